This is an optimization exercise on Yosys and OpenROAD, whose aim is a short achievable clock period and few clock cycles, not a production implementation.
RTL that was checked went through simulation tests only; none was proved equivalent to the original.
Order is by start time. A run may have started before the one above it ended, and the first run may already hold edits.
Not every run is shown, and edits may drop behaviour that the tests do not exercise.
Function not checked in run 1: the RTL went through the layout flow alone.
Power and IR drop assume default switching activity.

===== flow/config.mk =====
export PLATFORM = sky130hd
export DESIGN_NAME = d16_core
export DESIGN_NICKNAME = d16_core
export VERILOG_FILES = /design/flow/design.v
export SDC_FILE = /design/flow/constraint.sdc
export NUM_CORES = 4
export LEC_CHECK = 0
export CAP_MARGIN = 20
export CORE_MARGIN = 2
export CORE_UTILIZATION = 40
export PLACE_DENSITY = 0.6
export SLEW_MARGIN = 20

===== flow/constraint.sdc =====
create_clock -name core_clock -period 9.0 [get_ports {clk}]
set_input_delay 1.8000 -clock core_clock [delete_from_list [all_inputs] [get_ports {clk}]]
set_output_delay 1.8000 -clock core_clock [all_outputs]
set_load 0.01 [all_outputs]

===== flow/design.v =====
`timescale 1ns/1ps
module alu(
input wire clk,
input wire rst,
input wire en,
input wire [7:0] alu_control,
input wire en_imm,
input wire [15:0] rD_data,
input wire [15:0] rS_data,
input wire [15:0] immediate,
input wire [3:0] condition,
input wire [3:0] flags_in,
input wire mem_displacement,
output wire should_branch,
output wire [15:0] out,
output wire [15:0] mem_data,
output reg write,
output wire [3:0] flags_out,
output reg [15:0] SP_out,
output wire lr_wr_en
);
wire [15:0] data1;
wire [15:0] data2;
reg [16:0] s_output;
reg s_should_branch;
reg s_data1_sign;
reg s_data2_sign;
reg s_lr_wr_en;
wire [3:0] s_flags;
reg ov_op;
reg [15:0] s_mem_data;    
    assign data1 = rD_data;
    assign data2 = en_imm ? immediate : rS_data;
    assign out = s_output[15:0];
    assign should_branch = s_should_branch;
    assign s_flags[0] = s_output[15:0] == 16'h 0000 ? 1'b 1 : 1'b 0;
    assign s_flags[1] = s_output[16];
    assign s_flags[2] = s_output[15];
    assign s_flags[3] = ov_op == 1'b 1 && s_data1_sign == s_data2_sign && s_data1_sign != s_output[15] ? 1'b 1 : 1'b 0;
    assign flags_out = s_flags;
    assign mem_data = s_mem_data;
    assign lr_wr_en = s_lr_wr_en;
    always @(posedge clk) begin
        if(rst == 1'b 1) begin
            s_output <= 17'h 0;
            s_should_branch <= 1'b 0;
            s_lr_wr_en <= 1'b 0;
        end
        else if(en == 1'b 1) begin
            case(alu_control)
            8'h01,8'h02,8'h1F,8'h20,8'h15 : begin
                ov_op <= 1'b 1;
            end
            default : begin
                ov_op <= 1'b 0;
            end
            endcase
            case(alu_control)
            8'h15, 8'h22, 8'h14, 8'h16, 8'h03, 8'h23, 8'h17, 8'h18: begin
                write <= 1'b 0;
            end
            default : begin
                write <= 1'b 1;
            end
            endcase
            case(alu_control)
            8'h16 : begin
                s_should_branch <= get_should_branch(flags_in,condition);
            end
            8'h17 : begin
                if(get_should_branch(flags_in, condition) == 1) begin
                    s_should_branch <= 1;
                    s_lr_wr_en <= 1;
                end
                else begin
                    s_should_branch <= 0;
                    s_lr_wr_en <= 0;
                end
            end
            8'h18: begin
                s_should_branch <= 1;
            end
            default : begin
                s_should_branch <= 1'b 0;
                s_lr_wr_en <= 0;
            end
            endcase
            case(alu_control)
            8'h01 : begin
                s_output <= (data1 + data2);
                s_data1_sign <= data1[15];
                s_data2_sign <= data2[15];
            end
            8'h02 : begin
                s_output <= (data1 - data2);
                s_data1_sign <= data1[15];
                s_data2_sign <=    ~data2[15];
            end
            8'h1F : begin
                s_output <= (data1 + data2 + {15'b 0,flags_in[1]});
                s_data1_sign <= data1[15];
                s_data2_sign <= data2[15];
            end
            8'h20 : begin
                s_output <= (data1 - data2 - {15'b 0,flags_in[1]});
                s_data1_sign <= data1[15];
                s_data2_sign <=    ~data2[15];
            end
            8'h0D : begin
                s_output[15:0] <= data2;
                s_output[16] <= 1'b 0;
            end
            8'h0E : begin
                s_output[15:0] <= data1 & data2;
                s_output[16] <= 1'b 0;
            end
            8'h0F : begin
                s_output[15:0] <= data1 | data2;
                s_output[16] <= 1'b 0;
            end
            8'h10 : begin
                s_output[15:0] <= data1 ^ data2;
                s_output[16] <= 1'b 0;
            end
            8'h11 : begin
                s_output[15:0] <=    ~data1;
                s_output[16] <= 1'b 0;
            end
            8'h12 : begin
                s_output[15:0] <=  -data1;
                s_output[16] <= 1'b 0;
            end
            8'h19 : begin
                s_output <= {1'b0,data1} << data2; 
            end
            8'h1A : begin
                s_output <= {1'b0,data1} >> data2; 
            end
            8'h24 : begin
                s_output[15:0] <= $signed(data1) >>> $unsigned(data2[3:0]); 
                s_output[16] <= 0;
            end
            8'h1B : begin
                s_output[15:0] <= {data1,data1} >> (16-data2[3:0]);
                s_output[16] <= 1'b 0;
            end
            8'h1C : begin
                s_output <= {1'b0,16'hbeef};
            end
	    8'h1D: begin
	       case(condition)
		 0:
		   s_output <= {12'b0, flags_in};
		 default:
		   s_output <= 16'b0;
	       endcase  
	    end
            8'h15 : begin
                s_output <= (data1 - data2);
                s_data1_sign <= data1[15];
                s_data2_sign <=    ~data2[15];
            end
            8'h16 : begin
                if(en_imm == 1'b 1) begin
                    s_output <= {1'b 0,immediate};
                end
                else begin
                    s_output <= {1'b 0,data1};
                end
            end
            8'h17 : begin
                if(en_imm == 1'b1) begin
                    s_output <= {1'b0, immediate};
                end
                else begin
                    s_output <= {1'b0, data1};
                end
            end
            8'h18: begin
                s_output <= {1'b0,immediate};  
            end
            8'h14 : begin
                if(mem_displacement == 1'b 1) begin
                    s_output[15:0] <= rS_data + immediate;
                end
                else begin
                    s_output[15:0] <= data2;
                end
                s_mem_data <= data1;
            end
            8'h13 : begin
                if(mem_displacement == 1'b 1) begin
                    s_output[15:0] <= rS_data + immediate;
                end
                else begin
                    s_output[15:0] <= data2;
                end
            end
            8'h21 : begin
                s_output[16:0] <= {16'b000,get_should_branch(flags_in,condition)};
            end
            8'h22: begin
                s_output[15:0] <= data1 & data2;
                s_output[16] <= 0;
            end
            8'h03 : begin
                if(en_imm == 1'b 1) begin
                    s_mem_data <= immediate;
                end
                else begin
                    s_mem_data <= rD_data;
                end
                s_output[15:0] <= (((rS_data)) - 2);
                SP_out <= (((rS_data)) - 2);
            end
            8'h23: begin
                s_mem_data <= immediate;  
                s_output <= rS_data - 16'h2;
                SP_out <= rS_data - 16'h2;
            end
            8'h04 : begin
                s_output[15:0] <= rS_data;
                SP_out <= (((rS_data)) + 2);
            end
            default : begin
                s_output <= {1'b 0,16'h 0000};
            end
            endcase
        end
    end
    function get_should_branch;
    input [3:0] flags;
    input [3:0] code;
    begin
    case (code)
        4'b1111: get_should_branch = 1;
        4'b0001: get_should_branch = flags[0];
        4'b0010: get_should_branch = ~flags[0];
        4'b0011: get_should_branch = flags[3];
        4'b0100: get_should_branch = ~flags[3];
        4'b0101: get_should_branch = ~flags[1] & ~flags[0];
        4'b0110: get_should_branch = flags[1] | flags[0];
        4'b0111:  get_should_branch = ~flags[2];
        4'b1000:  get_should_branch = flags[2];
        4'b1001: get_should_branch = flags[1];
        4'b1010: get_should_branch = ~flags[1];
        4'b1011:  get_should_branch = 
            ~flags[2] ^ flags[3];
        4'b1100: get_should_branch = 
            (~flags[2] ^ flags[3]) & ~flags[0];
        4'b1101: get_should_branch =
            (flags[2] ^ flags[3]) | flags[0];
        4'b1110:  get_should_branch =
            flags[2] ^ flags[3];
        default:       get_should_branch = 0;
    endcase
    end
    endfunction
endmodule
`timescale 1ns/1ps
module control(
 input wire 			  clk,
 input wire 			  en,
 input wire 			  rst,
 input wire 			  en_mem,
 input wire 			  mem_wait,
 input wire 			  should_branch,
 input wire 			  imm,
 output reg [7:0] control_o,
 output reg [1:0] 		  pc_op
);
   localparam 			 
     RST = 0,
     FETCH = 4'h1,
     DECODE = 4'h2,
     REG_READ = 4'h3,
     ALU = 4'h4,
     MEM = 4'h5,
     REG_WR = 4'h6,
     PC_DELAY = 4'h7,
     MEM_DELAY = 4'h8;
   reg [3:0] 			 
				state, next_state;
   always @(posedge clk) begin
      if(rst)
	state <= 0;
      else if(en)
	state <= next_state;
   end  
   always @( should_branch or state) begin
      control_o <= 0;
	case(state)
	  FETCH:
	    control_o[0] <= 1;
	  DECODE:
	    control_o[1] <= 1;
	  REG_READ:
	    control_o[2] <= 1;
	  ALU:
	    control_o[3] <= 1;
	  REG_WR:begin
	     if(!should_branch)
	       control_o[0] <= 1;
	     control_o[5] <= 1;
	     end
	  MEM:
	    control_o[4] <= 1;
	  PC_DELAY:
	    control_o[6] <= 1;
	  default:
	    control_o <= 0;
	endcase  
   end
   always @( imm or should_branch or state) begin
      pc_op <= 2'b00;
      case(state)
	RST:
	  pc_op <= 2'b11;
        REG_READ:
	  if(imm)
	    pc_op <= 2'b01;
	FETCH:
	  pc_op <= 2'b01;
	REG_WR:
	  if(!should_branch)
	    pc_op <= 2'b01;
	  else
	    pc_op <= 2'b10;
      endcase  
   end
   always @( en_mem or mem_wait or should_branch or state) begin
      case(state)
	FETCH:
	  next_state <= DECODE;
	DECODE:
	  next_state <= REG_READ;
	REG_READ:
	  next_state <= ALU;
	ALU:
	   if(en_mem)
	     next_state <= MEM;
	   else
	     next_state <= REG_WR;
	MEM:
	  if(mem_wait)
	    next_state <= MEM;
	  else
	    next_state <= MEM_DELAY;
	REG_WR:
	  if(should_branch)
	    next_state <= PC_DELAY;
	  else
	    next_state <= DECODE;
	PC_DELAY:
	  next_state <= FETCH;
	MEM_DELAY:
	  next_state <= REG_WR;
	default:
	  next_state <= FETCH;
      endcase  
   end
   reg [71:0]		state_ascii;		 
   always @(state) begin
       case ({state})
	 RST:       state_ascii = "rst      ";
	 FETCH:     state_ascii = "fetch    ";
	 DECODE:    state_ascii = "decode   ";
	 REG_READ:  state_ascii = "reg_read ";
	 ALU:       state_ascii = "alu      ";
	 MEM:       state_ascii = "mem      ";
	 REG_WR:    state_ascii = "reg_wr   ";
	 PC_DELAY:  state_ascii = "pc_delay ";
	 MEM_DELAY: state_ascii = "mem_delay";
	 default:   state_ascii = "%Error   ";
       endcase
   end
endmodule  
`timescale 1ns/1ps
module decoder(
input wire clk,
input wire en,
input wire [15:0] instruction,
output wire [7:0] alu_control,
output wire [2:0] rD_sel,
output wire [2:0] rS_sel,
output wire [15:0] immediate,
output wire en_immediate,
output wire next_word,
output reg en_mem,
output reg mem_displacement,
output reg mem_byte,
output reg lr_is_input,
output reg [3:0] condition
);
reg [7:0] s_alu_control;
reg [2:0] s_rD_sel;
reg [2:0] s_rS_sel;
reg [15:0] s_immediate;
reg s_en_imm;
reg s_next_word;
wire [7:0] opcode;
assign opcode = instruction[15:8];
assign alu_control = s_alu_control;
assign rD_sel = s_rD_sel;
assign rS_sel = s_rS_sel;
assign immediate = s_immediate;
assign en_immediate = s_en_imm;
assign next_word = s_next_word;
always @(posedge clk) begin : P1
    if(en == 1'b 1) begin
        if((((opcode)) <= ((8'h0C)) && ((opcode)) >= ((8'h05)))) begin
            s_en_imm <= 1'b 1;
            s_alu_control <= 8'h0D;
            s_next_word <= 1'b 0;
            s_immediate <= {8'h 00,instruction[7:0]};
            case(opcode)
            8'h05 : begin
                s_rD_sel <= 3'b 000;
            end
            8'h06 : begin
                s_rD_sel <= 3'b 001;
            end
            8'h07 : begin
                s_rD_sel <= 3'b 010;
            end
            8'h08 : begin
                s_rD_sel <= 3'b 011;
            end
            8'h09 : begin
                s_rD_sel <= 3'b 100;
            end
            8'h0A : begin
                s_rD_sel <= 3'b 101;
            end
            8'h0B : begin
                s_rD_sel <= 3'b 110;
            end
            8'h0C : begin
                s_rD_sel <= 3'b 111;
            end
            default : begin
            end
            endcase
        end
        else begin
            s_alu_control <= {1'b 0,opcode[6:0]};
            s_en_imm <= instruction[15];
            s_next_word <= instruction[15];
            s_rD_sel <= instruction[2:0];
            s_immediate <= 16'h 0000;
            if(opcode == 8'h03 || opcode == 8'h04 ||
               opcode == 8'h83 || opcode == 8'h23) begin
                s_rS_sel <= ~instruction[5:3];
            end
            else begin
                s_rS_sel <= instruction[5:3];
            end
        end
        if(opcode == 8'h14 || opcode == 8'h13 || opcode == 8'h93 ||
           opcode == 8'h94 || opcode == 8'h03 || opcode == 8'h83 ||
           opcode == 8'h04 || opcode == 8'h23) begin
            en_mem <= 1'b 1;
            if(opcode == 8'h14 || opcode == 8'h13 ||
               opcode == 8'h93 || opcode == 8'h94) 
                mem_byte <= instruction[7];
            else
                mem_byte <= 0;
        end
        else begin
            mem_byte <= 1'b 0;
            en_mem <= 1'b 0;
        end
        if(opcode == 8'h93 || opcode == 8'h94) begin
            mem_displacement <= instruction[6];
        end
        else begin
            mem_displacement <= 1'b 0;
        end
        if(opcode == 8'h18 || opcode == 8'h23)
            lr_is_input <= 1;
        else
            lr_is_input <= 0;
        if(opcode == 8'h16 || opcode == 8'h96 ||
           opcode == 8'h21 || opcode == 8'h17 ||
           opcode == 8'h97 ) begin
            condition <= instruction[6:3];
        end
        else begin
            condition <= 4'b 0000;
        end
    end
end
endmodule
`timescale 1ns/1ps
module pc_unit(
clk,
en,
rst,
pc_in,
pc_op,
pc_out
);
input clk;
input en;
input rst;
input [15:0] pc_in;
input [1:0] pc_op;
output [15:0] pc_out;
wire clk;
wire en;
wire [15:0] pc_in;
wire [1:0] pc_op;
wire [15:0] pc_out;
reg [15:0] pc;
  assign pc_out = pc;
  always @(posedge clk) begin
    if(rst == 1) 
        pc <= 0;
    else if(en == 1'b 1) begin
      case(pc_op)
      2'b00 : begin
        pc <= pc;
      end
      2'b01 : begin
        pc <= (((pc)) + 2);
      end
      2'b10 : begin
        pc <= pc_in;
      end
      2'b11 : begin
        pc <= 16'h 0000;
      end
      default : begin
      end
      endcase
    end
  end
endmodule
`timescale 1ns/1ps
module register_unit(
    input  clk,
    input  en,
    input  rst,
    input  wr_en,
    input  rS_wr_en,
    input  [2:0] rD_sel,
    input  [2:0] rS_sel,
    input  [15:0] rD_data_in,
    output [15:0] rD_data_out,
    input  [15:0] rS_data_in,
    output [15:0] rS_data_out);
    reg [15:0] registers[0:7];
    integer i;
    reg [15:0] rD_data;
    reg [15:0] rS_data;
    assign rD_data_out = rD_data;
    assign rS_data_out = rS_data;
always @(posedge clk)
    if(rst == 1)
        for(i=0;i<8;i=i+1)
            registers[i] <= 0;
    else if(en == 1) begin
        rD_data <= registers[rD_sel];
        rS_data <= registers[rS_sel];
        if (wr_en == 1) 
            registers[rD_sel] <= rD_data_in;
        if (rS_wr_en == 1)
            registers[rS_sel] <= rS_data_in;
    end
endmodule
`timescale 1ns/1ps
module lr(input clk,
    input rst,
    input wr_en,
    input [15:0] lr_in,
    output [15:0] lr_out);
reg [15:0] link_register;
assign lr_out = link_register;
always @(posedge clk) begin
    if(rst == 1)
        link_register <= 0;
    else if(wr_en == 1)
        link_register <= lr_in;
end
endmodule
`timescale 1ns/1ps
module d16_core(
    input         clk,
    input         rst_n,
    output [14:0] mem_addr,    
    output [1:0]  mem_wmask,   
    output [15:0] mem_wdata,
    input  [15:0] mem_rdata    
);
wire [15:0]             SP_out;
wire [7:0]              alu_control;
wire [3:0]              condition;
wire [7:0] control_state;
wire [15:0]             data_out;
wire                    en_mem;
wire [3:0]              flags_out;
wire [15:0]             immediate;
wire                    mem_byte;
wire [15:0]             mem_data;
wire                    mem_displacement;
wire                    mem_wait;
wire                    next_word;
wire [15:0]             alu_output;
wire [15:0]             pc_out;
wire [2:0]              rD_sel;
wire [2:0]              rS_sel;
wire                    should_branch;
wire                    alu_wr_en;
wire                    en_immediate;
wire [15:0]             rD_data;
wire [15:0]             rS_data;
wire [15:0]             pc_in;
wire [15:0]             dec_immediate;
wire en_alu, en_pc, en_decoder, en_register;
wire [15:0]             addr;
wire [15:0]             mem_addr_out;
wire [15:0]             rS_data_in, rD_data_in;
wire [15:0]             data_in;
wire write_enable, byte_enable, byte_select;
wire reg_write_enable, rS_wr_en;
wire en;
wire rst;
wire [15:0] lr_in, lr_out;
wire lr_wr_en, alu_lr_wr_en;
wire lr_is_input, dec_lr_is_input;
wire [1:0]              pc_op;
reg [3:0]              flags_in;
reg [15:0]             instruction;
reg [15:0] 	       mem_out_reg;
reg                    rd_byte, rd_byte_sel;
alu alu(
        .should_branch                  (should_branch),
        .out                            (alu_output[15:0]),
        .mem_data                       (mem_data[15:0]),
        .write                          (alu_wr_en),
        .flags_out                      (flags_out[3:0]),
        .SP_out                         (SP_out[15:0]),
        .clk                            (clk),
        .rst                            (rst),
        .en                             (en_alu),
        .alu_control                    (alu_control[7:0]),
        .en_imm                         (en_immediate),
        .rD_data                        (rD_data[15:0]),
        .rS_data                        (rS_data[15:0]),
        .immediate                      (immediate[15:0]),
        .condition                      (condition[3:0]),
        .flags_in                       (flags_in[3:0]),
        .mem_displacement               (mem_displacement),
        .lr_wr_en                       (alu_lr_wr_en));
control control(
                .control_o              (control_state[7:0]),
		.pc_op			(pc_op[1:0]),
                .clk                    (clk),
                .en                     (en),
                .rst                    (rst),
                .en_mem                 (en_mem),
                .mem_wait               (mem_wait),
                .should_branch          (should_branch),
		.imm			(instruction[15]));
decoder decoder(
                .alu_control            (alu_control[7:0]),
                .rD_sel                 (rD_sel[2:0]),
                .rS_sel                 (rS_sel[2:0]),
                .immediate              (dec_immediate[15:0]),
                .en_immediate           (en_immediate),
                .next_word              (next_word),
                .en_mem                 (en_mem),
                .mem_displacement       (mem_displacement),
                .mem_byte               (mem_byte),
                .condition              (condition[3:0]),
                .lr_is_input            (dec_lr_is_input),
                .clk                    (clk),
                .en                     (en_decoder),
                .instruction            (instruction[15:0]));
pc_unit pc_unit(
                .pc_out                 (pc_out[15:0]),
                .clk                    (clk),
                .en                     (en_pc),
                .rst                    (rst),
                .pc_in                  (pc_in[15:0]),
                .pc_op                  (pc_op[1:0]));
register_unit reg_unit(
                       .rD_data_out     (rD_data[15:0]),
                       .rS_data_out     (rS_data[15:0]),
                       .clk             (clk),
                       .en              (en_register),
                       .rst             (rst),
                       .wr_en           (reg_write_enable),
                       .rS_wr_en        (rS_wr_en),
                       .rD_sel          (rD_sel[2:0]),
                       .rS_sel          (rS_sel[2:0]),
                       .rD_data_in      (rD_data_in[15:0]),
                       .rS_data_in      (rS_data_in[15:0]));
lr lr(
      .lr_out                           (lr_out[15:0]),
      .clk                              (clk),
      .rst                              (rst),
      .wr_en                            (lr_wr_en),
      .lr_in                            (lr_in[15:0]));
    assign mem_addr = addr[14:0];
    assign mem_wmask = !write_enable ? 2'b00 :
                       !byte_enable  ? 2'b11 :
                       byte_select   ? 2'b10 : 2'b01;
    assign mem_wdata = byte_enable ? {data_in[7:0], data_in[7:0]} : data_in;
    assign data_out = !rd_byte ? mem_rdata :
                      rd_byte_sel ? {8'b0, mem_rdata[15:8]} : {8'b0, mem_rdata[7:0]};
    always @(posedge clk) begin
        rd_byte <= byte_enable;
        rd_byte_sel <= byte_select;
    end
    assign en_alu = control_state[3];
    assign en_decoder = control_state[1];
    assign en_pc = control_state[0] | control_state[2] | control_state[5];
    assign en_register = control_state[2] | control_state[5];
    assign write_enable = control_state[4] &&
        ({1'b0,instruction[14:8]} == 8'h14 ||
         {1'b0,instruction[14:8]} == 8'h03 ||
         {1'b0,instruction[14:8]} == 8'h23);
    assign reg_write_enable = control_state[5] ? alu_wr_en : 0;
    assign immediate = lr_is_input ? lr_out : (next_word ? data_out : dec_immediate);
    assign rD_data_in = en_mem ? mem_out_reg : alu_output;
    assign pc_in = alu_output;
	assign mem_addr_out = control_state[4]? alu_output : pc_out;
	assign byte_select = mem_addr_out[0];
    assign byte_enable = control_state[4]? mem_byte : 0;
    assign addr = {1'b0,mem_addr_out[15:1]};
    assign rS_data_in = SP_out;
    assign rS_wr_en = (instruction[14:8] == 8'h03 ||
					   instruction[14:8] == 8'h04 ||
					   instruction[14:8] == 8'h23)
						&& control_state[5]? 1 : 0;
    assign data_in = mem_data;
    assign en = rst_n;  
    assign rst = ~rst_n;
    assign lr_in = pc_out;
    assign lr_wr_en = control_state[5] ? alu_lr_wr_en : 0;
    assign lr_is_input = dec_lr_is_input && control_state[3];
    assign mem_wait = 1'b0;
    always @(posedge clk) begin
		if (rst_n == 0)
		  flags_in <= 0;
	else begin
	   if(control_state[0])
		 instruction <= data_out;
	   if(control_state[1])
	     flags_in <= flags_out;
	end
    end
    always @(posedge clk) begin
	mem_out_reg <= data_out;
    end
endmodule

===== flow/run.sh =====
#!/bin/bash
# synth_recipe.tcl (not shown) runs the flow's synth.tcl, then flattens the netlist and writes it again
# the make line also repeats each setting of config.mk as NAME=value (left out here)
make -C /OpenROAD-flow-scripts/flow DESIGN_CONFIG=/design/flow/config.mk WORK_HOME=/design/flow/orfs CLKGATE_MAP_FILE= SYNTH_SCRIPT=/design/flow/synth_recipe.tcl finish

==> flow_summary.ini, run 1 <==
[power]
combPwrFrac_pct = 34.1
leakage_nw = 10.2
seqPwrFrac_pct = 35.1
powerDensity_mw_per_mm2 = 178
ir_drop_mv = 0.159
p_sw_w = 0.00193
p_int_w = 0.00316
swShare_pct = 37.9
power_frac_clock_pct = 30.9

[timing]
grt_setup_unrepaired = no
relSlewSlack_pct = 27.2
tightest_slew_ns = 1.09
fin_crit_ns = 7.09
setup_viol = 0
fin_worst_skew_ns = 0.0314
hold_violations = 0
finalSetupTns_ns = 0
report.final.slew_viol_count = 0
clock.fmax_ghz = 0.141
final.period_utilization_pct = 78.7

[finish]
drive_gt1_share_pct = 11.4
largest_register_ffs = 128
nFillCells = 6314
syn_to_final_growth_pct = 10.8
largest_register = reg_unit.registers
final_util_pct = 44.6
nets = 3042
final_cells = 3833

[routing]
met2_length_mm = 60.9
finalWirelength_mm = 137
wl_per_cell_um = 35.8
via_count = 26200
m1WireLength_mm = 51.2
drt_pre_antenna_iters = 8
antenna_left = 0
dr_wl_met3_mm = 13.2
drtIter0Drc = 3354
via_per_inst = 6.83
top_layer_used = met5
remaining_drc_errors = 0

[synth]
yosysMostFrequentCell = nand2_1
syn_area_mm2 = 0.0258
async_flop_share_pct = 0
syn-num-nets = 3095
synth_area_leader_cell = edfxtp_1
ys_types = 113
synth_warnings = 7
netlist.area_leader.share_pct = 28.3
ys_seq_area_share_pct = 34.3
postSynthCellCount = 3001
ys.flop_type = edfxtp_1
syn_area_per_cell_um2 = 8.58
netlist_top_cells_area = edfxtp_1 28%, dfxtp_1 6.0%, nand2_1 5.5%
synth_seq_cells = 320
synth_edf_count = 243
synth_common_cells = 378 x nand2_1, 250 x nor2_1, 243 x edfxtp_1

[min_path]
worstHoldStart = pc_unit.pc[0]$_SDFFE_PN0P_
hold_class = flop to flop

[die]
coreArea_mm2 = 0.0640
start_util_pct = 40.2
io-pin-count = 51
core.rowCount = 93
dieArea_mm2 = 0.0664
die_h_um = 258
dieWidth_um = 258

[clock_tree]
cts_resized = 0
cts_setup_buffers = 0
root_buffer = clkbuf_16
clock_latency_ns = 0.59
cts_buffer_depth = 3
cts_max_level = 2
cts_tree = built
cts_buffers = 37
clk_pin_slew_ns = 0.06
clock_sinks = 320
ctsHoldBuffers = 0

[critical_path]
worstPathArrival_ns = 7.48
path_class = primary input to flop
regToRegStartpoint = control.state[2]$_SDFF_PN0_
worstSetupEndpointType = flop
setup.worst_path.start = mem_rdata[13]
crit_path_cell_trace = clkdlybuf4s50_1 > and3_1 > a211o_1 > a21oi_1 > inv_1 > ha_1 > a2111o_1 > a31o_2 > a41oi_1 > xnor2_1 > a2111oi_0 > o311ai_1 > a2111oi_0 > a31oi_1
cp_common_cell = a2111oi_0
cp-start-kind = primary input
critPathSlowestCell = a2111oi_0
critPathMaxFanout = 6
critPathRequiredTime_ns = 9.39
cpPeakStageDelay_ns = 0.85

[global_route]
grt.total_usage_pct = 40.3
overflow = 0
grt_max_degree = 52
grt_antenna_before_repair = 4
grt_pass1_vias = 24800
grt_pass1_wl_mm = 191

[placement]
hpwl_mm = 102
post-place-cells = 3763
place.gp.congestion = 1.06
port_buffers = 50

[run_status]
status = complete, no violations

[run]
drv_cap = 0
==> path summary, 6_finish.rpt <==
check                                                        end  slack [ns]  cells past startpoint
worst max-delay path                alu.s_output[9]$_SDFFE_PN0N_        1.91                     14
worst min-delay path            lr.link_register[0]$_SDFFE_PN0P_        0.47                      2
worst max register to register      alu.s_output[9]$_SDFFE_PN0N_        2.65                     14
worst min register to register  lr.link_register[0]$_SDFFE_PN0P_        0.47                      2
==> metal layers <==
metal | up-vias | track usage, %
li1 | 11200 | -
met1 | 12800 | 49.4
met2 | 1740 | 63.6
met3 | 442 | 8.30
met4 | 2 | 28.1
met5 | - | 0
==> logic make-up after synthesis <==
logic type / Yosys count / synth area share, %
XOR/XNOR: 101 / 3.54
multiplexers: 174 / 7.69
buffers and inverters: 346 / 5.52
adder cells (fa/ha/maj): 76 / 3.78
AND/OR/NAND/NOR: 1079 / 20.1
AO/OA/AOI/OAI: 905 / 25.0
flip-flops: 320 / 34.3
==> critical path: cells and delay by family <==
family                   cells  cell delay, ns
AO/OA/AOI/OAI                9            3.97
buffers and inverters        2            0.93
adder cells (fa/ha/maj)      1            0.29
AND/OR/NAND/NOR              1            0.28
XOR/XNOR                     1            0.18
==> power by group through the flow <==
stage               Combinational (W)  Sequential (W)  Clock (W)
finish                        0.00173         0.00178    0.00157
CTS                           0.00168         0.00178    0.00158
global route                  0.00182         0.00179    0.00163
floorplan                     0.00113         0.00174          0
global placement              0.00167         0.00181          0
detailed placement            0.00167         0.00181          0
==> placed cells by master, fill, tap and decap left out, types with 16 or more instances in the layout <==
master,n
a211oi_1,33
a21o_1,22
a21oi_1,149
a221oi_1,25
a22oi_1,93
a31oi_1,33
and2_1,33
and3_1,37
buf_4,118
clkbuf_16,38
clkdlybuf4s50_1,50
dfxtp_1,77
edfxtp_1,243
ha_1,73
inv_1,75
mux2_2,50
mux2i_1,109
nand2_1,378
nand2b_1,21
nand3_1,79
nand4_1,45
nor2_1,247
nor2b_1,30
nor3_1,61
nor4_1,22
o211ai_1,42
o21ai_0,127
o22ai_1,16
o31ai_1,135
or2_2,18
or3_1,19
xnor2_1,62
xor2_1,37
==> cell type report <==
| type | instances | area (um^2) | share of cell area (%) |
|---|---|---|---|
| clock buffer | 46 | 1030 | 3.61 |
| clock inverter | 21 | 235 | 0.824 |
| tap | 855 | 1070 | 3.75 |
| antenna | 2 | 5.00 | 0.0175 |
| sequential | 320 | 8840 | 31.0 |
| multi-input combinational | 2335 | 15600 | 54.8 |
| timing repair buffer | 169 | 1400 | 4.91 |
| inverter | 85 | 319 | 1.12 |
==> stage by stage <==
stage,hold slack [ns],power (W),instance area (um^2),setup slack [ns]
after global routing,0.503,0.00524,28500,1.90
after floorplan,0.432,0.00287,25800,2.31
after global placement,0.462,0.00347,27200,1.65
final,0.473,0.00509,28500,1.91
after detailed placement,0.467,0.00348,27200,1.52
after CTS,0.474,0.00503,28500,2.07
==> inputs of run 2 (changes only) <==
==> flow/design.v (replaced) <==
`timescale 1ns/1ps
module d16_core(
    input         clk,
    input         rst_n,
    output [14:0] mem_addr,    
    output [1:0]  mem_wmask,   
    output [15:0] mem_wdata,
    input  [15:0] mem_rdata    
);
    reg [15:0] r0, r1, r2, r3, r4, r5, r6, r7;
    reg [15:0] lr;
    reg        fz, fc, fs, fv;      
    reg        lrflag;              
    reg [14:0] fpc;                 
    reg        fvld;                
    reg [14:0] fa;                  
    reg        dv;                  
    reg [15:0] ir;
    reg [14:0] ipc;                 
    reg        dhave;               
    reg [15:0] imm;
    reg        mreq;
    reg [14:0] maddr;
    reg [1:0]  mwmask;
    reg [15:0] mwdata;
    reg        mld;                 
    reg [2:0]  mrd;
    reg        mbyte, msel;
    reg        wld;
    reg [2:0]  wrd;
    reg        wbyte, wsel;
    wire       immf = ir[15];
    wire [6:0] op   = ir[14:8];
    wire       is_movb = !ir[15] && (ir[14:8] >= 7'h05) && (ir[14:8] <= 7'h0C);
    wire       dneed = immf;
    wire       complete = dv && (!dneed || dhave);
    wire o_add  = !is_movb && op == 7'h01;
    wire o_sub  = !is_movb && op == 7'h02;
    wire o_push = !is_movb && op == 7'h03;
    wire o_pop  = !is_movb && op == 7'h04;
    wire o_mov  = is_movb || op == 7'h0D;
    wire o_and  = !is_movb && op == 7'h0E;
    wire o_or   = !is_movb && op == 7'h0F;
    wire o_xor  = !is_movb && op == 7'h10;
    wire o_not  = !is_movb && op == 7'h11;
    wire o_neg  = !is_movb && op == 7'h12;
    wire o_ld   = !is_movb && op == 7'h13;
    wire o_st   = !is_movb && op == 7'h14;
    wire o_cmp  = !is_movb && op == 7'h15;
    wire o_jmp  = !is_movb && op == 7'h16;
    wire o_call = !is_movb && op == 7'h17;
    wire o_ret  = !is_movb && op == 7'h18;
    wire o_shl  = !is_movb && op == 7'h19;
    wire o_shr  = !is_movb && op == 7'h1A;
    wire o_rol  = !is_movb && op == 7'h1B;
    wire o_adc  = !is_movb && op == 7'h1F;
    wire o_sbb  = !is_movb && op == 7'h20;
    wire o_set  = !is_movb && op == 7'h21;
    wire o_test = !is_movb && op == 7'h22;
    wire o_pushlr = !is_movb && op == 7'h23;
    wire o_sar  = !is_movb && op == 7'h24;
    wire o_stack = o_push | o_pop | o_pushlr;
    wire [2:0] f_rd = is_movb ? (ir[10:8] - 3'd5) : ir[2:0];
    wire [2:0] f_rs = ir[5:3];
    wire [2:0] f_sp = ~ir[5:3];
    wire [3:0] cond = ir[6:3];
    function [15:0] rsel;
        input [2:0] s;
        input [15:0] a0, a1, a2, a3, a4, a5, a6, a7;
        case (s)
            3'd0: rsel = a0; 3'd1: rsel = a1; 3'd2: rsel = a2; 3'd3: rsel = a3;
            3'd4: rsel = a4; 3'd5: rsel = a5; 3'd6: rsel = a6; default: rsel = a7;
        endcase
    endfunction
    function cond_true;
        input [3:0] c;
        input z, cy, s, v;
        case (c)
            4'h0: cond_true = 1'b0;
            4'h1: cond_true = z;
            4'h2: cond_true = ~z;
            4'h3: cond_true = v;
            4'h4: cond_true = ~v;
            4'h5: cond_true = ~cy & ~z;
            4'h6: cond_true = cy | z;
            4'h7: cond_true = ~s;
            4'h8: cond_true = s;
            4'h9: cond_true = cy;
            4'hA: cond_true = ~cy;
            4'hB: cond_true = ~(s ^ v);
            4'hC: cond_true = ~(s ^ v) & ~z;
            4'hD: cond_true = (s ^ v) | z;
            4'hE: cond_true = s ^ v;
            default: cond_true = 1'b1;
        endcase
    endfunction
    wire [15:0] rdv = rsel(f_rd, r0, r1, r2, r3, r4, r5, r6, r7);
    wire [15:0] rsv = rsel(f_rs, r0, r1, r2, r3, r4, r5, r6, r7);
    wire [15:0] spv = rsel(f_sp, r0, r1, r2, r3, r4, r5, r6, r7);
    wire [15:0] data1 = rdv;
    wire [15:0] data2 = is_movb ? {8'h00, ir[7:0]} : (immf ? imm : rsv);
    wire        ctrue = cond_true(cond, fz, fc, fs, fv);
    wire        sub_like = o_sub | o_sbb | o_cmp;
    wire        cin = (o_adc | o_sbb) & fc;
    wire [16:0] addres = o_add ? {1'b0, data1} + {1'b0, data2} :
                         o_adc ? {1'b0, data1} + {1'b0, data2} + {16'b0, cin} :
                         o_sbb ? {1'b0, data1} - {1'b0, data2} - {16'b0, cin} :
                                 {1'b0, data1} - {1'b0, data2};
    wire [16:0] shl17 = (|data2[15:5]) ? 17'b0 : ({1'b0, data1} << data2[4:0]);
    wire [15:0] shr16 = (|data2[15:4]) ? 16'b0 : (data1 >> data2[3:0]);
    wire [15:0] sar16 = $signed(data1) >>> data2[3:0];
    wire [31:0] rol32 = {data1, data1} << data2[3:0];
    wire [15:0] rol16 = rol32[31:16];
    wire [15:0] ldst_addr = (immf && ir[6]) ? rsv + imm : (immf ? imm : rsv);
    wire [15:0] sp_dec = spv - 16'd2;
    wire [15:0] sp_inc = spv + 16'd2;
    wire        pushlr_b = (spv < 16'd2);
    wire [15:0] jtarget = o_ret ? lr : (immf ? imm : data1);
    reg  [16:0] res;        
    reg         keepc;
    always @* begin
        keepc = 1'b0;
        res = 17'b0;
        if (o_add | o_sub | o_adc | o_sbb | o_cmp) res = addres;
        else if (o_mov)  res = {1'b0, data2};
        else if (o_and | o_test) res = {1'b0, data1 & data2};
        else if (o_or)   res = {1'b0, data1 | data2};
        else if (o_xor)  res = {1'b0, data1 ^ data2};
        else if (o_not)  res = {1'b0, ~data1};
        else if (o_neg)  res = {1'b0, -data1};
        else if (o_shl)  res = shl17;
        else if (o_shr)  res = {1'b0, shr16};
        else if (o_sar)  res = {1'b0, sar16};
        else if (o_rol)  res = {1'b0, rol16};
        else if (o_ld | o_st) begin res = {1'b0, ldst_addr}; keepc = 1'b1; end
        else if (o_push) begin res = {1'b0, sp_dec}; keepc = 1'b1; end
        else if (o_pop)  begin res = {1'b0, spv}; keepc = 1'b1; end
        else if (o_pushlr) res = {pushlr_b, sp_dec};
        else if (o_jmp | o_call | o_ret) res = {1'b0, jtarget};
        else if (o_set)  res = {16'b0, ctrue};
    end
    wire ovop = o_add | o_sub | o_adc | o_sbb | o_cmp;
    wire d2s  = sub_like ? ~data2[15] : data2[15];
    wire n_fz = (res[15:0] == 16'b0);
    wire n_fc = keepc ? fc : res[16];
    wire n_fs = res[15];
    wire n_fv = ovop && (data1[15] == d2s) && (data1[15] != res[15]);
    wire wr_rd = o_add | o_sub | o_adc | o_sbb | o_mov | o_and | o_or | o_xor |
                 o_not | o_neg | o_shl | o_shr | o_sar | o_rol | o_set;
    wire use_rd = o_add | o_sub | o_adc | o_sbb | o_and | o_or | o_xor | o_not | o_neg |
                  o_cmp | o_test | o_shl | o_shr | o_sar | o_rol | o_st |
                  (o_push & ~immf) | ((o_jmp | o_call) & ~immf);
    wire use_rs = (~immf & (o_add | o_sub | o_adc | o_sbb | o_and | o_or | o_xor |
                            o_cmp | o_test | o_shl | o_shr | o_sar | o_rol |
                            (o_mov & ~is_movb) | o_ld | o_st)) |
                  ((o_ld | o_st) & immf & ir[6]);
    wire use_sp = o_stack;
    function hit;
        input v;
        input [2:0] a;
        input urd, urs, usp;
        input [2:0] frd, frs, fsp;
        hit = v && ((urd && a == frd) || (urs && a == frs) || (usp && a == fsp));
    endfunction
    wire stall = hit(mld, mrd, use_rd, use_rs, use_sp, f_rd, f_rs, f_sp) ||
                 hit(wld, wrd, use_rd, use_rs, use_sp, f_rd, f_rs, f_sp);
    wire ex_fire = complete && !stall;
    wire jtaken = (o_jmp | o_call) ? ctrue : o_ret;
    wire ex_redirect = ex_fire && jtaken && ((o_jmp | o_call) ? ~immf : o_ret);
    wire fword = fvld;                                   
    wire d_wait_imm = dv && dneed && !dhave;
    wire d_redirect = d_wait_imm && fword && (o_jmp | o_call) && ctrue;
    wire accept = fword && !ex_redirect && (d_wait_imm || !dv || ex_fire);
    wire reject = fword && !ex_redirect && !accept;
    wire [14:0] nfa = ex_redirect ? jtarget[15:1] :
                      d_redirect  ? mem_rdata[15:1] :
                      reject      ? fa : fpc;
    wire [15:0] ldata = !wbyte ? mem_rdata : (wsel ? {8'h00, mem_rdata[15:8]} : {8'h00, mem_rdata[7:0]});
    assign mem_addr  = mreq ? maddr : nfa;
    assign mem_wmask = rst_n ? mwmask : 2'b00;
    assign mem_wdata = mwdata;
    wire [15:0] nextpc_b = {ipc + 15'd1 + {14'b0, immf}, 1'b0};
    wire        wr_sp = ex_fire & o_stack;
    wire [15:0] sp_new = o_pop ? sp_inc : sp_dec;
    wire        wr_d  = ex_fire & wr_rd;
    integer k;
    always @(posedge clk) begin
        if (!rst_n) begin
            r0 <= 0; r1 <= 0; r2 <= 0; r3 <= 0; r4 <= 0; r5 <= 0; r6 <= 0; r7 <= 0;
            lr <= 0;
            fz <= 1'b1; fc <= 1'b0; fs <= 1'b0; fv <= 1'b0;
            lrflag <= 1'b0;
            fpc <= 15'd0; fvld <= 1'b0; fa <= 15'd0;
            dv <= 1'b0; dhave <= 1'b0;
            mreq <= 1'b0; mwmask <= 2'b00; mld <= 1'b0;
            wld <= 1'b0;
        end else begin
            if (wld) begin
                case (wrd)
                    3'd0: r0 <= ldata; 3'd1: r1 <= ldata; 3'd2: r2 <= ldata; 3'd3: r3 <= ldata;
                    3'd4: r4 <= ldata; 3'd5: r5 <= ldata; 3'd6: r6 <= ldata; default: r7 <= ldata;
                endcase
            end
            if (wr_d) begin
                case (f_rd)
                    3'd0: r0 <= res[15:0]; 3'd1: r1 <= res[15:0]; 3'd2: r2 <= res[15:0]; 3'd3: r3 <= res[15:0];
                    3'd4: r4 <= res[15:0]; 3'd5: r5 <= res[15:0]; 3'd6: r6 <= res[15:0]; default: r7 <= res[15:0];
                endcase
            end
            if (wr_sp) begin
                case (f_sp)
                    3'd0: r0 <= sp_new; 3'd1: r1 <= sp_new; 3'd2: r2 <= sp_new; 3'd3: r3 <= sp_new;
                    3'd4: r4 <= sp_new; 3'd5: r5 <= sp_new; 3'd6: r6 <= sp_new; default: r7 <= sp_new;
                endcase
            end
            if (ex_fire) begin
                fz <= n_fz; fc <= n_fc; fs <= n_fs; fv <= n_fv;
                if (o_call) lrflag <= ctrue;
                else if (!(o_jmp | o_ret)) lrflag <= 1'b0;
                if ((o_call && ctrue) || ((o_jmp | o_ret) && lrflag)) lr <= nextpc_b;
            end
            wld   <= mld && !((wr_d && f_rd == mrd) || (wr_sp && f_sp == mrd));
            wrd   <= mrd;
            wbyte <= mbyte;
            wsel  <= msel;
            if (ex_fire && (o_ld | o_st | o_stack)) begin
                mreq   <= 1'b1;
                maddr  <= o_pop ? spv[15:1] : (o_ld | o_st) ? ldst_addr[15:1] : sp_dec[15:1];
                msel   <= ldst_addr[0];
                mbyte  <= (o_ld | o_st) & ir[7];
                mld    <= o_ld | (o_pop && f_rd != f_sp);
                mrd    <= f_rd;
                mwmask <= !(o_st | o_push | o_pushlr) ? 2'b00 :
                          !(o_st & ir[7]) ? 2'b11 :
                          ldst_addr[0] ? 2'b10 : 2'b01;
                mwdata <= o_pushlr ? lr :
                          o_push ? (immf ? imm : data1) :
                          ir[7] ? {data1[7:0], data1[7:0]} : data1;
            end else begin
                mreq   <= 1'b0;
                mld    <= 1'b0;
                mwmask <= 2'b00;
            end
            if (ex_redirect) begin
                dv <= 1'b0;
            end else if (accept) begin
                if (d_wait_imm) begin
                    imm <= mem_rdata;
                    dhave <= 1'b1;
                end else begin
                    ir <= mem_rdata;
                    ipc <= fa;
                    dv <= 1'b1;
                    dhave <= 1'b0;
                end
            end else if (ex_fire) begin
                dv <= 1'b0;
            end
            if (!mreq) begin
                fvld <= 1'b1;
                fa   <= nfa;
                fpc  <= nfa + 15'd1;
            end else begin
                fvld <= 1'b0;
                fpc  <= nfa;
            end
        end
    end
endmodule
==> flow_summary.ini, run 2 <==
[run_status]
status = complete, no violations

[finish]
mostFrequentLayoutCell = nor2_1
final_cell_mix = 432 x nor2_1, 416 x nand2_1, 268 x a21oi_1, 268 x o21ai_0, 236 x a211oi_1
final_cells = 4877
final_area_mm2 = 0.0319
syn_to_final_growth_pct = 10.8
nets = 4002
drive_gt1_share_pct = 10.9
nFillCells = 7374

[timing]
setup_viol = 0
hold_violations = 0
report.final.slew_viol_count = 0
clock.fmax_ghz = 0.114
fin_worst_skew_ns = 0.0347
grt_setup_unrepaired = no
finalWorstSetupSlack_ns = 0.236
finalSetupTns_ns = 0
tightest_slew_ns = 1.25
fin_crit_ns = 8.76
final.period_utilization_pct = 97.4
relSlewSlack_pct = 16.5

[synth]
synth_edf_count = 88
synth_common_cells = 446 x nor2_1, 416 x nand2_1, 269 x o21ai_0
synth_area_leader_cell = dfxtp_1
syn_area_per_cell_um2 = 7.34
yosysMostFrequentCell = nor2_1
syn_area_mm2 = 0.0288
syn-num-nets = 4033
netlist.area_leader.share_pct = 12.9
ys.flop_type = dfxtp_1
netlist_top_cells_area = dfxtp_1 13%, edfxtp_1 9.2%, a211oi_1 6.1%
ys_seq_area_share_pct = 22.1
synth_warnings = 1
postSynthCellCount = 3930
async_flop_share_pct = 0
ys_types = 126
synth_seq_cells = 274

[clock_tree]
clk_pin_slew_ns = 0.07
ctsHoldBuffers = 0
clock_sinks = 274
cts_buffers = 34
cts_setup_buffers = 0
cts_tree = built
root_buffer = clkbuf_16
clock_latency_ns = 0.59
cts_max_level = 2
cts_buffer_depth = 3

[die]
io-pin-count = 51
start_util_pct = 40.3
dieWidth_um = 273
coreArea_mm2 = 0.0715
core.rowCount = 98
dieArea_mm2 = 0.0743
die_h_um = 273

[placement]
place.gp.congestion = 1.12
port_buffers = 50
hpwl_mm = 135
placed_area_mm2 = 0.0307
post-place-cells = 4810
pre_cts_ws_ns = 0.596

[routing]
remaining_drc_errors = 0
drt_pre_antenna_iters = 8
drtIter0Drc = 6122
antenna_left = 0
finalWirelength_mm = 176
via_count = 35300
wl_per_cell_um = 36.1
via_per_inst = 7.25

[critical_path]
critPathMaxFanout = 24
cpPeakStageDelay_ns = 0.89
cp-start-kind = flop
path_class = flop to output pin
critPathSlowestCell = edfxtp_1
cp_common_cell = buf_4
critPathRequiredTime_ns = 7.20
worstSetupEndpointType = output pin
crit_path_cell_trace = or4_2 > buf_4 > a311o_1 > buf_4 > nand2_1 > or2_2 > o41ai_1 > nor2_1 > a211oi_4 > o22ai_4 > mux2_2 > o221ai_1 > o21ai_0 > clkdlybuf4s50_1
worstPathArrival_ns = 6.96

[global_route]
grt_use_met2_pct = 63.6
grt_max_degree = 67
busiest_layer = met2
grt_pass1_vias = 31400
overflow = 0
use_met3_pct = 12.0
grt.total_usage_pct = 45.7
grt_antenna_before_repair = 12
grt_pass1_wl_mm = 245
met1_usage_pct = 62.9

[power]
powerDensity_mw_per_mm2 = 116
ir_drop_mv = 0.136
leakage_nw = 11.1
total_power_w = 0.00372

[min_path]
hold_class = flop to flop

[run]
drv_cap = 0
## run 2: metal layers
layer	up-vias	part of all wire [%]
met4	18	7.4
li1	14900	-
met1	16900	40
met2	2846	39
met5	-	0.067
met3	675	13
## run 2: path summary, 6_finish.rpt
kind                          from                 to  slack, ns  cells past startpoint
setup reg to reg  ir[11]$_DFFE_PP_  r6[11]$_SDFF_PN0_       0.41                     26
hold / removal     mbyte$_DFFE_PP_    wbyte$_DFFE_PP_       0.44                      0
setup / recovery  ir[11]$_DFFE_PP_        mem_addr[4]       0.24                     14
hold reg to reg    mbyte$_DFFE_PP_    wbyte$_DFFE_PP_       0.44                      0
## run 2: per-stage QoR
stage / hold slack (ns) / util, %
3_3_place_gp: 0.404 / 43.0
3_5_place_dp: 0.417 / 43.0
2_1_floorplan: 0.400 / -
5_1_grt: 0.453 / 44.7
6_report: 0.443 / 44.7
4_1_cts: 0.447 / 44.6
## run 2: area by class of cell
| type | count | area, um^2 | share of cell area [%] |
|---|---|---|---|
| Inverter | 114 | 432 | 1.35 |
| Timing Repair Buffer | 246 | 1980 | 6.20 |
| Sequential cell | 274 | 6370 | 19.9 |
| Antenna cell | 4 | 10.0 | 0.0313 |
| Clock inverter | 13 | 174 | 0.544 |
| Tap cell | 950 | 1190 | 3.72 |
| Clock buffer | 47 | 971 | 3.04 |
| Multi-Input combinational cell | 3229 | 20800 | 65.2 |
## run 2: power breakdown
| part | total (W) | internal [W] | switching (W) |
|---|---|---|---|
| Clock | 0.00145 | 0.000827 | 0.000627 |
| Sequential | 0.00132 | 0.00129 | 0.0000248 |
| Combinational | 0.000948 | 0.000267 | 0.000681 |
| Total | 0.00372 | 0.00238 | 0.00133 |
## run 2: worst max-delay path, delay by kind of cell, from the launching register on
| kind | cells | cell delay [ns] |
|---|---|---|
| flops | 1 | 0.89 |
| compound gates | 6 | 2.71 |
| simple gates | 4 | 1.22 |
| mux | 1 | 0.37 |
| buf+inv | 3 | 1.17 |
## run 2: cell families after synthesis
kind of cell,share of synthesized area (%)
adder cells (fa/ha/maj),3.77
AND/OR/NAND/NOR,21.7
AO/OA/AOI/OAI,37.0
buffers and inverters,6.32
XOR/XNOR,3.25
multiplexers,5.90
flip-flops,22.1
## run 2: repair_timing
| item | 4_1_cts | 5_1_grt |
|---|---|---|
| endpoints found under the hold margin | 0 | 0 |
| setup endpoints to repair | 0 | 8 |
| gates resized for setup | 0 | 1 |
Testbench counts for the RTL of run 2, summed over its fixed seeds: cycles 56,601.
==> inputs of run 3 (changes only) <==
==> flow/design.v (replaced) <==
`timescale 1ns/1ps
module d16_core(
    input         clk,
    input         rst_n,
    output [14:0] mem_addr,    
    output [1:0]  mem_wmask,   
    output [15:0] mem_wdata,
    input  [15:0] mem_rdata    
);
    reg [15:0] r0, r1, r2, r3, r4, r5, r6, r7;
    reg [15:0] lr;
    reg        fz, fc, fs, fv;      
    reg        lrflag;              
    reg [14:0] fpc;                 
    reg        fvld;                
    reg [14:0] fa;                  
    reg        dv;                  
    reg        dcomp;               
    reg        dwait;               
    reg        stall;               
    reg [15:0] imm;                 
    reg [15:0] npc;                 
    reg [15:0] opa;                 
    reg [15:0] opb;                 
    reg [15:0] opd;                 
    reg [2:0]  ia, ib, widx, rdw;   
    reg [3:0]  cond;
    reg        use_a, use_b, a_lr, d2imm, disp, bytef;
    reg        o_add, o_sub, o_adc, o_sbb, o_cmp, o_mov, o_and, o_or, o_xor,
               o_test, o_not, o_neg, o_shl, o_shr, o_sar, o_rol, o_set,
               o_ldst, o_push, o_pop, o_pushlr, o_jreg, o_jimm, o_jmp, o_call, o_ret,
               o_exw, o_mem, o_ldw, o_st, o_pushd;
    reg        mreq;
    reg [14:0] maddr;
    reg [1:0]  mwmask;
    reg [15:0] mwdata;
    reg        mld;                 
    reg [2:0]  mrd;
    reg        mbyte, msel;
    reg        wld;
    reg [2:0]  wrd;
    reg        wbyte, wsel;
    function [15:0] rsel;
        input [2:0] s;
        input [15:0] a0, a1, a2, a3, a4, a5, a6, a7;
        case (s)
            3'd0: rsel = a0; 3'd1: rsel = a1; 3'd2: rsel = a2; 3'd3: rsel = a3;
            3'd4: rsel = a4; 3'd5: rsel = a5; 3'd6: rsel = a6; default: rsel = a7;
        endcase
    endfunction
    function cond_true;
        input [3:0] c;
        input z, cy, s, v;
        case (c)
            4'h0: cond_true = 1'b0;
            4'h1: cond_true = z;
            4'h2: cond_true = ~z;
            4'h3: cond_true = v;
            4'h4: cond_true = ~v;
            4'h5: cond_true = ~cy & ~z;
            4'h6: cond_true = cy | z;
            4'h7: cond_true = ~s;
            4'h8: cond_true = s;
            4'h9: cond_true = cy;
            4'hA: cond_true = ~cy;
            4'hB: cond_true = ~(s ^ v);
            4'hC: cond_true = ~(s ^ v) & ~z;
            4'hD: cond_true = (s ^ v) | z;
            4'hE: cond_true = s ^ v;
            default: cond_true = 1'b1;
        endcase
    endfunction
    wire [15:0] w = mem_rdata;
    wire [6:0]  wop = w[14:8];
    wire p_movb = !w[15] && (wop >= 7'h05) && (wop <= 7'h0C);
    wire p_add  = wop == 7'h01, p_sub = wop == 7'h02, p_push = wop == 7'h03,
         p_pop  = wop == 7'h04, p_and = wop == 7'h0E, p_or   = wop == 7'h0F,
         p_xor  = wop == 7'h10, p_not = wop == 7'h11, p_neg  = wop == 7'h12,
         p_ld   = wop == 7'h13, p_st  = wop == 7'h14, p_cmp  = wop == 7'h15,
         p_jmp  = wop == 7'h16, p_call = wop == 7'h17, p_ret = wop == 7'h18,
         p_shl  = wop == 7'h19, p_shr = wop == 7'h1A, p_rol  = wop == 7'h1B,
         p_adc  = wop == 7'h1F, p_sbb = wop == 7'h20, p_set  = wop == 7'h21,
         p_test = wop == 7'h22, p_pushlr = wop == 7'h23, p_sar = wop == 7'h24;
    wire p_mov   = p_movb || wop == 7'h0D;
    wire p_stack = p_push | p_pop | p_pushlr;
    wire p_alu2  = p_add | p_sub | p_adc | p_sbb | p_and | p_or | p_xor |
                   p_cmp | p_test | p_shl | p_shr | p_sar | p_rol;
    wire p_wr    = (p_alu2 & ~p_cmp & ~p_test) | p_mov | p_not | p_neg | p_set;
    wire [2:0] p_ia  = w[2:0];
    wire [2:0] p_ib  = w[5:3] ^ {3{p_stack}};
    wire [2:0] p_rdw = p_movb ? (w[10:8] - 3'd5) : w[2:0];
    wire p_alr   = p_ret | p_pushlr;
    wire p_use_a = p_alu2 | p_not | p_neg | p_st | (p_push & ~w[15]) |
                   ((p_jmp | p_call) & ~w[15]);
    wire p_use_b = (~w[15] & (p_alu2 | (p_mov & ~p_movb) | p_ld | p_st)) |
                   ((p_ld | p_st) & w[15] & w[6]) | p_stack;
    wire        fire  = dcomp & ~stall;
    wire        ctrue = cond_true(cond, fz, fc, fs, fv);
    wire [15:0] a = opa;
    wire [15:0] d = opd;
    wire [16:0] sum = {1'b0, a} + {1'b0, d} + {16'b0, o_adc & fc};
    wire [16:0] dif = {1'b0, a} - {1'b0, d} - {16'b0, o_sbb & fc};
    wire [16:0] shl17 = (|d[15:5]) ? 17'b0 : ({1'b0, a} << d[4:0]);
    wire [15:0] shr16 = (|d[15:4]) ? 16'b0 : (a >> d[3:0]);
    wire [15:0] sar16 = $signed(a) >>> d[3:0];
    wire [31:0] rol32 = {a, a} << d[3:0];
    wire [15:0] rol16 = rol32[31:16];
    wire [15:0] ldst_addr = disp ? opb + imm : d;
    wire [15:0] sp_dec = opb - 16'd2;
    wire [15:0] sp_inc = opb + 16'd2;
    wire        pushlr_b = (opb[15:1] == 15'd0);
    wire addf = o_add | o_adc;
    wire subf = o_sub | o_sbb | o_cmp;
    wire [16:0] resc =
        ({17{addf}}           & sum) |
        ({17{subf}}           & dif) |
        ({17{o_mov}}          & {1'b0, d}) |
        ({17{o_and | o_test}} & {1'b0, a & d}) |
        ({17{o_or}}           & {1'b0, a | d}) |
        ({17{o_xor}}          & {1'b0, a ^ d}) |
        ({17{o_not}}          & {1'b0, ~a}) |
        ({17{o_neg}}          & {1'b0, -a}) |
        ({17{o_shl}}          & shl17) |
        ({17{o_shr}}          & {1'b0, shr16}) |
        ({17{o_sar}}          & {1'b0, sar16}) |
        ({17{o_rol}}          & {1'b0, rol16}) |
        ({17{o_ldst}}         & {1'b0, ldst_addr}) |
        ({17{o_push}}         & {1'b0, sp_dec}) |
        ({17{o_pushlr}}       & {pushlr_b, sp_dec}) |
        ({17{o_jreg | o_ret}} & {1'b0, a}) |
        ({17{o_jimm}}         & {1'b0, d}) |
        ({17{o_set}}          & {16'b0, ctrue});
    wire [15:0] res   = resc[15:0] | ({16{o_pop}} & opb);       
    wire [15:0] ex_val = resc[15:0] | ({16{o_pop}} & sp_inc);   
    wire keepc = o_ldst | o_push | o_pop;
    wire ovop = addf | subf;
    wire d2s  = subf ? ~d[15] : d[15];
    wire n_fz = (res == 16'b0);
    wire n_fc = keepc ? fc : resc[16];
    wire n_fs = res[15];
    wire n_fv = ovop && (a[15] == d2s) && (a[15] != res[15]);
    wire ex_redirect = fire && (o_ret || (o_jreg && ctrue));
    wire ex_we   = fire && o_exw;
    wire lr_we   = fire && ((o_call && ctrue) || ((o_jmp || o_ret) && lrflag));
    wire [15:0] ldata = !wbyte ? mem_rdata : (wsel ? {8'h00, mem_rdata[15:8]} : {8'h00, mem_rdata[7:0]});
    wire d_redirect = dwait && fvld && o_jimm && ctrue;
    wire accept     = fvld && !ex_redirect && (dwait || !dv || fire);
    wire reject     = fvld && dcomp && stall;
    wire new_instr  = accept && !dwait;
    wire imm_arrive = accept && dwait;
    wire [14:0] nfa_o = ex_redirect ? opa[15:1] : reject ? fa : fpc;    
    wire [14:0] nfa   = d_redirect ? w[15:1] : nfa_o;
    wire [14:0] nfa1  = d_redirect  ? w[15:1] + 15'd1 :
                        ex_redirect ? opa[15:1] + 15'd1 :
                        reject      ? fpc : fpc + 15'd1;
    wire sel_w = d_redirect && !mreq;
    wire [14:0] addr_o = mreq ? maddr : nfa_o;
    assign mem_addr  = sel_w ? w[15:1] : addr_o;
    assign mem_wmask = mwmask & {2{rst_n}};
    assign mem_wdata = mwdata;
    function [15:0] fwd;
        input [2:0] i;
        input [15:0] cur;
        begin
            if (ex_we && widx == i) fwd = ex_val;
            else if (wld && wrd == i) fwd = ldata;
            else fwd = cur;
        end
    endfunction
    wire [15:0] rf_a = rsel(p_ia, r0, r1, r2, r3, r4, r5, r6, r7);
    wire [15:0] rf_b = rsel(p_ib, r0, r1, r2, r3, r4, r5, r6, r7);
    wire       mld_n = fire && o_ldw;
    wire       wld_n = mld && !(ex_we && widx == mrd);
    wire [2:0] ia_n  = new_instr ? p_ia : ia;
    wire [2:0] ib_n  = new_instr ? p_ib : ib;
    wire       ua_n  = new_instr ? p_use_a : use_a;
    wire       ub_n  = new_instr ? p_use_b : use_b;
    wire stall_n = (mld_n && ((ua_n && rdw == ia_n) || (ub_n && rdw == ib_n))) ||
                   (wld_n && ((ua_n && mrd == ia_n) || (ub_n && mrd == ib_n)));
    always @(posedge clk) begin
        if (!rst_n) begin
            r0 <= 0; r1 <= 0; r2 <= 0; r3 <= 0; r4 <= 0; r5 <= 0; r6 <= 0; r7 <= 0;
            lr <= 0;
            fz <= 1'b1; fc <= 1'b0; fs <= 1'b0; fv <= 1'b0;
            lrflag <= 1'b0;
            fpc <= 15'd0; fvld <= 1'b0; fa <= 15'd0;
            dv <= 1'b0; dcomp <= 1'b0; dwait <= 1'b0; stall <= 1'b0;
            mreq <= 1'b0; mwmask <= 2'b00; mld <= 1'b0;
            wld <= 1'b0;
        end else begin
            r0 <= fwd(3'd0, r0); r1 <= fwd(3'd1, r1); r2 <= fwd(3'd2, r2); r3 <= fwd(3'd3, r3);
            r4 <= fwd(3'd4, r4); r5 <= fwd(3'd5, r5); r6 <= fwd(3'd6, r6); r7 <= fwd(3'd7, r7);
            if (fire) begin
                fz <= n_fz; fc <= n_fc; fs <= n_fs; fv <= n_fv;
                if (o_call) lrflag <= ctrue;
                else if (!(o_jmp || o_ret)) lrflag <= 1'b0;
            end
            if (lr_we) lr <= npc;
            mld   <= mld_n;
            mrd   <= rdw;
            wld   <= wld_n;
            wrd   <= mrd;
            wbyte <= mbyte;
            wsel  <= msel;
            stall <= stall_n;
            if (fire && o_mem) begin
                mreq   <= 1'b1;
                maddr  <= o_pop ? opb[15:1] : o_ldst ? ldst_addr[15:1] : sp_dec[15:1];
                msel   <= ldst_addr[0];
                mbyte  <= o_ldst & bytef;
                mwmask <= !(o_st | o_pushd) ? 2'b00 :
                          !(o_st & bytef) ? 2'b11 :
                          ldst_addr[0] ? 2'b10 : 2'b01;
                mwdata <= o_pushlr ? opa :
                          o_push ? (d2imm ? imm : opa) :
                          bytef ? {opa[7:0], opa[7:0]} : opa;
            end else begin
                mreq   <= 1'b0;
                mwmask <= 2'b00;
            end
            if (ex_redirect) begin
                dv <= 1'b0; dcomp <= 1'b0; dwait <= 1'b0;
            end else if (imm_arrive) begin
                imm <= w;
                dcomp <= 1'b1; dwait <= 1'b0;
            end else if (new_instr) begin
                dv <= 1'b1;
                dcomp <= !w[15];
                dwait <= w[15];
                imm <= {8'h00, w[7:0]};
                npc <= {w[15] ? fpc + 15'd1 : fpc, 1'b0};
                ia <= p_ia; ib <= p_ib; rdw <= p_rdw;
                widx <= p_stack ? p_ib : p_rdw;
                cond <= w[6:3];
                use_a <= p_use_a; use_b <= p_use_b; a_lr <= p_alr;
                d2imm <= w[15] | p_movb;
                disp <= w[15] & w[6];
                bytef <= w[7];
                o_add <= p_add; o_sub <= p_sub; o_adc <= p_adc; o_sbb <= p_sbb;
                o_cmp <= p_cmp; o_mov <= p_mov; o_and <= p_and; o_or <= p_or; o_xor <= p_xor;
                o_test <= p_test; o_not <= p_not; o_neg <= p_neg; o_shl <= p_shl;
                o_shr <= p_shr; o_sar <= p_sar; o_rol <= p_rol; o_set <= p_set;
                o_ldst <= p_ld | p_st; o_st <= p_st;
                o_push <= p_push; o_pop <= p_pop; o_pushlr <= p_pushlr;
                o_pushd <= p_push | p_pushlr;
                o_jreg <= (p_jmp | p_call) & ~w[15];
                o_jimm <= (p_jmp | p_call) & w[15];
                o_jmp <= p_jmp; o_call <= p_call; o_ret <= p_ret;
                o_exw <= p_wr | p_stack;
                o_mem <= p_ld | p_st | p_stack;
                o_ldw <= p_ld | (p_pop && p_rdw != p_ib);
            end else if (fire) begin
                dv <= 1'b0; dcomp <= 1'b0; dwait <= 1'b0;
            end
            if (new_instr) begin
                opa <= p_alr ? (lr_we ? npc : lr) : fwd(p_ia, rf_a);
                opb <= fwd(p_ib, rf_b);
                opd <= p_movb ? {8'h00, w[7:0]} : fwd(p_ib, rf_b);
            end else begin
                if (!a_lr) opa <= fwd(ia, opa);
                opb <= fwd(ib, opb);
                if (!d2imm) opd <= fwd(ib, opd);
                else if (imm_arrive) opd <= w;
            end
            if (!mreq) begin
                fvld <= 1'b1;
                fa   <= nfa;
                fpc  <= nfa1;
            end else begin
                fvld <= 1'b0;
                fpc  <= nfa;
            end
        end
    end
endmodule
--- a/flow/config.mk
+++ b/flow/config.mk
@@ -5,8 +5,10 @@
 export SDC_FILE = /design/flow/constraint.sdc
 export NUM_CORES = 4
 export LEC_CHECK = 0
+export ABC_CLOCK_PERIOD_IN_PS = 4500
 export CAP_MARGIN = 20
 export CORE_MARGIN = 2
 export CORE_UTILIZATION = 40
 export PLACE_DENSITY = 0.6
+export SETUP_SLACK_MARGIN = 4
 export SLEW_MARGIN = 20
==> flow_summary.ini, run 3 <==
[finish]
final_cell_mix = 421 x nor2_1, 324 x nand2_1, 262 x o21ai_0
nFillCells = 6874
syn_to_final_growth_pct = 13.6
seqCellArea_mm2 = 0.00898
nets = 3606
multi_input_area_mm2 = 0.0182
drive_gt1_share_pct = 13.2
mostFrequentLayoutCell = nor2_1

[routing]
finalWirelength_mm = 122
via_count = 29100
via_per_inst = 6.53
antenna_left = 0
wl_per_cell_um = 27.3
remaining_drc_errors = 0
drtIter0Drc = 3741
drt_pre_antenna_iters = 9

[clock_tree]
cts_max_level = 2
cts_buffers = 41
root_buffer = clkbuf_16
cts_buffer_depth = 3
ctsHoldBuffers = 0
clock_sinks = 362
clk_pin_slew_ns = 0.06
cts_tree = built
clock_latency_ns = 0.58

[critical_path]
critPathMaxFanout = 6
rrSetupSlack_ns = 4.13
regToRegStartpoint = opa[1]$_DFFE_PP_
rr_worst_depth = 13
worstSetupEndpointType = output pin
path_class = flop to output pin
cp-start-kind = flop
r2r_end = opb[5]$_DFFE_PP_
worstPathArrival_ns = 3.45
critPathRequiredTime_ns = 7.20

[synth]
synth_seq_cells = 362
synth_top_family_by_area = compound AO/OA/AOI/OAI gates
postSynthCellCount = 3543
synth_common_cells = 431 x nor2_1, 325 x nand2_1, 265 x o21ai_0
synth_compound_area_share_pct = 26.7
ys_types = 102
synthSimpleGateAreaFrac_pct = 19.5
async_flop_share_pct = 0
synthMuxAreaShare_pct = 7.27
yosysMostFrequentCell = nor2_1
syn-num-nets = 3657
synth_edf_count = 173
synthAdderAreaFrac_pct = 4.35
syn_area_mm2 = 0.0285
post_synth_xor_area_fraction_pct = 4.28
synth_warnings = 1
netlist.area_leader.share_pct = 18.2
ys.flop_type = dfxtp_1
synth_area_leader_cell = edfxtp_1
syn_area_per_cell_um2 = 8.04
ys_seq_area_share_pct = 31.5
netlist_top_cells_area = edfxtp_1 18%, dfxtp_1 13%, nor2_1 5.7%

[placement]
pre_cts_ws_ns = 2.82
place.gp.congestion = 1.03
port_buffers = 50
hpwl_mm = 86.2

[min_path]
hold-path-cell-count = 0
hold_path_end = wsel$_DFFE_PP_
hold_class = flop to flop
worstHoldStart = msel$_DFFE_PP_

[timing]
finalWorstSetupSlack_ns = 3.75
fin_worst_skew_ns = 0.0235
setup_viol = 0
clock.fmax_ghz = 0.190
grt_setup_unrepaired = yes
fin_crit_ns = 5.25
tightest_slew_ns = 1.26
report.final.slew_viol_count = 0
finalSetupTns_ns = 0
relSlewSlack_pct = 13.9
final.period_utilization_pct = 58.4
hold_violations = 0

[power]
swShare_pct = 34.0
p_int_w = 0.00332
ir_drop_mv = 0.127
combPwrFrac_pct = 27.4
seqPwrFrac_pct = 38.6
powerDensity_mw_per_mm2 = 156
power_frac_clock_pct = 34.0
leakage_nw = 11.8
p_sw_w = 0.00171

[global_route]
overflow = 0
grt_antenna_before_repair = 1
grt_max_degree = 81
grt_pass1_wl_mm = 179
grt_pass1_vias = 26600
grt.total_usage_pct = 32.0

[die]
core.rowCount = 97
start_util_pct = 40.5
die_h_um = 271
dieArea_mm2 = 0.0733
coreArea_mm2 = 0.0703
io-pin-count = 51
dieWidth_um = 271

[run]
drv_cap = 0

[run_status]
status = complete, no violations
[run 3: cell count changes after synthesis, sizes merged, moves of 31 or more]
cell    before  now
a211oi     239  112
buf        127   71
clkbuf     186  252
edfxtp      88  173
mux2i      118   80
nand2      417  325
nor3       106   63
o211ai     158   82
o221ai      51   20
o22ai       72   29
[run 3: critical path, stage by stage, from the launching register on]
cell and delay [ns]:
edfxtp_1 0.46, or3b_4 0.42, o21ai_2 0.13, and3_1 0.15, a211o_1 0.13, o21a_4 0.15, o21ai_4 0.07, buf_6 0.14
buf_12 0.13, buf_16 0.13, buf_8 0.12, buf_6 0.11, a311oi_2 0.24, a21oi_2 0.10, a21oi_2 0.22, buf_2 0.17
[run 3: logic make-up (layout without fill, tap and decap cells)]
logic type,after synthesis,in the layout
AND/OR/NAND/NOR,1189,1189
AO/OA/AOI/OAI,1145,1145
buffers and inverters,455,435
flip-flops,362,362
multiplexers,157,157
XOR/XNOR,139,139
adder cells (fa/ha/maj),96,96
other,0,1
[run 3: area by class of cell]
class,instances,share of cell area [%]
Tap cell,940,3.64
Antenna cell,1,0.00774
Multi-Input combinational cell,2726,56.4
Sequential cell,362,27.8
Timing Repair Buffer,229,6.54
Clock buffer,61,3.75
Inverter,132,1.54
Clock inverter,13,0.395
[run 3: how the worst max path moves through the flow]
stage,from,endpoint,depth (start not counted)
after floorplan,mem_rdata[10],mem_addr[9],5
after global placement,mem_rdata[9],opd[15]$_DFFE_PP_,12
after detailed placement,mem_rdata[9],opb[2]$_DFFE_PP_,13
after CTS,cond[1]$_DFFE_PP_,mem_addr[11],11
after global routing,cond[0]$_DFFE_PP_,mem_addr[7],15
final,cond[0]$_DFFE_PP_,mem_addr[7],15
[run 3: timing repair]
action / CTS / global route
pin swaps: 29 / 24
cloned: 5 / 1
setup endpoints to repair: 89 / 71
gates resized for setup: 146 / 66
setup buffers: 63 / 20
[run 3: power groups by stage]
stage               combinational [W]  clock, W  sequential, W
CTS                           0.00129   0.00173        0.00193
global placement              0.00122         0        0.00197
detailed placement            0.00122         0        0.00197
global route                  0.00146   0.00179        0.00194
finish                        0.00138   0.00171        0.00194
floorplan                    0.000842         0        0.00190
[run 3: per-layer routing]
layer / share of wire (%) / up-vias / GRT usage [%]
met5: 0 / - / 0
met2: 43 / 1822 / 47.6
met3: 9.5 / 442 / 5.49
met4: 7.9 / 0 / 21.9
met1: 40 / 13900 / 42.4
li1: - / 13000 / -
[run 3: metrics by stage]
| step | instance area, um^2 | total power (W) | utilization (%) | hold WS (ns) | instances |
|---|---|---|---|---|---|
| global route | 32300 | 0.00519 | 46.0 | 0.439 | 4463 |
| CTS | 31900 | 0.00495 | 45.3 | 0.423 | 4441 |
| detailed placement | 29600 | 0.00318 | 42.1 | 0.425 | 4299 |
| floorplan | 28500 | 0.00274 | - | 0.400 | 3543 |
| finish | 32300 | 0.00503 | 46.0 | 0.423 | 4464 |
| global placement | 29600 | 0.00319 | 42.1 | 0.405 | 4299 |
Testbench counts for the RTL of run 3, summed over its fixed seeds: cycles 56,601.
==> inputs of run 4 (changes only) <==
--- a/flow/design.v
+++ b/flow/design.v
@@ -18,13 +18,18 @@
     reg        dcomp;               
     reg        dwait;               
     reg        stall;               
+    reg        arm_xret;            
+    reg        arm_xj;              
+    reg        arm_d;               
+    reg        arm_w;               
+    reg        arm_rej;             
     reg [15:0] imm;                 
     reg [15:0] npc;                 
     reg [15:0] opa;                 
     reg [15:0] opb;                 
     reg [15:0] opd;                 
     reg [2:0]  ia, ib, widx, rdw;   
-    reg [3:0]  cond;
+    reg        ctrue;               
     reg        use_a, use_b, a_lr, d2imm, disp, bytef;
     reg        o_add, o_sub, o_adc, o_sbb, o_cmp, o_mov, o_and, o_or, o_xor,
                o_test, o_not, o_neg, o_shl, o_shr, o_sar, o_rol, o_set,
@@ -70,6 +75,35 @@
             default: cond_true = 1'b1;
         endcase
     endfunction
+    function [16:0] ksadd;
+        input [15:0] x, y;
+        input ci;
+        reg [15:0] g, p, gg, pp;
+        integer i, k;
+        begin
+            g = x & y; p = x ^ y;
+            gg = g; pp = p;
+            gg[0] = g[0] | (p[0] & ci);
+            for (k = 1; k < 16; k = k * 2)
+                for (i = 15; i >= k; i = i - 1) begin
+                    gg[i] = gg[i] | (pp[i] & gg[i-k]);
+                    pp[i] = pp[i] & pp[i-k];
+                end
+            ksadd = {gg[15], p ^ {gg[14:0], ci}};
+        end
+    endfunction
+    function [14:0] inc15;
+        input [14:0] x;
+        reg [14:0] c;
+        integer i, k;
+        begin
+            c = {x[13:0], 1'b1};
+            for (k = 1; k < 15; k = k * 2)
+                for (i = 14; i >= k; i = i - 1)
+                    c[i] = c[i] & c[i-k];
+            inc15 = x ^ c;
+        end
+    endfunction
     wire [15:0] w = mem_rdata;
     wire [6:0]  wop = w[14:8];
     wire p_movb = !w[15] && (wop >= 7'h05) && (wop <= 7'h0C);
@@ -95,19 +129,22 @@
     wire p_use_b = (~w[15] & (p_alu2 | (p_mov & ~p_movb) | p_ld | p_st)) |
                    ((p_ld | p_st) & w[15] & w[6]) | p_stack;
     wire        fire  = dcomp & ~stall;
-    wire        ctrue = cond_true(cond, fz, fc, fs, fv);
     wire [15:0] a = opa;
     wire [15:0] d = opd;
-    wire [16:0] sum = {1'b0, a} + {1'b0, d} + {16'b0, o_adc & fc};
-    wire [16:0] dif = {1'b0, a} - {1'b0, d} - {16'b0, o_sbb & fc};
+    wire [16:0] sum = ksadd(a, d, o_adc & fc);
+    wire [16:0] difc = ksadd(a, ~d, ~(o_sbb & fc));
+    wire [16:0] dif = {~difc[16], difc[15:0]};
+    wire [16:0] negc = ksadd(~a, 16'h0000, 1'b1);
     wire [16:0] shl17 = (|d[15:5]) ? 17'b0 : ({1'b0, a} << d[4:0]);
     wire [15:0] shr16 = (|d[15:4]) ? 16'b0 : (a >> d[3:0]);
     wire [15:0] sar16 = $signed(a) >>> d[3:0];
     wire [31:0] rol32 = {a, a} << d[3:0];
     wire [15:0] rol16 = rol32[31:16];
-    wire [15:0] ldst_addr = disp ? opb + imm : d;
-    wire [15:0] sp_dec = opb - 16'd2;
-    wire [15:0] sp_inc = opb + 16'd2;
+    wire [16:0] bsum = ksadd(opb, imm, 1'b0);
+    wire [15:0] ldst_addr = disp ? bsum[15:0] : d;
+    wire [16:0] spd = ksadd(opb, 16'hfffe, 1'b0);
+    wire [15:0] sp_dec = spd[15:0];
+    wire [15:0] sp_inc = {inc15(opb[15:1]), opb[0]};
     wire        pushlr_b = (opb[15:1] == 15'd0);
     wire addf = o_add | o_adc;
     wire subf = o_sub | o_sbb | o_cmp;
@@ -119,7 +156,7 @@
         ({17{o_or}}           & {1'b0, a | d}) |
         ({17{o_xor}}          & {1'b0, a ^ d}) |
         ({17{o_not}}          & {1'b0, ~a}) |
-        ({17{o_neg}}          & {1'b0, -a}) |
+        ({17{o_neg}}          & {1'b0, negc[15:0]}) |
         ({17{o_shl}}          & shl17) |
         ({17{o_shr}}          & {1'b0, shr16}) |
         ({17{o_sar}}          & {1'b0, sar16}) |
@@ -139,21 +176,21 @@
     wire n_fc = keepc ? fc : resc[16];
     wire n_fs = res[15];
     wire n_fv = ovop && (a[15] == d2s) && (a[15] != res[15]);
-    wire ex_redirect = fire && (o_ret || (o_jreg && ctrue));
+    wire ex_redirect = arm_xret | (arm_xj & ctrue);
     wire ex_we   = fire && o_exw;
     wire lr_we   = fire && ((o_call && ctrue) || ((o_jmp || o_ret) && lrflag));
     wire [15:0] ldata = !wbyte ? mem_rdata : (wsel ? {8'h00, mem_rdata[15:8]} : {8'h00, mem_rdata[7:0]});
-    wire d_redirect = dwait && fvld && o_jimm && ctrue;
+    wire d_redirect = arm_d & ctrue;
     wire accept     = fvld && !ex_redirect && (dwait || !dv || fire);
-    wire reject     = fvld && dcomp && stall;
+    wire reject     = arm_rej;
     wire new_instr  = accept && !dwait;
     wire imm_arrive = accept && dwait;
     wire [14:0] nfa_o = ex_redirect ? opa[15:1] : reject ? fa : fpc;    
     wire [14:0] nfa   = d_redirect ? w[15:1] : nfa_o;
-    wire [14:0] nfa1  = d_redirect  ? w[15:1] + 15'd1 :
-                        ex_redirect ? opa[15:1] + 15'd1 :
-                        reject      ? fpc : fpc + 15'd1;
-    wire sel_w = d_redirect && !mreq;
+    wire [14:0] nfa1  = d_redirect  ? inc15(w[15:1]) :
+                        ex_redirect ? inc15(opa[15:1]) :
+                        reject      ? fpc : inc15(fpc);
+    wire sel_w = arm_w & ctrue;
     wire [14:0] addr_o = mreq ? maddr : nfa_o;
     assign mem_addr  = sel_w ? w[15:1] : addr_o;
     assign mem_wmask = mwmask & {2{rst_n}};
@@ -177,6 +214,19 @@
     wire       ub_n  = new_instr ? p_use_b : use_b;
     wire stall_n = (mld_n && ((ua_n && rdw == ia_n) || (ub_n && rdw == ib_n))) ||
                    (wld_n && ((ua_n && mrd == ia_n) || (ub_n && mrd == ib_n)));
+    wire fz_a = fire ? n_fz : fz;
+    wire fc_a = fire ? n_fc : fc;
+    wire fs_a = fire ? n_fs : fs;
+    wire fv_a = fire ? n_fv : fv;
+    wire ctrue_n = new_instr ? cond_true(w[6:3], fz_a, fc_a, fs_a, fv_a) : ctrue;
+    wire dcomp_n = ex_redirect ? 1'b0 : imm_arrive ? 1'b1 : new_instr ? !w[15] : fire ? 1'b0 : dcomp;
+    wire dwait_n = ex_redirect ? 1'b0 : imm_arrive ? 1'b0 : new_instr ? w[15] : fire ? 1'b0 : dwait;
+    wire jimm_n  = new_instr ? ((p_jmp | p_call) & w[15]) : o_jimm;
+    wire jreg_n  = new_instr ? ((p_jmp | p_call) & ~w[15]) : o_jreg;
+    wire ret_n   = new_instr ? p_ret : o_ret;
+    wire mreq_n  = fire & o_mem;
+    wire fvld_n  = !mreq;
+    wire issue_n = dcomp_n & ~stall_n;
     always @(posedge clk) begin
         if (!rst_n) begin
             r0 <= 0; r1 <= 0; r2 <= 0; r3 <= 0; r4 <= 0; r5 <= 0; r6 <= 0; r7 <= 0;
@@ -185,6 +235,8 @@
             lrflag <= 1'b0;
             fpc <= 15'd0; fvld <= 1'b0; fa <= 15'd0;
             dv <= 1'b0; dcomp <= 1'b0; dwait <= 1'b0; stall <= 1'b0;
+            ctrue <= 1'b0;
+            arm_xret <= 1'b0; arm_xj <= 1'b0; arm_d <= 1'b0; arm_w <= 1'b0; arm_rej <= 1'b0;
             mreq <= 1'b0; mwmask <= 2'b00; mld <= 1'b0;
             wld <= 1'b0;
         end else begin
@@ -203,6 +255,12 @@
             wbyte <= mbyte;
             wsel  <= msel;
             stall <= stall_n;
+            ctrue <= ctrue_n;
+            arm_xret <= issue_n & ret_n;
+            arm_xj   <= issue_n & jreg_n;
+            arm_d    <= dwait_n & jimm_n & fvld_n;
+            arm_w    <= dwait_n & jimm_n & fvld_n & !mreq_n;
+            arm_rej  <= fvld_n & dcomp_n & stall_n;
             if (fire && o_mem) begin
                 mreq   <= 1'b1;
                 maddr  <= o_pop ? opb[15:1] : o_ldst ? ldst_addr[15:1] : sp_dec[15:1];
@@ -228,10 +286,9 @@
                 dcomp <= !w[15];
                 dwait <= w[15];
                 imm <= {8'h00, w[7:0]};
-                npc <= {w[15] ? fpc + 15'd1 : fpc, 1'b0};
+                npc <= {w[15] ? inc15(fpc) : fpc, 1'b0};
                 ia <= p_ia; ib <= p_ib; rdw <= p_rdw;
                 widx <= p_stack ? p_ib : p_rdw;
-                cond <= w[6:3];
                 use_a <= p_use_a; use_b <= p_use_b; a_lr <= p_alr;
                 d2imm <= w[15] | p_movb;
                 disp <= w[15] & w[6];
==> flow/flow/run.sh (new file) <==
#!/bin/bash
set -euo pipefail
export BUFFER_PORTS_ARGS="-buffer_cell sky130_fd_sc_hd__buf_4"
bash standard.sh > flow_standard.log 2>&1
==> flow/standard.sh (new file) <==
#!/bin/bash
# synth_recipe.tcl (not shown) runs the flow's synth.tcl, then flattens the netlist and writes it again
# the make line also repeats each setting of config.mk as NAME=value (left out here)
make -C /OpenROAD-flow-scripts/flow DESIGN_CONFIG=/design/flow/config.mk WORK_HOME=/design/flow/orfs CLKGATE_MAP_FILE= SYNTH_SCRIPT=/design/flow/synth_recipe.tcl "${@:-finish}"
==> flow/config.mk (replaced) <==
export PLATFORM = sky130hd
export DESIGN_NAME = d16_core
export DESIGN_NICKNAME = d16_core
export VERILOG_FILES = /design/flow/design.v
export SDC_FILE = /design/flow/constraint.sdc
export NUM_CORES = 4
export LEC_CHECK = 0
export ABC_CLOCK_PERIOD_IN_PS = 4000
export CAP_MARGIN = 20
export CORE_MARGIN = 2
export CORE_UTILIZATION = 40
export PLACE_DENSITY = 0.6
export SETUP_SLACK_MARGIN = 4.5
export SLEW_MARGIN = 20
removed: flow/run.sh
==> flow_summary.ini, run 4 <==
[run_status]
status = complete, no violations

[clock_tree]
cts_buffers = 42
cts_buffer_depth = 3
root_buffer = clkbuf_16
clock_latency_ns = 0.59
cts_max_level = 2
clock_sinks = 364
ctsHoldBuffers = 0
clk_pin_slew_ns = 0.06
cts_tree = built

[power]
ir_drop_mv = 0.126
leakage_nw = 11.5
total_power_w = 0.00495
powerDensity_mw_per_mm2 = 155

[die]
start_util_pct = 40.4
dieWidth_um = 270
dieArea_mm2 = 0.0728
core.rowCount = 97
die_h_um = 270
coreArea_mm2 = 0.0700
io-pin-count = 51

[synth]
synth_seq_cells = 364
synth_common_cells = 474 x nor2_1, 426 x nand2_1, 351 x o21ai_0
syn_area_mm2 = 0.0283
syn-num-nets = 3739
syn_area_per_cell_um2 = 7.76
netlist.area_leader.share_pct = 18.0
netlist_top_cells_area = edfxtp_1 18%, dfxtp_1 14%, nor2_1 6.3%
synth_warnings = 1
yosysMostFrequentCell = nor2_1
ys_types = 93
synth_area_leader_cell = edfxtp_1
ys.flop_type = dfxtp_1
async_flop_share_pct = 0
postSynthCellCount = 3640
synth_edf_count = 169
ys_seq_area_share_pct = 31.8

[finish]
final_area_mm2 = 0.0319
mostFrequentLayoutCell = nor2_1
nets = 3630
drive_gt1_share_pct = 13.0
syn_to_final_growth_pct = 12.9
nFillCells = 6948
final_cell_mix = 467 x nor2_1, 422 x nand2_1, 339 x o21ai_0

[routing]
via_count = 29000
drtIter0Drc = 4007
via_per_inst = 6.43
antenna_left = 0
finalWirelength_mm = 126
drt_pre_antenna_iters = 9
remaining_drc_errors = 0
wl_per_cell_um = 27.9

[placement]
placed_area_mm2 = 0.0294
hpwl_mm = 87.4
port_buffers = 50
place.gp.congestion = 1.14

[global_route]
grt_pass1_vias = 26400
grt.total_usage_pct = 33.4
grt_pass1_wl_mm = 184
grt_max_degree = 94
grt_antenna_before_repair = 4
overflow = 0

[timing]
tightest_slew_ns = 1.08
hold_violations = 0
setup_viol = 0
fin_crit_ns = 4.55
grt_setup_unrepaired = yes
fin_worst_skew_ns = 0.0269
clock.fmax_ghz = 0.220
fin_hold_ws_ns = 0.432
relSlewSlack_pct = 27.8
final.period_utilization_pct = 50.5
finalSetupTns_ns = 0
report.final.slew_viol_count = 0

[run]
drv_cap = 0

[min_path]
hold_class = flop to flop

[critical_path]
critPathMaxFanout = 11
worstSetupEndpointType = output pin
worstPathArrival_ns = 2.75
path_class = primary input to output pin
cp-start-kind = primary input
critPathRequiredTime_ns = 7.20
run 4: layer usage:
| metal | global-route usage [%] | up-vias | routed length [um] |
|---|---|---|---|
| met5 | 0 | - | 36 |
| met2 | 50.4 | 1882 | 53800 |
| met4 | 22.5 | 6 | 10100 |
| li1 | - | 13000 | - |
| met3 | 6.78 | 464 | 13100 |
| met1 | 43.0 | 13600 | 48700 |
run 4: layout make-up:
cell class	instances	area, um^2	area share, %
Timing Repair Buffer	183	1660	5.19
Tap cell	940	1180	3.69
Clock buffer	56	1200	3.75
Inverter	92	372	1.16
Multi-Input combinational cell	2848	18300	57.3
Clock inverter	20	249	0.781
Antenna cell	2	5.00	0.0157
Sequential cell	364	8980	28.2
run 4: metrics by stage:
step | setup slack [ns] | util (%) | std cells
after floorplan | 4.48 | - | 3640
after global placement | 3.48 | 42.0 | 4394
after detailed placement | 3.32 | 42.0 | 4394
after CTS | 4.36 | 44.7 | 4488
after global routing | 4.45 | 45.5 | 4503
final | 4.45 | 45.6 | 4505
run 4: timing repair:
item | CTS | global route
endpoints found under the hold margin | 0 | 0
gates resized for setup | 52 | 104
gates cloned | 3 | 0
setup endpoints to repair | 145 | 87
pin swaps | 2 | 9
buffers inserted | 15 | 14
run 4: where the power goes:
part | switching, W | internal (W)
sequential | 0.0000884 | 0.00181
combinational | 0.000802 | 0.000417
clock | 0.000754 | 0.00108
run 4: kinds of logic (layout without fill, tap and decap cells):
group,after synthesis,after routing,synth area share (%)
AOI/OAI and AO/OA,1111,1111,24.3
xor gates and xnor gates,152,153,4.74
adders and majority gates,81,81,3.72
buffers and inverters,429,351,5.89
DFF,364,364,31.8
muxes,193,193,8.84
other,0,2,0
and+or+nand+nor,1310,1310,20.7
run 4: path summary, 6_finish.rpt:
path / slack, ns / start / cells past startpoint / to
setup / recovery: 4.45 / mem_rdata[9] / 4 / mem_addr[8]
setup reg to reg: 4.50 / opb[2]$_DFFE_PP_ / 15 / ctrue$_SDFFE_PN0P_
hold / removal: 0.43 / msel$_DFFE_PP_ / 0 / wsel$_DFFE_PP_
hold reg to reg: 0.43 / msel$_DFFE_PP_ / 0 / wsel$_DFFE_PP_
run 4: worst max-delay path, cell delays in order:
cell and delay, ns:
buf_4 0.20, inv_4 0.08, a21oi_2 0.43, buf_4 0.21
Testbench counts for the RTL of run 4, summed over its fixed seeds: cycles 56,601.
==> inputs of run 5 (changes only) <==
--- a/flow/design.v
+++ b/flow/design.v
@@ -28,6 +28,7 @@
     reg [15:0] opa;                 
     reg [15:0] opb;                 
     reg [15:0] opd;                 
+    reg [15:0] opdn;                
     reg [2:0]  ia, ib, widx, rdw;   
     reg        ctrue;               
     reg        use_a, use_b, a_lr, d2imm, disp, bytef;
@@ -92,6 +93,11 @@
             ksadd = {gg[15], p ^ {gg[14:0], ci}};
         end
     endfunction
+    function zsum;
+        input [15:0] x, y;
+        input ci;
+        zsum = ~|((x ^ y) ^ {x[14:0] | y[14:0], ci});
+    endfunction
     function [14:0] inc15;
         input [14:0] x;
         reg [14:0] c;
@@ -132,7 +138,7 @@
     wire [15:0] a = opa;
     wire [15:0] d = opd;
     wire [16:0] sum = ksadd(a, d, o_adc & fc);
-    wire [16:0] difc = ksadd(a, ~d, ~(o_sbb & fc));
+    wire [16:0] difc = ksadd(a, opdn, ~(o_sbb & fc));
     wire [16:0] dif = {~difc[16], difc[15:0]};
     wire [16:0] negc = ksadd(~a, 16'h0000, 1'b1);
     wire [16:0] shl17 = (|d[15:5]) ? 17'b0 : ({1'b0, a} << d[4:0]);
@@ -172,7 +178,12 @@
     wire keepc = o_ldst | o_push | o_pop;
     wire ovop = addf | subf;
     wire d2s  = subf ? ~d[15] : d[15];
-    wire n_fz = (res == 16'b0);
+    wire zo_sel = ~(addf | subf | (o_ldst & disp) | o_push | o_pushlr);
+    wire n_fz = (addf & zsum(a, d, o_adc & fc)) |
+                (subf & zsum(a, opdn, ~(o_sbb & fc))) |
+                (o_ldst & disp & zsum(opb, imm, 1'b0)) |
+                ((o_push | o_pushlr) & zsum(opb, 16'hfffe, 1'b0)) |
+                (zo_sel & (res == 16'b0));
     wire n_fc = keepc ? fc : resc[16];
     wire n_fs = res[15];
     wire n_fv = ovop && (a[15] == d2s) && (a[15] != res[15]);
@@ -313,11 +324,12 @@
                 opa <= p_alr ? (lr_we ? npc : lr) : fwd(p_ia, rf_a);
                 opb <= fwd(p_ib, rf_b);
                 opd <= p_movb ? {8'h00, w[7:0]} : fwd(p_ib, rf_b);
+                opdn <= ~(p_movb ? {8'h00, w[7:0]} : fwd(p_ib, rf_b));
             end else begin
                 if (!a_lr) opa <= fwd(ia, opa);
                 opb <= fwd(ib, opb);
-                if (!d2imm) opd <= fwd(ib, opd);
-                else if (imm_arrive) opd <= w;
+                if (!d2imm) begin opd <= fwd(ib, opd); opdn <= ~fwd(ib, opd); end
+                else if (imm_arrive) begin opd <= w; opdn <= ~w; end
             end
             if (!mreq) begin
                 fvld <= 1'b1;
==> flow/config.mk (replaced) <==
export PLATFORM = sky130hd
export DESIGN_NAME = d16_core
export DESIGN_NICKNAME = d16_core
export VERILOG_FILES = /design/flow/design.v
export SDC_FILE = /design/flow/constraint.sdc
export NUM_CORES = 4
export LEC_CHECK = 0
export ABC_CLOCK_PERIOD_IN_PS = 3800
export CAP_MARGIN = 20
export CORE_MARGIN = 2
export CORE_UTILIZATION = 40
export PLACE_DENSITY = 0.6
export SETUP_SLACK_MARGIN = 5
export SLEW_MARGIN = 20
==> flow_summary.ini, run 5 <==
[run_status]
status = complete, no violations

[timing]
tightest_slew_ns = 1.17
final.period_utilization_pct = 47.1
fin_worst_skew_ns = 0.0364
fin_crit_ns = 4.24
setup_viol = 0
report.final.slew_viol_count = 0
finalWorstSetupSlack_ns = 4.76
relSlewSlack_pct = 22.0
hold_violations = 0
clock.fmax_ghz = 0.236
grt_setup_unrepaired = yes
finalSetupTns_ns = 0

[die]
dieArea_mm2 = 0.0770
io-pin-count = 51
die_h_um = 277
dieWidth_um = 277
coreArea_mm2 = 0.0742
start_util_pct = 40.3
core.rowCount = 100

[synth]
netlist.area_leader.share_pct = 18.6
synth_common_cells = 476 x nor2_1, 378 x nand2_1, 331 x clkbuf_1
syn_area_per_cell_um2 = 7.86
yosysMostFrequentCell = nor2_1
synth_area_leader_cell = edfxtp_1
netlist_top_cells_area = edfxtp_1 19%, dfxtp_1 13%, nor2_1 6.0%
postSynthCellCount = 3805
synth_warnings = 1
ys_types = 88
synth_seq_cells = 380
syn_area_mm2 = 0.0299
ys.flop_type = dfxtp_1
ys_seq_area_share_pct = 31.6
async_flop_share_pct = 0
syn-num-nets = 3934
synth_edf_count = 185

[finish]
drive_gt1_share_pct = 22.5
nets = 4026
mostFrequentLayoutCell = nor2_1
final_cell_mix = 465 x nor2_1, 351 x nand2_1, 270 x o21ai_0
final_util_pct = 51.1
syn_to_final_growth_pct = 26.8

[routing]
drt_pre_antenna_iters = 9
wl_per_cell_um = 30.6
finalWirelength_mm = 150
drtIter0Drc = 5043
via_per_inst = 6.60
via_count = 32400
remaining_drc_errors = 0
antenna_left = 0

[global_route]
overflow = 0
grt_max_degree = 71
grt.total_usage_pct = 36.7
grt_antenna_before_repair = 8
grt_pass1_vias = 28900
grt_pass1_wl_mm = 208

[placement]
place.gp.congestion = 1.12
port_buffers = 50
hpwl_mm = 96.0
pre_cts_ws_ns = 3.38

[clock_tree]
cts_buffer_depth = 3
ctsHoldBuffers = 0
cts_max_level = 2
clk_pin_slew_ns = 0.06
clock_sinks = 380
cts_buffers = 44
clock_latency_ns = 0.61
root_buffer = clkbuf_16
cts_tree = built

[critical_path]
path_class = flop to flop
critPathMaxFanout = 16
worstPathArrival_ns = 4.77
cp-start-kind = flop
rr_worst_depth = 14
worstSetupEndpointType = flop
critPathRequiredTime_ns = 9.53

[power]
total_power_w = 0.00573
power_frac_clock_pct = 31.8
combPwrFrac_pct = 32.5
swShare_pct = 35.8
ir_drop_mv = 0.123
p_int_w = 0.00368
leakage_nw = 14.3
seqPwrFrac_pct = 35.7
powerDensity_mw_per_mm2 = 151
p_sw_w = 0.00205

[min_path]
hold-path-cell-count = 0
hold_class = flop to flop

[run]
drv_cap = 0
## run 5: final cells by class
class                   instances  area, um^2
fillers                      6896       36300
multi-input cells            2916       20600
flip-flops and latches        380        9460
repair buffers                402        4540
clock buffers                  64        1280
well taps                     969        1210
inverters                     152         718
clock inverters                14         131
diodes                          5        12.5
repair inverters                1        5.00
## run 5: critical path, stage by stage (launching register included)
cell	delay [ns]
edfxtp_1	0.33
buf_4	0.31
inv_1	0.34
ha_1	0.56
inv_1	0.07
o21ai_0	0.20
a211oi_2	0.10
a21oi_2	0.18
mux2i_2	0.34
and4_4	0.32
and2_2	0.24
mux2i_4	0.34
and3_1	0.24
mux2_2	0.36
a41oi_2	0.18
## run 5: power groups by stage
stage                     combinational (W)  clock, W  sequential, W
after CTS                           0.00168   0.00183        0.00204
after global routing                0.00194   0.00189        0.00205
after detailed placement            0.00142         0        0.00208
after floorplan                    0.000969         0        0.00201
after global placement              0.00142         0        0.00208
final                               0.00186   0.00182        0.00205
## run 5: layer usage
layer	track usage [%]	part of all wire, %
met5	0	0.020
met4	28.3	9.7
met3	7.65	11
met2	55.1	42
met1	46.1	37
## run 5: repair_timing
item,4_1_cts,5_1_grt
setup endpoints to repair,195,109
pin swaps,60,54
hold endpoints to repair,0,0
buffers inserted,154,77
resized for setup,359,203
cloned,16,8
## run 5: cells by family (layout without fill, tap and decap cells)
kind of cell               after synthesis  count (layout)  share of synthesized area, %
and+or+nand+nor                       1268            1268                          19.3
AOI/OAI and AO/OA                     1169            1170                          25.0
buffers and inverters                  510             633                          6.47
DFF                                    380             380                          31.6
xor gates and xnor gates               190             190                          5.56
muxes                                  177             177                          7.35
adders and majority gates              111             111                          4.77
other                                    0               5                             0
## run 5: path summary, 6_finish.rpt
check	startpoint	end	slack, ns
setup reg to reg	opa[13]$_DFFE_PP_	ctrue$_SDFFE_PN0P_	4.76
hold / removal	mbyte$_DFFE_PP_	wbyte$_DFFE_PP_	0.42
hold reg to reg	mbyte$_DFFE_PP_	wbyte$_DFFE_PP_	0.42
setup / recovery	opa[13]$_DFFE_PP_	ctrue$_SDFFE_PN0P_	4.76
## run 5: stage by stage
stage | hold WS, ns | cell area, um^2 | instances
detailed placement | 0.416 | 31300 | 4564
global placement | 0.405 | 31300 | 4562
global route | 0.431 | 37900 | 4898
floorplan | 0.400 | 30500 | 3805
CTS | 0.424 | 36200 | 4812
finish | 0.422 | 37900 | 4903
Testbench counts for the RTL of run 5, summed over its fixed seeds: cycles 56,601.
==> inputs of run 6 (changes only) <==
--- a/flow/design.v
+++ b/flow/design.v
@@ -23,6 +23,9 @@
     reg        arm_d;               
     reg        arm_w;               
     reg        arm_rej;             
+    reg        arm_xret_f;          
+    reg        arm_xj_f;            
+    reg [14:0] abase;               
     reg [15:0] imm;                 
     reg [15:0] npc;                 
     reg [15:0] opa;                 
@@ -36,6 +39,19 @@
                o_test, o_not, o_neg, o_shl, o_shr, o_sar, o_rol, o_set,
                o_ldst, o_push, o_pop, o_pushlr, o_jreg, o_jimm, o_jmp, o_call, o_ret,
                o_exw, o_mem, o_ldw, o_st, o_pushd;
+    reg [15:0] ir;                  
+    reg [14:0] ipc;                 
+    reg        o_jc;                
+    reg [31:0] cv;
+    reg [9:0]  ctg [0:31];
+    reg [15:0] cw0 [0:31];
+    reg [15:0] cw1 [0:31];
+    reg [31:0] c2w;                 
+    reg        hvld;                
+    reg        fl_v;                
+    reg [14:0] fl_pc;
+    reg [15:0] fl_w0, fl_w1;
+    reg [15:0] hw0, hw1;
     reg        mreq;
     reg [14:0] maddr;
     reg [1:0]  mwmask;
@@ -84,12 +100,12 @@
         begin
             g = x & y; p = x ^ y;
             gg = g; pp = p;
-            gg[0] = g[0] | (p[0] & ci);
             for (k = 1; k < 16; k = k * 2)
                 for (i = 15; i >= k; i = i - 1) begin
                     gg[i] = gg[i] | (pp[i] & gg[i-k]);
                     pp[i] = pp[i] & pp[i-k];
                 end
+            gg = gg | (pp & {16{ci}});    
             ksadd = {gg[15], p ^ {gg[14:0], ci}};
         end
     endfunction
@@ -110,7 +126,7 @@
             inc15 = x ^ c;
         end
     endfunction
-    wire [15:0] w = mem_rdata;
+    wire [15:0] w = hvld ? hw0 : mem_rdata;       
     wire [6:0]  wop = w[14:8];
     wire p_movb = !w[15] && (wop >= 7'h05) && (wop <= 7'h0C);
     wire p_add  = wop == 7'h01, p_sub = wop == 7'h02, p_push = wop == 7'h03,
@@ -178,12 +194,26 @@
     wire keepc = o_ldst | o_push | o_pop;
     wire ovop = addf | subf;
     wire d2s  = subf ? ~d[15] : d[15];
-    wire zo_sel = ~(addf | subf | (o_ldst & disp) | o_push | o_pushlr);
+    wire zo_sel = ~(addf | subf | (o_ldst & disp) | o_push | o_pushlr | o_neg);
+    wire [15:0] res_z =                   
+        ({16{o_mov | o_jimm | (o_ldst & ~disp)}} & d) |
+        ({16{o_and | o_test}} & (a & d)) |
+        ({16{o_or}}           & (a | d)) |
+        ({16{o_xor}}          & (a ^ d)) |
+        ({16{o_not}}          & ~a) |
+        ({16{o_shl}}          & shl17[15:0]) |
+        ({16{o_shr}}          & shr16) |
+        ({16{o_sar}}          & sar16) |
+        ({16{o_rol}}          & rol16) |
+        ({16{o_pop}}          & opb) |
+        ({16{o_jreg | o_ret}} & a) |
+        ({16{o_set}}          & {15'b0, ctrue});
     wire n_fz = (addf & zsum(a, d, o_adc & fc)) |
                 (subf & zsum(a, opdn, ~(o_sbb & fc))) |
                 (o_ldst & disp & zsum(opb, imm, 1'b0)) |
                 ((o_push | o_pushlr) & zsum(opb, 16'hfffe, 1'b0)) |
-                (zo_sel & (res == 16'b0));
+                (o_neg & (a == 16'b0)) |
+                (zo_sel & (res_z == 16'b0));
     wire n_fc = keepc ? fc : resc[16];
     wire n_fs = res[15];
     wire n_fv = ovop && (a[15] == d2s) && (a[15] != res[15]);
@@ -192,18 +222,42 @@
     wire lr_we   = fire && ((o_call && ctrue) || ((o_jmp || o_ret) && lrflag));
     wire [15:0] ldata = !wbyte ? mem_rdata : (wsel ? {8'h00, mem_rdata[15:8]} : {8'h00, mem_rdata[7:0]});
     wire d_redirect = arm_d & ctrue;
-    wire accept     = fvld && !ex_redirect && (dwait || !dv || fire);
+    wire accept     = (fvld || hvld) && !ex_redirect && (dwait || !dv || fire);
     wire reject     = arm_rej;
     wire new_instr  = accept && !dwait;
     wire imm_arrive = accept && dwait;
     wire [14:0] nfa_o = ex_redirect ? opa[15:1] : reject ? fa : fpc;    
-    wire [14:0] nfa   = d_redirect ? w[15:1] : nfa_o;
-    wire [14:0] nfa1  = d_redirect  ? inc15(w[15:1]) :
+    wire [14:0] nfa   = d_redirect ? mem_rdata[15:1] : nfa_o;
+    wire [14:0] nfa1  = d_redirect  ? inc15(mem_rdata[15:1]) :
                         ex_redirect ? inc15(opa[15:1]) :
                         reject      ? fpc : inc15(fpc);
     wire sel_w = arm_w & ctrue;
     wire [14:0] addr_o = mreq ? maddr : nfa_o;
-    assign mem_addr  = sel_w ? w[15:1] : addr_o;
+    wire exr_f = arm_xret_f | (arm_xj_f & ctrue);
+    assign mem_addr  = sel_w ? mem_rdata[15:1] : exr_f ? opa[15:1] : abase;
+    wire nfa_start = !d_redirect & (ex_redirect | reject |
+                     (hvld ? 1'b1 : fvld ? (dwait | !mem_rdata[15]) : !dwait));
+    wire [4:0] cix = nfa_o[4:0];
+    wire [14:0] xo = opa[15:1];
+    wire hit_o = cv[xo[4:0]] & (ctg[xo[4:0]] == xo[14:5]);
+    wire hit_a = cv[fa[4:0]] & (ctg[fa[4:0]] == fa[14:5]);
+    wire hit_p = cv[fpc[4:0]] & (ctg[fpc[4:0]] == fpc[14:5]);
+    wire hit = nfa_start & (ex_redirect ? hit_o : reject ? hit_a : hit_p);
+    function [14:0] after;          
+        input [14:0] x;
+        input two;
+        reg [14:0] t;
+        begin
+            t = inc15({1'b0, x[14:1]});
+            after = two ? {t[13:0], x[0]} : inc15(x);
+        end
+    endfunction
+    wire [14:0] cnx_sel = ex_redirect ? after(xo, c2w[xo[4:0]]) :
+                          reject ? after(fa, c2w[fa[4:0]]) : after(fpc, c2w[fpc[4:0]]);
+    wire [14:0] fa_n  = hit ? nfa_o : !mreq ? nfa : fa;
+    wire [14:0] fpc_n = hit ? cnx_sel : !mreq ? nfa1 : nfa;
+    wire [14:0] maddr_n = (fire && o_mem) ?
+                          (o_pop ? opb[15:1] : o_ldst ? ldst_addr[15:1] : sp_dec[15:1]) : maddr;
     assign mem_wmask = mwmask & {2{rst_n}};
     assign mem_wdata = mwdata;
     function [15:0] fwd;
@@ -216,7 +270,9 @@
         end
     endfunction
     wire [15:0] rf_a = rsel(p_ia, r0, r1, r2, r3, r4, r5, r6, r7);
-    wire [15:0] rf_b = rsel(p_ib, r0, r1, r2, r3, r4, r5, r6, r7);
+    wire [15:0] rf_bp = fwd(w[5:3], rsel(w[5:3], r0, r1, r2, r3, r4, r5, r6, r7));
+    wire [15:0] rf_bi = fwd(~w[5:3], rsel(~w[5:3], r0, r1, r2, r3, r4, r5, r6, r7));
+    wire [15:0] rf_b = p_stack ? rf_bi : rf_bp;
     wire       mld_n = fire && o_ldw;
     wire       wld_n = mld && !(ex_we && widx == mrd);
     wire [2:0] ia_n  = new_instr ? p_ia : ia;
@@ -229,14 +285,17 @@
     wire fc_a = fire ? n_fc : fc;
     wire fs_a = fire ? n_fs : fs;
     wire fv_a = fire ? n_fv : fv;
-    wire ctrue_n = new_instr ? cond_true(w[6:3], fz_a, fc_a, fs_a, fv_a) : ctrue;
-    wire dcomp_n = ex_redirect ? 1'b0 : imm_arrive ? 1'b1 : new_instr ? !w[15] : fire ? 1'b0 : dcomp;
-    wire dwait_n = ex_redirect ? 1'b0 : imm_arrive ? 1'b0 : new_instr ? w[15] : fire ? 1'b0 : dwait;
+    wire ct_z1 = cond_true(w[6:3], 1'b1, fc_a, fs_a, fv_a);
+    wire ct_z0 = cond_true(w[6:3], 1'b0, fc_a, fs_a, fv_a);
+    wire ctrue_n = new_instr ? (fz_a ? ct_z1 : ct_z0) : ctrue;
+    wire dcomp_n = ex_redirect ? 1'b0 : imm_arrive ? 1'b1 : new_instr ? (hvld | !w[15]) : fire ? 1'b0 : dcomp;
+    wire dwait_n = ex_redirect ? 1'b0 : imm_arrive ? 1'b0 : new_instr ? (!hvld & w[15]) : fire ? 1'b0 : dwait;
     wire jimm_n  = new_instr ? ((p_jmp | p_call) & w[15]) : o_jimm;
     wire jreg_n  = new_instr ? ((p_jmp | p_call) & ~w[15]) : o_jreg;
     wire ret_n   = new_instr ? p_ret : o_ret;
     wire mreq_n  = fire & o_mem;
-    wire fvld_n  = !mreq;
+    wire fvld_n  = !mreq & !hit;
+    wire jc_n    = new_instr ? (hvld & (p_jmp | p_call) & w[15]) : o_jc;
     wire issue_n = dcomp_n & ~stall_n;
     always @(posedge clk) begin
         if (!rst_n) begin
@@ -245,9 +304,11 @@
             fz <= 1'b1; fc <= 1'b0; fs <= 1'b0; fv <= 1'b0;
             lrflag <= 1'b0;
             fpc <= 15'd0; fvld <= 1'b0; fa <= 15'd0;
+            cv <= 32'd0; hvld <= 1'b0; fl_v <= 1'b0;
             dv <= 1'b0; dcomp <= 1'b0; dwait <= 1'b0; stall <= 1'b0;
             ctrue <= 1'b0;
             arm_xret <= 1'b0; arm_xj <= 1'b0; arm_d <= 1'b0; arm_w <= 1'b0; arm_rej <= 1'b0;
+            arm_xret_f <= 1'b0; arm_xj_f <= 1'b0; abase <= 15'd0;
             mreq <= 1'b0; mwmask <= 2'b00; mld <= 1'b0;
             wld <= 1'b0;
         end else begin
@@ -268,13 +329,16 @@
             stall <= stall_n;
             ctrue <= ctrue_n;
             arm_xret <= issue_n & ret_n;
-            arm_xj   <= issue_n & jreg_n;
+            arm_xj   <= issue_n & (jreg_n | jc_n);
             arm_d    <= dwait_n & jimm_n & fvld_n;
             arm_w    <= dwait_n & jimm_n & fvld_n & !mreq_n;
-            arm_rej  <= fvld_n & dcomp_n & stall_n;
+            arm_rej  <= (fvld_n | hit) & dcomp_n & stall_n;
+            arm_xret_f <= issue_n & ret_n & !mreq_n;
+            arm_xj_f   <= issue_n & (jreg_n | jc_n) & !mreq_n;
+            abase    <= mreq_n ? maddr_n : ((fvld_n | hit) & dcomp_n & stall_n) ? fa_n : fpc_n;
             if (fire && o_mem) begin
                 mreq   <= 1'b1;
-                maddr  <= o_pop ? opb[15:1] : o_ldst ? ldst_addr[15:1] : sp_dec[15:1];
+                maddr  <= maddr_n;
                 msel   <= ldst_addr[0];
                 mbyte  <= o_ldst & bytef;
                 mwmask <= !(o_st | o_pushd) ? 2'b00 :
@@ -294,10 +358,12 @@
                 dcomp <= 1'b1; dwait <= 1'b0;
             end else if (new_instr) begin
                 dv <= 1'b1;
-                dcomp <= !w[15];
-                dwait <= w[15];
-                imm <= {8'h00, w[7:0]};
-                npc <= {w[15] ? inc15(fpc) : fpc, 1'b0};
+                dcomp <= hvld | !w[15];
+                dwait <= !hvld & w[15];
+                imm <= (hvld & w[15]) ? hw1 : {8'h00, w[7:0]};
+                npc <= {(!hvld & w[15]) ? inc15(fpc) : fpc, 1'b0};
+                ir <= w; ipc <= fa;
+                o_jc <= hvld & (p_jmp | p_call) & w[15];
                 ia <= p_ia; ib <= p_ib; rdw <= p_rdw;
                 widx <= p_stack ? p_ib : p_rdw;
                 use_a <= p_use_a; use_b <= p_use_b; a_lr <= p_alr;
@@ -321,24 +387,37 @@
                 dv <= 1'b0; dcomp <= 1'b0; dwait <= 1'b0;
             end
             if (new_instr) begin
-                opa <= p_alr ? (lr_we ? npc : lr) : fwd(p_ia, rf_a);
-                opb <= fwd(p_ib, rf_b);
-                opd <= p_movb ? {8'h00, w[7:0]} : fwd(p_ib, rf_b);
-                opdn <= ~(p_movb ? {8'h00, w[7:0]} : fwd(p_ib, rf_b));
+                opa <= p_alr ? (lr_we ? npc : lr) :
+                       (hvld & w[15] & (p_jmp | p_call)) ? hw1 : fwd(p_ia, rf_a);
+                opb <= rf_b;
+                opd <= p_movb ? {8'h00, w[7:0]} : (hvld & w[15]) ? hw1 : rf_b;
+                opdn <= ~(p_movb ? {8'h00, w[7:0]} : (hvld & w[15]) ? hw1 : rf_b);
             end else begin
                 if (!a_lr) opa <= fwd(ia, opa);
                 opb <= fwd(ib, opb);
                 if (!d2imm) begin opd <= fwd(ib, opd); opdn <= ~fwd(ib, opd); end
                 else if (imm_arrive) begin opd <= w; opdn <= ~w; end
             end
-            if (!mreq) begin
-                fvld <= 1'b1;
-                fa   <= nfa;
-                fpc  <= nfa1;
-            end else begin
-                fvld <= 1'b0;
-                fpc  <= nfa;
+            fl_v <= fire;
+            fl_pc <= ipc;
+            fl_w0 <= ir;
+            fl_w1 <= imm;
+            if (fl_v) begin
+                cv[fl_pc[4:0]] <= 1'b1;
+                c2w[fl_pc[4:0]] <= fl_w0[15];
             end
+            hvld <= hit;
+            hw0 <= cw0[cix];
+            hw1 <= cw1[cix];
+            fa  <= fa_n;
+            fpc <= fpc_n;
+            fvld <= fvld_n;
         end
     end
+    always @(posedge clk)
+        if (fl_v) begin
+            ctg[fl_pc[4:0]] <= fl_pc[14:5];
+            cw0[fl_pc[4:0]] <= fl_w0;
+            cw1[fl_pc[4:0]] <= fl_w1;
+        end
 endmodule
--- a/flow/config.mk
+++ b/flow/config.mk
@@ -9,6 +9,8 @@
 export CAP_MARGIN = 20
 export CORE_MARGIN = 2
 export CORE_UTILIZATION = 40
+export CTS_CLUSTER_DIAMETER = 100
+export CTS_CLUSTER_SIZE = 20
 export PLACE_DENSITY = 0.6
 export SETUP_SLACK_MARGIN = 5
 export SLEW_MARGIN = 20
==> flow_summary.ini, run 6 <==
[routing]
via_per_inst = 6.59
wl_per_cell_um = 35.9
finalWirelength_mm = 414
drtIter0Drc = 11100
via_count = 76000
drt_pre_antenna_iters = 9
antenna_left = 0
remaining_drc_errors = 0

[min_path]
hold-path-cell-count = 0
hold_path_end = fl_w0[15]$_DFFE_PP_
worstHoldStart = ir[15]$_DFFE_PP_
hold_class = flop to flop

[power]
combPwrFrac_pct = 26.1
p_sw_w = 0.00677
p_int_w = 0.0145
seqPwrFrac_pct = 48.0
ir_drop_mv = 0.177
power_frac_clock_pct = 25.9
leakage_nw = 38.5
powerDensity_mw_per_mm2 = 186
swShare_pct = 31.7

[placement]
place.gp.congestion = 1.01
port_buffers = 50
hpwl_mm = 253
placed_area_mm2 = 0.104

[global_route]
use_met3_pct = 6.44
grt.total_usage_pct = 31.7
grt_pass1_vias = 71300
met1_usage_pct = 42.2
grt_pass1_wl_mm = 567
busiest_layer = met2
grt_antenna_before_repair = 19
grt_max_degree = 95
grt_use_met2_pct = 49.2
overflow = 0

[die]
core.rowCount = 183
io-pin-count = 51
start_util_pct = 40.1
dieArea_mm2 = 0.253
dieWidth_um = 503
die_h_um = 503
coreArea_mm2 = 0.248

[critical_path]
rr_worst_depth = 15
r2r_end = opd[13]$_DFFE_PP_
rrSetupSlack_ns = 4.74
cp-start-kind = primary input
critPathRequiredTime_ns = 9.75
path_class = primary input to flop
critPathMaxFanout = 9
regToRegStartpoint = opb[2]$_DFFE_PP_
worstPathArrival_ns = 5.03
worstSetupEndpointType = flop

[timing]
setup_viol = 0
relSlewSlack_pct = 10.6
hold_violations = 0
grt_setup_unrepaired = yes
report.final.slew_viol_count = 0
tightest_slew_ns = 1.33
fin_worst_skew_ns = 0.0659
final.period_utilization_pct = 47.5
fin_crit_ns = 4.28
finalSetupTns_ns = 0
clock.fmax_ghz = 0.234

[clock_tree]
cts_tree = built
clock_latency_ns = 0.85
cts_max_level = 3
cts_buffer_depth = 3
cts_buffers = 112
root_buffer = clkbuf_16
clk_pin_slew_ns = 0.09
clock_sinks = 1907

[finish]
final_area_mm2 = 0.115
syn_to_final_growth_pct = 15.5
mostFrequentLayoutCell = edfxtp_1
nets = 8274
final_cell_mix = 1656 x edfxtp_1, 768 x nand2_1, 592 x nor2_1
final_util_pct = 46.3
drive_gt1_share_pct = 23.4

[synth]
async_flop_share_pct = 0
netlist.area_leader.share_pct = 50.0
postSynthCellCount = 8010
syn_area_mm2 = 0.0995
yosysMostFrequentCell = edfxtp_1
netlist_top_cells_area = edfxtp_1 50%, mux4_2 11%, dfxtp_1 5.1%
ys.flop_type = edfxtp_1
ys_types = 107
ys_seq_area_share_pct = 55.0
synth_edf_count = 1656
syn-num-nets = 8147
syn_area_per_cell_um2 = 12.4
synth_warnings = 1
synth_common_cells = 1656 x edfxtp_1, 792 x nand2_1, 664 x nor2_1
synth_seq_cells = 1907
synth_area_leader_cell = edfxtp_1

[run]
drv_cap = 0

[run_status]
status = complete, no violations
## run 6: worst max path at each step
| stage | startpoint | endpoint | slack [ns] | cells past startpoint |
|---|---|---|---|---|
| global placement | mem_rdata[8] | abase[5]$_SDFF_PN0_ | 2.67 | 14 |
| global route | mem_rdata[8] | opdn[1]$_DFFE_PP_ | 4.67 | 15 |
| floorplan | mem_rdata[9] | abase[4]$_SDFF_PN0_ | 4.09 | 16 |
| CTS | mem_rdata[8] | abase[10]$_SDFF_PN0_ | 4.73 | 15 |
| detailed placement | mem_rdata[8] | abase[5]$_SDFF_PN0_ | 2.75 | 14 |
| finish | mem_rdata[9] | abase[10]$_SDFF_PN0_ | 4.72 | 16 |
## run 6: cells by family (layout without fill, tap and decap cells)
kind of cell    Yosys count  count (layout)  share of synthesized area (%)
xor+xnor                267             267                           2.35
fa+ha+maj               119             119                           1.52
simple gates           2121            2128                           9.52
flops                  1907            1907                           55.0
mux                    1027            1027                           16.7
buf+inv                 819             997                           3.49
other cells               0               4                              0
compound gates         1750            1750                           11.3
## run 6: layout make-up
class | instances | area [um^2]
repair buffers | 655 | 7390
fillers | 22000 | 133000
well taps | 3330 | 4170
clock buffers | 147 | 2980
clock inverters | 25 | 394
multi-input cells | 5291 | 44400
flip-flops and latches | 1907 | 54800
diodes | 4 | 10.0
inverters | 170 | 746
## run 6: through the flow
step	hold WS, ns	instances	setup WS [ns]	total power [W]
3_3_place_gp	0.400	11000	2.67	0.0150
5_1_grt	0.431	11500	4.67	0.0219
3_5_place_dp	0.405	11000	2.75	0.0150
6_report	0.424	11500	4.72	0.0213
2_1_floorplan	0.400	8010	4.09	0.0134
4_1_cts	0.425	11400	4.73	0.0211
## run 6: what timing repair did
action	in CTS	in global routing
hold buffers	0	0
gates resized for setup	572	265
setup endpoints to repair	363	209
cloned	34	10
setup buffers	233	94
pin swaps	102	92
## run 6: power by group through the flow
stage / clock network [W] / registers, W / logic, W
2_1_floorplan: 0 / 0.0102 / 0.00319
3_3_place_gp: 0 / 0.0105 / 0.00451
3_5_place_dp: 0 / 0.0105 / 0.00452
4_1_cts: 0.00560 / 0.0102 / 0.00524
5_1_grt: 0.00588 / 0.0103 / 0.00576
6_report: 0.00551 / 0.0102 / 0.00556
## run 6: metal layers
layer	wire [um]	up-vias
met5	54	-
met4	28300	8
met3	42900	1168
met2	185000	4983
met1	157000	38800
li1	-	31000
## run 6: critical path: stages
cell       delay (ns)
buf_8            0.13
mux2i_4          0.16
inv_2            0.10
ha_4             0.19
or2_4            0.24
buf_4            0.15
a21o_1           0.14
a2bb2o_2         0.26
o2bb2ai_2        0.13
o32a_1           0.37
a21boi_4         0.16
or3_4            0.48
nand3_4          0.20
nor2_4           0.06
o21a_1           0.19
o32ai_2          0.24
Testbench counts for the RTL of run 6, summed over its fixed seeds: cycles 51,829.
==> inputs of run 7 (changes only) <==
--- a/flow/config.mk
+++ b/flow/config.mk
@@ -6,11 +6,11 @@
 export NUM_CORES = 4
 export LEC_CHECK = 0
 export ABC_CLOCK_PERIOD_IN_PS = 3800
-export CAP_MARGIN = 20
+export CAP_MARGIN = 25
 export CORE_MARGIN = 2
-export CORE_UTILIZATION = 40
+export CORE_UTILIZATION = 50
 export CTS_CLUSTER_DIAMETER = 100
 export CTS_CLUSTER_SIZE = 20
-export PLACE_DENSITY = 0.6
+export PLACE_DENSITY = 0.7
 export SETUP_SLACK_MARGIN = 5
 export SLEW_MARGIN = 20
==> flow_summary.ini, run 7 <==
[critical_path]
crit_path_cell_trace = buf_4 > mux4_2 > mux2_2 > inv_1 > nor2_1 > o31ai_2 > and3_1 > nand2_1 > a221oi_4 > o21ai_1 > buf_4 > o221ai_4 > nor2_2 > or4_1
regToRegStartpoint = opa[6]$_DFFE_PP_
cpPeakStageDelay_ns = 0.54
r2r_end = opd[13]$_DFFE_PP_
critPathRequiredTime_ns = 9.54
crit_buf_inv = 3
rrSetupSlack_ns = 4.63
cp_common_cell = buf_4
path_delay_family = simple AND/OR/NAND/NOR gates
rr_worst_depth = 14
worstPathArrival_ns = 4.91
path_class = flop to flop
worst-path-stages = 14
worstSetupEndpointType = flop
cp-start-kind = flop
critPathSlowestCell = mux4_2
critPathMaxFanout = 20

[timing]
fin_crit_ns = 4.37
setup_viol = 0
final.period_utilization_pct = 48.5
clock.fmax_ghz = 0.229
finalSetupTns_ns = 0
finalWorstSetupSlack_ns = 4.63
report.final.slew_viol_count = 0
fin_worst_skew_ns = 0.0911
grt_setup_unrepaired = yes
tightest_slew_ns = 1.15
hold_violations = 0
relSlewSlack_pct = 23.1

[min_path]
worstHoldStart = mbyte$_DFFE_PP_
hold_path_end = wbyte$_DFFE_PP_
hold_class = flop to flop
hold-path-cell-count = 0

[synth]
async_flop_share_pct = 0
syn_area_per_cell_um2 = 12.4
synth_common_cells = 1656 x edfxtp_1, 792 x nand2_1, 664 x nor2_1
ys_types = 107
syn-num-nets = 8147
synth_area_leader_cell = edfxtp_1
postSynthCellCount = 8010
netlist.area_leader.share_pct = 50.0
synth_warnings = 1
ys_seq_area_share_pct = 55.0
synth_seq_cells = 1907
syn_area_mm2 = 0.0995
ys.flop_type = edfxtp_1
synth_edf_count = 1656
yosysMostFrequentCell = edfxtp_1
netlist_top_cells_area = edfxtp_1 50%, mux4_2 11%, dfxtp_1 5.1%

[power]
ir_drop_mv = 0.199
powerDensity_mw_per_mm2 = 186
leakage_nw = 38.1
total_power_w = 0.0210

[routing]
wl_per_cell_um = 35.7
remaining_drc_errors = 0
finalWirelength_mm = 386
via_per_inst = 7.06
antenna_left = 0
drtIter0Drc = 12300
via_count = 76200
drt_pre_antenna_iters = 9

[finish]
syn_to_final_growth_pct = 13.5
nets = 8238
mostFrequentLayoutCell = edfxtp_1
drive_gt1_share_pct = 22.3
final_cell_mix = 1656 x edfxtp_1, 766 x nand2_1, 596 x nor2_1

[die]
io-pin-count = 51
dieArea_mm2 = 0.203
coreArea_mm2 = 0.198
core.rowCount = 163
start_util_pct = 50.3
die_h_um = 450
dieWidth_um = 450

[clock_tree]
cts_tree = built
cts_buffer_depth = 3
clock_latency_ns = 0.87
clock_sinks = 1907
cts_max_level = 3
clk_pin_slew_ns = 0.09
root_buffer = clkbuf_16
cts_buffers = 110

[global_route]
busiest_layer = met2
grt_use_met2_pct = 55.7
grt_pass1_wl_mm = 535
grt_max_degree = 115
grt_antenna_before_repair = 14
overflow = 0
grt.total_usage_pct = 36.9
use_met3_pct = 9.35
met1_usage_pct = 47.9
grt_pass1_vias = 71200

[placement]
port_buffers = 50
place.gp.congestion = 1.06
hpwl_mm = 237
pre_cts_ws_ns = 2.93

[run_status]
status = complete, no violations

[run]
drv_cap = 0
run 7: cell count changes in the layout (fill, tap and decap cells not counted), moves of 10 or more:
cell,previous run,this run
buf_4,452,415
bufbuf_16,26,14
ha_1,84,94
a21oi_1,361,371
a21oi_4,23,13
buf_12,78,67
nor2_4,56,42
buf_6,52,72
nor2_2,18,28
run 7: logic make-up (layout without fill, tap and decap cells):
family	after synthesis	in the layout	share of synthesized area (%)
mux	1027	1027	16.7
compound gates	1750	1750	11.3
buf+inv	819	958	3.49
xor+xnor	267	267	2.35
other cells	0	8	0
fa+ha+maj	119	119	1.52
flops	1907	1907	55.0
simple gates	2121	2125	9.52
run 7: layout make-up:
class | count | area (um^2)
fill | 15700 | 84700
sequential | 1907 | 54800
multi-input combinational | 5288 | 43800
timing repair buffer | 624 | 6960
tap | 2640 | 3300
clock buffer | 145 | 2910
inverter | 170 | 748
clock inverter | 19 | 337
antenna | 8 | 20.0
run 7: metrics by stage:
stage / instance area, um^2 / std cells / hold WS [ns] / utilization (%)
floorplan: 99800 / 8010 / 0.400 / -
global placement: 103000 / 10300 / 0.404 / 52.0
detailed placement: 103000 / 10300 / 0.405 / 52.1
CTS: 111000 / 10700 / 0.424 / 56.0
global route: 113000 / 10800 / 0.432 / 57.1
finish: 113000 / 10800 / 0.429 / 57.1
run 7: worst max path at each step:
stage | start | end | slack, ns
floorplan | mem_rdata[9] | abase[4]$_SDFF_PN0_ | 4.09
global placement | mem_rdata[8] | abase[5]$_SDFF_PN0_ | 2.86
detailed placement | mem_rdata[8] | abase[9]$_SDFF_PN0_ | 2.93
CTS | mem_rdata[8] | abase[4]$_SDFF_PN0_ | 4.68
global route | mem_rdata[8] | abase[8]$_SDFF_PN0_ | 4.58
finish | opa[6]$_DFFE_PP_ | opd[13]$_DFFE_PP_ | 4.63
run 7: what timing repair did:
item,in CTS,in global routing
pin swaps,59,97
setup endpoints to repair,249,164
setup buffers,228,82
cloned,18,10
hold buffers,0,0
gates resized for setup,523,257
run 7: worst reg2reg max path, cell delays in order, from the launching register on:
cell	delay (ns)
edfxtp_1	0.53
buf_4	0.34
mux4_2	0.55
mux2_2	0.27
inv_1	0.09
nor2_1	0.06
o31ai_2	0.35
and3_1	0.29
nand2_1	0.13
a221oi_4	0.34
o21ai_1	0.12
buf_4	0.20
o221ai_4	0.25
nor2_2	0.09
or4_1	0.53
run 7: where the power goes:
| group | total (W) | switching [W] | internal, W | leakage, nW |
|---|---|---|---|---|
| Clock | 0.00535 | 0.00302 | 0.00234 | 1.55 |
| Sequential | 0.0102 | 0.000407 | 0.00984 | 17.1 |
| Combinational | 0.00535 | 0.00313 | 0.00222 | 19.5 |
run 7: metal layers:
metal / share of wire [%] / vias up
met2: 44 / 5963
met4: 7.9 / 10
met1: 35 / 37900
met5: 0.019 / -
li1: - / 30900
met3: 13 / 1421
==> inputs of run 8 (changes only) <==
==> flow/config.mk (replaced) <==
export PLATFORM = sky130hd
export DESIGN_NAME = d16_core
export DESIGN_NICKNAME = d16_core
export VERILOG_FILES = /design/flow/design.v
export SDC_FILE = /design/flow/constraint.sdc
export NUM_CORES = 4
export LEC_CHECK = 0
export ABC_CLOCK_PERIOD_IN_PS = 3500
export CAP_MARGIN = 25
export CORE_MARGIN = 2
export CORE_UTILIZATION = 40
export CTS_CLUSTER_DIAMETER = 100
export CTS_CLUSTER_SIZE = 20
export PLACE_DENSITY = 0.6
export SETUP_SLACK_MARGIN = 5
export SLEW_MARGIN = 20
==> flow_summary.ini, run 8 <==
[run_status]
status = complete, no violations

[timing]
final.period_utilization_pct = 48.1
tightest_slew_ns = 1.15
fin_worst_skew_ns = 0.0469
clock.fmax_ghz = 0.231
report.final.slew_viol_count = 0
finalSetupTns_ns = 0
grt_setup_unrepaired = yes
setup_viol = 0
fin_hold_ws_ns = 0.415
finalWorstSetupSlack_ns = 4.67
hold_violations = 0
fin_crit_ns = 4.33
relSlewSlack_pct = 21.3

[finish]
final_cell_mix = 1656 x edfxtp_1, 761 x nand2_1, 594 x nor2_1
syn_to_final_growth_pct = 16.6
drive_gt1_share_pct = 24.2
mostFrequentLayoutCell = edfxtp_1
final_util_pct = 46.8
nFillCells = 21900
multi_input_area_mm2 = 0.0445
nets = 8349
seqCellArea_mm2 = 0.0548

[global_route]
grt_antenna_before_repair = 17
overflow = 0
grt.total_usage_pct = 31.8
grt_pass1_wl_mm = 567
grt_max_degree = 95
grt_pass1_vias = 71600

[power]
powerDensity_mw_per_mm2 = 184
p_sw_w = 0.00678
total_power_w = 0.0214
combPwrFrac_pct = 26.4
swShare_pct = 31.7
p_int_w = 0.0146
leakage_nw = 39.1
ir_drop_mv = 0.188
power_frac_clock_pct = 25.8
seqPwrFrac_pct = 47.8

[die]
io-pin-count = 51
core.rowCount = 183
die_h_um = 503
dieArea_mm2 = 0.253
start_util_pct = 40.1
dieWidth_um = 503
coreArea_mm2 = 0.248

[clock_tree]
cts_tree = built
clock_sinks = 1907
clk_pin_slew_ns = 0.10
root_buffer = clkbuf_16
cts_max_level = 3
cts_buffers = 111
cts_buffer_depth = 3
clock_latency_ns = 0.85

[critical_path]
path_class = primary input to flop
regToRegStartpoint = opa[8]$_DFFE_PP_
critPathMaxFanout = 6
critPathSlowestCell = or3_4
worstPathArrival_ns = 5.02
setup.worst_path.start = mem_rdata[8]
cp-start-kind = primary input
worstSetupEndpointType = flop
cpPeakStageDelay_ns = 0.47
crit_path_cell_trace = buf_12 > mux2i_4 > inv_4 > ha_4 > or2_4 > a31oi_4 > nor3_2 > or4_4 > o32a_1 > a21boi_4 > or3_4 > nand2_8 > nor2_4 > o31a_1 > o2bb2ai_2
critPathRequiredTime_ns = 9.69

[synth]
ys.flop_type = edfxtp_1
synth_common_cells = 1656 x edfxtp_1, 792 x nand2_1, 664 x nor2_1
postSynthCellCount = 8010
syn_area_mm2 = 0.0995
synth_edf_count = 1656
syn_area_per_cell_um2 = 12.4
ys_types = 107
synth_area_leader_cell = edfxtp_1
netlist.area_leader.share_pct = 50.0
ys_seq_area_share_pct = 55.0
async_flop_share_pct = 0
netlist_top_cells_area = edfxtp_1 50%, mux4_2 11%, dfxtp_1 5.1%
yosysMostFrequentCell = edfxtp_1
syn-num-nets = 8147
synth_warnings = 1
synth_seq_cells = 1907

[placement]
pre_cts_ws_ns = 2.76
port_buffers = 50
place.gp.congestion = 1.01
hpwl_mm = 253

[routing]
via_count = 76600
drt_pre_antenna_iters = 14
drtIter0Drc = 11200
antenna_left = 0
finalWirelength_mm = 415
remaining_drc_errors = 0
wl_per_cell_um = 35.8
via_per_inst = 6.60

[min_path]
worstHoldStart = ir[0]$_DFFE_PP_
hold_class = flop to flop

[run]
drv_cap = 0
run 8: cells by family after synthesis:
| family | after synthesis | synth area share [%] |
|---|---|---|
| and+or+nand+nor | 2121 | 9.52 |
| DFF | 1907 | 55.0 |
| adders and majority gates | 119 | 1.52 |
| buffers and inverters | 819 | 3.49 |
| xor gates and xnor gates | 267 | 2.35 |
| AOI/OAI and AO/OA | 1750 | 11.3 |
| muxes | 1027 | 16.7 |
run 8: path summary, 6_finish.rpt:
kind                                       endpoint  slack, ns  cells past startpoint
worst max-delay path            abase[9]$_SDFF_PN0_       4.67                     15
worst max register to register    opd[13]$_DFFE_PP_       4.70                     15
worst min-delay path             fl_w0[0]$_DFFE_PP_       0.41                      0
worst min register to register   fl_w0[0]$_DFFE_PP_       0.41                      0
run 8: critical path: cells and delay by family:
family          cells  cell delay (ns)
buf+inv             2             0.22
compound gates      5             1.05
fa+ha+maj           1             0.18
mux                 1             0.24
simple gates        6             1.50
run 8: layout make-up:
| class | count | area share, % |
|---|---|---|
| sequential | 1907 | 47.2 |
| multi-input combinational | 5291 | 38.4 |
| antenna | 4 | 0.00863 |
| tap | 3330 | 3.59 |
| inverter | 170 | 0.636 |
| clock inverter | 21 | 0.308 |
| timing repair buffer | 731 | 7.25 |
| clock buffer | 150 | 2.58 |
run 8: power by group through the flow:
stage	clock network, W	logic (W)	registers, W
after floorplan	0	0.00319	0.0102
after global placement	0	0.00451	0.0105
after detailed placement	0	0.00453	0.0105
after CTS	0.00558	0.00525	0.0102
after global routing	0.00585	0.00584	0.0102
final	0.00551	0.00564	0.0102
run 8: timing repair:
action | 4_1_cts | 5_1_grt
endpoints found under the setup margin | 361 | 173
buffers inserted | 261 | 124
gates cloned | 35 | 11
hold buffers | 0 | 0
gates resized for setup | 555 | 329
pin swaps | 94 | 99
run 8: per-layer routing:
metal  share of wire, %  wire [um]  up-vias  track usage (%)
met5              0.023         97        -                0
met4                6.9      28500       16             17.5
met3                 11      46000     1184             6.98
met2                 45     185000     5082             48.9
met1                 37     155000    39100             41.7
li1                   -          -    31200                -
run 8: per-stage QoR:
step	instance area [um^2]	instances
2_1_floorplan	99800	8010
3_3_place_gp	104000	11000
3_5_place_dp	104000	11000
4_1_cts	113000	11500
5_1_grt	116000	11600
6_report	116000	11600

## re-timing with driven ports
Ports are ideal in the flow. The routed layouts listed here were re-timed in OpenROAD.
Step 1 assumes that a clkbuf_16 drives the clock port and a buf_2 every other input.
Step 2 moves the port delays by t, midway between the first and last clock arrival at a register: inputs arrive t later, outputs are due t later. That takes back most of the time a late clock gives input paths.
Slacks: ideal ports / drivers / drivers and shift; pairs: ideal ports / drivers.
run	t, ns	setup WS [ns]	worst hold slack (ns)
run 1	0.638	1.915 / 1.954 / 1.316	0.473 / 0.473 / 0.473
run 2	0.640	0.236 / 0.166 / 0.408	0.443 / 0.443 / 0.443
run 3	0.631	3.746 / 3.688 / 3.549	0.423 / 0.423 / 0.423
run 4	0.646	4.453 / 4.427 / 3.981	0.432 / 0.432 / 0.432
run 5	0.661	4.765 / 4.692 / 4.083	0.422 / 0.422 / 0.422
run 6	0.929	4.723 / 4.649 / 3.749	0.424 / 0.424 / 0.424
run 7	0.913	4.633 / 4.633 / 3.726	0.429 / 0.429 / 0.429
run 8	0.926	4.672 / 4.634 / 3.708	0.415 / 0.415 / 0.415
After both steps setup and hold are still met in every run listed. For run 6, which loses most, drivers alone change the setup slack by -0.074 ns; drivers and shift together by -0.974 ns.
